From an optimization exercise on the open Yosys and OpenROAD flow, aimed at small area; shortcuts taken in it are not production practice.
Where RTL was checked, it was by simulation tests only, not by an equivalence proof against the original.
Order is by start time. A run may have started before the one above it ended, and the first run may already hold edits.
Some runs may be left out. An edit can pass the tests and still lose a function that they never use.
Only the layout flow was run in run 17; the RTL was not checked for function there.
In runs 8 to 18 the design's own scripts or RTL, not TritonCTS, make the clock network.
The flow treats the clock pin as an ideal source. Dropping or thinning the clock tree relies on that and would not hold on a real chip.
Power is estimated from default activity; no workload was simulated.

**flow/design.v**
```verilog
module ROM (
    input  [4:0] address,
    output [3:0] data
);
    localparam [127:0] TABLE = 128'h65321100011235679acdeefffeedca98;
    assign data = TABLE >> {address, 2'b00};
endmodule
module LEDROM (
    input  [4:0] address,
    output [3:0] code
);
    localparam [127:0] TABLE = 128'h22100088800012234456667776665443;
    assign code = TABLE >> {address, 2'b00};
endmodule
module CLK_DIV #(
    parameter N     = 11,
    parameter TAPS  = 11'h401,
    parameter START = 11'h0,
    parameter DMASK = 11'h7ff,
    parameter DVAL  = 11'h0
) (
    input  clk,
    input  rst,
    output term
);
    reg [N-1:0] q;
    assign term = (q & DMASK) == DVAL;
    wire fb = ~^(q & TAPS);
    always @(posedge clk)
        if (rst | term) q <= START;
        else            q <= {q[N-2:0], fb};
endmodule
module CLK_DIV2 (
    input  clk,
    input  rst,
    output reg [4:0] q
);
    always @(posedge clk)
        if (rst) q <= 5'h0;
        else     q <= q + 5'h1;
endmodule
module MAIN(
    input c,
    input d,
    input e,
    input clk,
    input rst,
    output [3:0] data,
    output [7:0] ledsx,
    output [7:0] ledsy
);
    wire [4:0] t32;
    wire       end37, end665, end15625, end1493;
    CLK_DIV2 m32(.clk(clk), .rst(rst), .q(t32));
    CLK_DIV #(.N(6),  .TAPS(6'h21),     .START(6'h3E),     .DMASK(6'h07),     .DVAL(6'h07))
        m37   (.clk(clk), .rst(rst), .term(end37));
    CLK_DIV #(.N(10), .TAPS(10'h204),   .START(10'h338),   .DMASK(10'h137),   .DVAL(10'h136))
        m665  (.clk(clk), .rst(rst), .term(end665));
    CLK_DIV #(.N(14), .TAPS(14'h2205),  .START(14'h07CD),  .DMASK(14'h0FFF),  .DVAL(14'h03E7))
        m15625(.clk(clk), .rst(rst), .term(end15625));
    CLK_DIV #(.N(11), .TAPS(11'h401),   .START(11'h0AA),   .DMASK(11'h0FF),   .DVAL(11'h0FF))
        m1493 (.clk(clk), .rst(rst), .term(end1493));
    wire t31 = &t32;
    reg fc, fd, fe, s;
    always @(posedge clk)
        if (rst) begin
            fc <= 1'b0; fd <= 1'b0; fe <= 1'b0; s <= 1'b0;
        end else begin
            fc <= fc ^ end1493;
            fd <= fd ^ (t32[0] & end665);
            fe <= fe ^ (t31 & end37);
            s  <= s  ^ (t31 & end15625);
        end
    wire t  = c ? fc : d ? fd : e ? fe : 1'b0;
    wire t2 = (c | d | e) & s;
    reg tq, t2q;
    always @(posedge clk)
        if (rst) begin
            tq <= 1'b0; t2q <= 1'b0;
        end else begin
            tq <= t; t2q <= t2;
        end
    wire rise  = t & ~tq;
    wire rise2 = t2 & ~t2q;
    reg [4:0] address, address2;
    always @(posedge clk)
        if (rst) begin
            address <= 5'h0; address2 <= 5'h0;
        end else begin
            if (rise)  address  <= address + 5'h1;
            if (rise2) address2 <= address2 + 5'h1;
        end
    ROM vrom(.address(address), .data(data));
    wire [3:0] code;
    LEDROM vrom2(.address(address2), .code(code));
    reg z, posi;
    reg [2:0] k;
    always @(posedge clk)
        if (rst) begin
            z <= 1'b1; posi <= 1'b0;
        end else if (rise) begin
            if (code[3]) begin
                if (posi) z <= 1'b1;
            end else begin
                z <= 1'b0;
                k <= code[2:0];
                if (&code[2:0]) posi <= ~posi;
            end
        end
    wire       m = posi ^ (&k);
    wire [2:0] j = k ^ {3{m}};
    genvar i;
    generate
        for (i = 0; i < 8; i = i + 1) begin : g
            assign ledsx[7-i] = ~z & (k >= i);
            assign ledsy[i]   = ~z & (j != i);
        end
    endgenerate
endmodule
```
**flow/run.sh**
```bash
#!/bin/bash
# synth_recipe.tcl (not shown) runs the flow's synth.tcl, then flattens the netlist and writes it again
# the make line also repeats each setting of config.mk as NAME=value (left out here)
make -C /OpenROAD-flow-scripts/flow DESIGN_CONFIG=/design/flow/config.mk WORK_HOME=/design/flow/orfs CLKGATE_MAP_FILE= SYNTH_SCRIPT=/design/flow/synth_recipe.tcl finish
```
**flow/config.mk**
```make
export PLATFORM = sky130hd
export DESIGN_NAME = MAIN
export DESIGN_NICKNAME = MAIN
export VERILOG_FILES = /design/flow/design.v
export SDC_FILE = /design/flow/constraint.sdc
export NUM_CORES = 4
export LEC_CHECK = 0
export CAP_MARGIN = 20
export CORE_MARGIN = 2
export CORE_UTILIZATION = 40
export SLEW_MARGIN = 20
```
**flow/constraint.sdc**
```tcl
create_clock -name core_clock -period 5.0 [get_ports {clk}]
set_input_delay 1.0000 -clock core_clock [delete_from_list [all_inputs] [get_ports {clk}]]
set_output_delay 1.0000 -clock core_clock [all_outputs]
set_load 0.01 [all_outputs]
```
==> results of run 1 <==
power breakdown:
group	leakage, µW	total [µW]	switching (µW)	internal (µW)
combinational	0.000640	86.4	37.6	48.8
clock	0.0000953	394	178	216
sequential	0.000549	580	16.7	563
layout by cell type (no fill, tap or decap), types with 8 or more instances in the layout:
cell and instances:
clkbuf_8 12, nor2b_1 8, inv_1 12, or2_2 18, xor2_1 9, and2_1 12, nor2_1 43, nand2_1 19
ha_1 14, a21oi_1 10, xnor2_1 12, dfxtp_1 64, nor3_1 9, clkdlybuf4s50_1 24
metal layers:
layer  up-vias  global-route usage (%)
met4         0                   6.294
met2        34                   18.80
met3         4                   3.676
met5         -                       0
met1       868                   17.45
li1       1046                       -
sequential cells by signal, summed over array words and instances (netlist names), 3 cells and up:
name and flops:
address 5, address2 5, k 3, m1493.q 11, m15625.q 14, m32.q 5
m37.q 6, m665.q 10
per-stage QoR:
step | cell area, µm² | utilization [%]
floorplan | 2813 | -
global placement | 3137 | 46.17
detailed placement | 3137 | 46.17
CTS | 3316 | 48.80
global route | 3316 | 48.80
finish | 3316 | 48.80
cells by family after synthesis:
family | count (synthesis) | share of synthesized area, %
and+or+nand+nor | 136 | 25.76
AOI/OAI and AO/OA | 36 | 8.541
DFF | 67 | 48.75
muxes | 2 | 0.7562
buffers and inverters | 25 | 3.425
adders and majority gates | 14 | 6.228
xor gates and xnor gates | 21 | 6.539
Yosys cell counts (all sizes together):
cell and number:
mux2i 1, a21o 1, buf 5, nand4b 2, clkbuf 8, nand2b 5, o22ai 3, or3 2
a311oi 2, o31ai 1, o21a 3, nor2 43, nor2b 8, nand3b 2, xor2 9, and3 2
a21oi 10, inv 12, and2 12, edfxtp 3, o311ai 1, o211ai 2, nor3b 4, nand4 6
or2 18, nand4bb 1, nand2 19, xnor2 12, o21ai 8, ha 14, a31oi 1, a211oi 4
nand3 2, nor3 9, dfxtp 64, mux2 1, and4 1
critical path, stage by stage, from the launching register on:
cell and delay [ps]:
dfxtp_1 470, ha_1 220, inv_1 60, ha_1 170, nor2_1 80, a211oi_1 50, a21oi_1 130, clkdlybuf4s50_1 540
final cells by class:
class | count | area [µm²]
fill | 631 | 3478
sequential | 67 | 1371
multi-input combinational | 209 | 1345
timing repair buffer | 26 | 255.2
clock buffer | 13 | 168.9
tap | 96 | 120.1
inverter | 12 | 45.04
clock inverter | 2 | 10.01
worst max path at each step:
stage / cells past startpoint / to / slack (ps) / start
floorplan: 5 / posi / 2750 / d
global placement: 6 / posi / 2130 / d
detailed placement: 6 / posi / 2070 / d
CTS: 7 / data[2] / 1910 / address[1]
global route: 6 / data[0] / 1810 / address[0]
finish: 7 / data[2] / 1930 / address[0]
==> results.toml, run 1 <==
[detailed_routing]
finalWirelength_mm = 4.505
wl_met2_mm = 1.939
drt_first_pass_iters = 4
detail-route-antenna-nets = 0
route.layer.met1.wl_mm = 2.349
route.detailed.drc = 0
detailedRoute.firstIterationViolations = 94
topRoutingLayerUsed = "met4"
via_count = 1952
routedWlPerCell_um = 10.60
met3RoutedLength_um = 162
avgViaCountPerCell = 4.593

[synthesis]
yosysWarningCount = 6
syn_inst = 301
yosys.cell_types.count = 42
synthesis.area_um2 = 2813
synth_seq_cells = 67
synth.avg_cell_area_um2 = 9.345
syn_nets = 320
synthDominantCellAreaShare_pct = 45.55
synth.area.top_cells = "dfxtp_1 (46%), ha_1 (6.2%), nor2_1 (5.7%)"
seq_area_frac_synth_pct = 48.75
synth.largest_area_cell = "dfxtp_1"

[layout]
final_cell_count_no_fill = 425
areaGrowthSynthToFinish_pct = 17.88
finalNetCount = 344
antenna_cells = 0
final_layout_size_suffix_gt1_share_pct = 11.85

[worst_setup_path]
rr_startpoint = "address2[1]"
worst_ep_arrival_time_ps = 2070
crit_fanout = 7
critical_path_startpoint_category = "flop"
timing.critical_path.to_type = "output pin"
worst-r2r-setup-slack_ps = 3050
worst_r2r_path_depth = 6
critical_path_required_ps = 4000
rr_endpoint = "posi"
criticalPathCategory = "flop to output pin"

[global_route]
overflow = 0
grt_max_degree = 22
global_route.usage.total_pct = 12.87
vias_in_the_first_global_route = 1728
grt_pass1_wl_mm = 7.783
grt_antenna_before_repair = 0

[floorplan]
fp.dieArea_um2 = 7719
floorplan.core_area_um2 = 6794
floorplan.die.height_um = 87.86
die_width_um = 87.86
rows = 30
io_pins = 25
floorplan.initialDensity_pct = 41.40

[worst_hold_path]
hold_depth = 1
hold-path-endpoint = "m37.q[4]"
holdCritStartpoint = "m37.q[3]"
worst_min_delay_path_category = "flop to flop"

[timing]
period_share_pct = 61.33
fin_setup_tns_ps = 0
final-hold-violation-count = 0
worst-slew-pin-transition_ps = 606.2
final-setup-viol-count = 0
clock.fmax_ghz = 0.3261
finalHoldWorstSlack_ps = 407.4
finalMaxSlewViolations = 0
min_period_ps = 3067
finClkSkew_ps = 7.115
max-slew-margin-rel_pct = 59.46
setup_ws_post_layout_ps = 1933
grt_setup_unrepaired = "false"

[flow_run]
maxCapViolCount = 0

[placed_design]
place.detailed.instances = 410
hpwlAfterDp_mm = 3.209
place_congestion = 0.8135
detailedPlace.worstSlack_ps = 2074
buffer_ports.inserted = 24

[power]
report.power.total_uw = 1060
ir_drop_uv = 219.9
power.static_leakage_uw = 0.001284
power.density_cell_area_nw_per_um2 = 319.7

[clocking]
worstSkewPairLatency_ps = 320
cts.reportedPaths.clkPinSlew_ps = 70
postCtsHoldBufs = 0
clockRootBuffer = "clkbuf_8"
ctsResizeCount = 0
numCtsBuffers = 9
cts_tree = "yes"
clock_sink_count = 67
cts_htree_levels = 3
cts.repair_timing.setup_buffer_count = 0
max-clock-path-buffers = 2

[outcome]
run_status = "finished clean"
==> run 2, diff against run 1 <==
--- a/flow/design.v
+++ b/flow/design.v
@@ -23,12 +23,13 @@
     input  rst,
     output term
 );
-    reg [N-1:0] q;
-    assign term = (q & DMASK) == DVAL;
-    wire fb = ~^(q & TAPS);
+    localparam [N-1:0] P = {N{2'b10}};
+    reg [N-1:0] s;
+    assign term = (s & DMASK) == ((DVAL ^ P) & DMASK);
+    wire fb = ~^(s & TAPS) ^ (^(P & TAPS));
     always @(posedge clk)
-        if (rst | term) q <= START;
-        else            q <= {q[N-2:0], fb};
+        if (rst | term) s <= START ^ P;
+        else            s <= {~s[N-2:0], fb};
 endmodule
 module CLK_DIV2 (
     input  clk,
==> run 2 against run 1 <==
Compared with the run above:
- still clean on timing, DRC and antenna
- clock skew is 0.73 ps higher
- clock-buffer cell count shrank 3
- total power is 1.0% higher
- fmax fell by 0.31%
- non-clock buffer count shrank 2
- global-route usage increased by 0.83 points
- register-to-register slack barely moved
- via count hardly changed
- sequential share of layout area increased by 1.1 points
- flip-flop and latch count unchanged
- clock power increased by 3%
- critical path type unchanged
- highest routed layer unchanged
==> results.toml, run 2 <==
[placed_design]
buffer_ports.inserted = 24
hpwlAfterDp_mm = 3.077
detailedPlace.worstSlack_ps = 2049
place_congestion = 0.8178

[detailed_routing]
detail-route-antenna-nets = 0
detailedRoute.firstIterationViolations = 86
route.detailed.drc = 0
via_count = 1951
avgViaCountPerCell = 4.770
finalWirelength_mm = 4.500
drt_first_pass_iters = 4
routedWlPerCell_um = 11.00

[floorplan]
fp.dieArea_um2 = 7574
die_width_um = 87.03
floorplan.die.height_um = 87.03
rows = 30
io_pins = 25
floorplan.core_area_um2 = 6719
floorplan.initialDensity_pct = 41.04

[synthesis]
yosys.cell_types.count = 42
synth_ff_type = "dfxtp_1"
post-synth-top-count-cell = "nor2_1"
synth.largest_area_cell = "dfxtp_1"
post_synth_most_frequent_cells = "nor2_1 (67), dfxtp_1 (64), nand2_1 (24)"
yosysWarningCount = 6
seq_area_frac_synth_pct = 49.73
synth.avg_cell_area_um2 = 9.131
syn_nets = 321
syn_inst = 302
synth_seq_cells = 67
synthDominantCellAreaShare_pct = 46.46
synthesis.area_um2 = 2758
async_set_reset_flop_share_out_of_synthesis_pct = 0
synth_edf_count = 3
synth.area.top_cells = "dfxtp_1 (46%), nor2_1 (9.1%), ha_1 (6.4%)"

[worst_setup_path]
criticalPathCategory = "flop to output pin"
critical_path_required_ps = 4000
critical_path_startpoint_category = "flop"
crit_fanout = 7
worst_ep_arrival_time_ps = 2080
timing.critical_path.to_type = "output pin"

[timing]
finalMaxSlewViolations = 0
max-slew-margin-rel_pct = 39.60
grt_setup_unrepaired = "false"
final-setup-viol-count = 0
setup_ws_post_layout_ps = 1924
min_period_ps = 3076
worst-slew-pin-transition_ps = 905.9
finClkSkew_ps = 7.849
clock.fmax_ghz = 0.3251
final-hold-violation-count = 0
period_share_pct = 61.53
fin_setup_tns_ps = 0

[layout]
final_layout_size_suffix_gt1_share_pct = 6.991
largest_reg_flops = 14
layout.cells.most_common = "nor2_1"
largest_registers = "m15625.s (14), m1493.s (11), m665.s (10)"
mostFrequentLayoutCells = "nor2_1 (67), dfxtp_1 (64), nand2_1 (24)"
antenna_cells = 0
final.fill_count = 642
largest_register = "m15625.s"
areaGrowthSynthToFinish_pct = 17.11
finalNetCount = 343

[global_route]
met2_usage_pct = 20.61
grt_max_degree = 55
vias_in_the_first_global_route = 1822
global_route.usage.total_pct = 13.70
grt_most_used_layer = "met2"
overflow = 0
grt_pass1_wl_mm = 8.024
grt_util_met3_pct = 5.687
grt_antenna_before_repair = 0
grt_util_met1_pct = 16.83

[clocking]
ctsResizeCount = 0
cts_tree = "yes"
max-clock-path-buffers = 2
worstSkewPairLatency_ps = 340
clockRootBuffer = "clkbuf_8"
clock_sink_count = 67
cts_htree_levels = 3
cts.repair_timing.setup_buffer_count = 0
postCtsHoldBufs = 0
cts.reportedPaths.clkPinSlew_ps = 70
numCtsBuffers = 9

[power]
power.static_leakage_uw = 0.001264
ir_drop_uv = 266.6
power.density_cell_area_nw_per_um2 = 331.6

[flow_run]
maxCapViolCount = 0

[worst_hold_path]
worst_min_delay_path_category = "flop to flop"

[outcome]
run_status = "finished clean"
-- run 2: changes by cell type after synthesis, moves of 3 or more --
cell and change:
nor2_1 +24, or2_2 -17, and2_1 -11, nand2b_1 +7, nand2_1 +5, nand4_1 -3, nor2b_1 -3
-- run 2: layout make-up --
| type | count | area, µm² | share of cell area [%] |
|---|---|---|---|
| clock buffers | 10 | 137.6 | 4.262 |
| clock inverters | 6 | 50.05 | 1.550 |
| inverters | 12 | 45.04 | 1.395 |
| multi-input cells | 210 | 1290 | 39.95 |
| flip-flops and latches | 67 | 1371 | 42.46 |
| well taps | 80 | 100.1 | 3.100 |
| repair buffers | 24 | 235.2 | 7.284 |
-- run 2: cells by family (layout without fill, tap and decap cells) --
family	count (synthesis)	in the layout	share of synthesized area (%)
xor+xnor	21	21	6.670
mux	3	3	1.134
flops	67	67	49.73
simple gates	137	137	24.05
compound gates	35	35	8.576
fa+ha+maj	14	14	6.352
buf+inv	25	52	3.494
-- run 2: through the flow --
step | total power (µW) | hold WS, ps | utilization [%] | cells | instance area [µm²]
finish | 1071 | 363.3 | 48.06 | 409 | 3229
floorplan | 643.3 | 343.4 | - | 302 | 2758
CTS | 1092 | 368.2 | 48.06 | 409 | 3229
global route | 1125 | 380.3 | 48.06 | 409 | 3229
detailed placement | 676.9 | 351.5 | 45.27 | 393 | 3042
global placement | 675.5 | 346.6 | 45.27 | 393 | 3042
-- run 2: path summary, 6_finish.rpt --
check	to	slack, ps	cells past startpoint	startpoint
max	data[0]	1920	5	address[0]
min reg2reg	m37.s[4]	360	1	m37.s[3]
max reg2reg	posi	3050	6	address2[1]
min	m37.s[4]	360	1	m37.s[3]
-- run 2: worst max-delay path: stages (launching register included) --
cell and delay, ps:
dfxtp_1 450, inv_1 100, ha_1 340, xnor2_1 130, a21oi_1 150, clkdlybuf4s50_1 550
-- run 2: per-layer routing --
layer  part of all wire [%]  up-vias
met5                      0        -
met4                    1.7        0
li1                       -     1035
met2                     40       38
met1                     53      870
met3                    5.2        8
-- run 2: power by group --
group          total (µW)  internal [µW]  leakage (µW)  switching [µW]
Sequential            581            563      0.000548            18.1
Combinational        83.0           44.4      0.000626            38.6
Clock                 407            197     0.0000891             210
Total                1070            804       0.00126             267
==> run 3, diff against run 2 <==
--- a/flow/config.mk
+++ b/flow/config.mk
@@ -8,4 +8,7 @@
 export CAP_MARGIN = 20
 export CORE_MARGIN = 2
 export CORE_UTILIZATION = 40
+export CTS_BUF_LIST = sky130_fd_sc_hd__clkbuf_4
+export CTS_CLUSTER_DIAMETER = 100
+export CTS_CLUSTER_SIZE = 30
 export SLEW_MARGIN = 20
==> run 3 against run 2 <==
Compared with the run above:
- combinational power is essentially flat
- sequential share of layout area is 0.89 points higher
- register-to-register slack is essentially flat
- clock skew is 8.4 ps higher
- routed wire length shrank 1.9%
- critical path depth unchanged
- final cell count stayed put
- flip-flop and latch count unchanged
- clock power decreased by 26%
- core utilization fell by 0.99 points
- global-route usage down 0.63 points
==> results.toml, run 3 <==
[detailed_routing]
detail-route-antenna-nets = 0
via_count = 1956
avgViaCountPerCell = 4.782
drt_first_pass_iters = 4
route.detailed.drc = 0
finalWirelength_mm = 4.413
routedWlPerCell_um = 10.79
detailedRoute.firstIterationViolations = 98

[power]
swShare_pct = 26.24
report.power.total_uw = 964.6
ir_drop_uv = 190.6
power.share.combinational_pct = 8.6
power.static_leakage_uw = 0.001235
power_frac_clock_pct = 31.2
p_sw_uw = 253.1
p_int_uw = 711.4
power.density_cell_area_nw_per_um2 = 304.9
p_seq_share_pct = 60.2

[layout]
largest_register = "m15625.s"
largest_registers = "m15625.s (14), m1493.s (11), m665.s (10)"
antenna_cells = 0
final_layout_size_suffix_gt1_share_pct = 6.687
largest_reg_flops = 14
mostFrequentLayoutCells = "nor2_1 (67), dfxtp_1 (64), nand2_1 (24)"
finalNetCount = 343
finish.utilization_pct = 47.08
layout.cells.most_common = "nor2_1"
areaGrowthSynthToFinish_pct = 14.70

[synthesis]
seq_area_frac_synth_pct = 49.73
synth.area.top_cells = "dfxtp_1 (46%), nor2_1 (9.1%), ha_1 (6.4%)"
synth.largest_area_cell = "dfxtp_1"
yosysWarningCount = 6
post-synth-top-count-cell = "nor2_1"
synth_seq_cells = 67
syn_inst = 302
synthDominantCellAreaShare_pct = 46.46
post_synth_most_frequent_cells = "nor2_1 (67), dfxtp_1 (64), nand2_1 (24)"
synthesis.area_um2 = 2758
synth_edf_count = 3
syn_nets = 321
synth.avg_cell_area_um2 = 9.131
synth_ff_type = "dfxtp_1"
yosys.cell_types.count = 42
async_set_reset_flop_share_out_of_synthesis_pct = 0

[worst_setup_path]
crit_fanout = 7
critical_path.top_delay_family = "buffers and inverters"
worst_r2r_path_depth = 6
worst-r2r-setup-slack_ps = 3050
criticalPathCategory = "flop to output pin"
critical_path_depth = 5
cp_slowest_cell = "clkdlybuf4s50_1"
critical_path_startpoint_category = "flop"
crit_path_cell_trace = "inv_1 -> ha_1 -> xnor2_1 -> a21oi_1 -> clkdlybuf4s50_1"
critical_path_required_ps = 4000
timing.critical_path.to_type = "output pin"
worst_setup_path_endpoint = "data[0]"
rr_startpoint = "address2[1]"
critical_path_max_stage_delay_ps = 550
rr_endpoint = "posi"
worst_ep_arrival_time_ps = 2140
critical_path_buf_inv_count = 2
timing.critical_path.from = "address[0]"

[worst_hold_path]
worst_min_delay_path_category = "flop to flop"
hold_depth = 1

[floorplan]
fp.dieArea_um2 = 7574
floorplan.initialDensity_pct = 41.04
io_pins = 25
floorplan.core_area_um2 = 6719
rows = 30
floorplan.die.height_um = 87.03
die_width_um = 87.03

[clocking]
ctsResizeCount = 0
cts.repair_timing.setup_buffer_count = 0
max-clock-path-buffers = 2
postCtsHoldBufs = 0
numCtsBuffers = 9
worstSkewPairLatency_ps = 400
clock_sink_count = 67
cts_htree_levels = 3
cts_tree = "yes"
clockRootBuffer = "clkbuf_4"
cts.reportedPaths.clkPinSlew_ps = 110

[timing]
period_share_pct = 62.87
worst-slew-pin-transition_ps = 908.4
final-setup-viol-count = 0
finClkSkew_ps = 16.24
max-slew-margin-rel_pct = 39.44
min_period_ps = 3143
final-hold-violation-count = 0
fin_setup_tns_ps = 0
clock.fmax_ghz = 0.3181
grt_setup_unrepaired = "false"
finalHoldWorstSlack_ps = 373.4
setup_ws_post_layout_ps = 1857
finalMaxSlewViolations = 0

[placed_design]
place_congestion = 0.8178
hpwlAfterDp_mm = 3.077
buffer_ports.inserted = 24
detailedPlace.worstSlack_ps = 2049

[global_route]
global_route.usage.total_pct = 13.06
overflow = 0
vias_in_the_first_global_route = 1835
grt_max_degree = 55
grt_antenna_before_repair = 0
grt_pass1_wl_mm = 7.907

[outcome]
run_status = "finished clean"

[flow_run]
maxCapViolCount = 0
-- run 3: cell counts after synthesis --
No cell type changed its count.
-- run 3: metal layers --
layer / vias up / track usage [%] / share of wire, %
li1: 1040 / - / -
met3: 6 / 3.128 / 4.6
met5: - / 0 / 0
met1: 876 / 16.73 / 53
met2: 34 / 20.40 / 40
met4: 0 / 6.818 / 1.5
-- run 3: cells by family (layout without fill, tap and decap cells) --
kind of cell / count (synthesis) / in the layout / synth area share [%]
flops: 67 / 67 / 49.73
buf+inv: 25 / 52 / 3.494
mux: 3 / 3 / 1.134
fa+ha+maj: 14 / 14 / 6.352
compound gates: 35 / 35 / 8.576
simple gates: 137 / 137 / 24.05
xor+xnor: 21 / 21 / 6.670
-- run 3: how the worst min path moves through the flow --
| stage | end | slack (ps) | start |
|---|---|---|---|
| 2_1_floorplan | m15625.s[13] | 340 | m15625.s[12] |
| 3_3_place_gp | m37.s[4] | 350 | m37.s[3] |
| 3_5_place_dp | m37.s[4] | 350 | m37.s[3] |
| 4_1_cts | m37.s[4] | 380 | m37.s[3] |
| 5_1_grt | m37.s[4] | 390 | m37.s[3] |
| 6_report | m37.s[4] | 370 | m37.s[3] |
-- run 3: layout make-up --
cell class                      count  area (µm²)
Fill cell                         645        3556
Multi-Input combinational cell    210        1290
Sequential cell                    67        1371
Timing Repair Buffer               24       235.2
Clock buffer                        9       67.56
Inverter                           12       45.04
Clock inverter                      7       53.80
Tap cell                           80       100.1
-- run 3: metrics by stage --
step                cells  cell area, µm²
floorplan             302            2758
global placement      393            3042
detailed placement    393            3042
CTS                   409            3163
global route          409            3163
finish                409            3163
-- run 3: power groups by stage --
| stage | combinational (µW) | clock (µW) | sequential [µW] |
|---|---|---|---|
| 5_1_grt | 93.9 | 336 | 584 |
| 2_1_floorplan | 56.4 | 0 | 587 |
| 3_5_place_dp | 84.1 | 0 | 593 |
| 3_3_place_gp | 82.9 | 0 | 593 |
| 6_report | 83.1 | 301 | 581 |
| 4_1_cts | 84.6 | 318 | 581 |
==> run 4, diff against run 3 <==
==> flow/flow/run.sh (new file) <==
#!/bin/bash
# Standard synthesis, then an area-oriented remap of the combinational
# logic (registers untouched), then the standard layout with small port
# buffers and a lighter clock tree.
set -euo pipefail
HERE=$(pwd)
LIB=$FLOW_HOME/platforms/$FLOW_PLATFORM/lib/sky130_fd_sc_hd__tt_025C_1v80.lib
RES=$HERE/orfs/results/$FLOW_PLATFORM/MAIN/base

bash standard.sh synth > make_synth.log 2>&1

cp $RES/1_2_yosys.v $HERE/std_synth.v
DU=$(sed 's/^/-dont_use /' flow/dont_use.txt | tr '\n' ' ')
cat > reopt.ys <<EOS
read_liberty -ignore_miss_func $LIB
setattr -mod -set keep_hierarchy 1 sky130_fd_sc_hd__dfxtp_1 sky130_fd_sc_hd__edfxtp_1
read_verilog $HERE/std_synth.v
hierarchy -top $FLOW_TOP
flatten
opt -purge
abc -liberty $LIB $DU -script $HERE/flow/reopt.abc
opt_clean -purge
setundef -zero
hilomap -singleton -hicell sky130_fd_sc_hd__conb_1 HI -locell sky130_fd_sc_hd__conb_1 LO
insbuf -buf sky130_fd_sc_hd__buf_1 A X
splitnets
opt_clean -purge
stat -liberty $LIB
select $FLOW_TOP
write_verilog -noattr -nohex -nodec -selected $HERE/reopt.v
EOS
yosys -l reopt_yosys.log -s reopt.ys > /dev/null 2>&1
cp $HERE/reopt.v $RES/1_2_yosys.v
rm -f $RES/1_synth.odb $RES/1_synth.sdc

export BUFFER_PORTS_ARGS="-buffer_cell sky130_fd_sc_hd__buf_1"
export CTS_ARGS="${CTS_ARGS_OVERRIDE:--sink_clustering_enable -repair_clock_nets -dont_use_dummy_load -buf_list sky130_fd_sc_hd__clkbuf_4}"
bash standard.sh > make_layout.log 2>&1
==> flow/flow/dont_use.txt (new file) <==
sky130_fd_sc_hd__lpflow_bleeder_1
sky130_fd_sc_hd__lpflow_clkbufkapwr_1
sky130_fd_sc_hd__lpflow_clkbufkapwr_16
sky130_fd_sc_hd__lpflow_clkbufkapwr_2
sky130_fd_sc_hd__lpflow_clkbufkapwr_4
sky130_fd_sc_hd__lpflow_clkbufkapwr_8
sky130_fd_sc_hd__lpflow_clkinvkapwr_1
sky130_fd_sc_hd__lpflow_clkinvkapwr_16
sky130_fd_sc_hd__lpflow_clkinvkapwr_2
sky130_fd_sc_hd__lpflow_clkinvkapwr_4
sky130_fd_sc_hd__lpflow_clkinvkapwr_8
sky130_fd_sc_hd__lpflow_decapkapwr_12
sky130_fd_sc_hd__lpflow_decapkapwr_3
sky130_fd_sc_hd__lpflow_decapkapwr_4
sky130_fd_sc_hd__lpflow_decapkapwr_6
sky130_fd_sc_hd__lpflow_decapkapwr_8
sky130_fd_sc_hd__lpflow_inputiso0n_1
sky130_fd_sc_hd__lpflow_inputiso0p_1
sky130_fd_sc_hd__lpflow_inputiso1n_1
sky130_fd_sc_hd__lpflow_inputiso1p_1
sky130_fd_sc_hd__lpflow_inputisolatch_1
sky130_fd_sc_hd__lpflow_isobufsrc_1
sky130_fd_sc_hd__lpflow_isobufsrc_16
sky130_fd_sc_hd__lpflow_isobufsrc_2
sky130_fd_sc_hd__lpflow_isobufsrc_4
sky130_fd_sc_hd__lpflow_isobufsrc_8
sky130_fd_sc_hd__lpflow_isobufsrckapwr_16
sky130_fd_sc_hd__lpflow_lsbuf_lh_hl_isowell_tap_1
sky130_fd_sc_hd__lpflow_lsbuf_lh_hl_isowell_tap_2
sky130_fd_sc_hd__lpflow_lsbuf_lh_hl_isowell_tap_4
sky130_fd_sc_hd__lpflow_lsbuf_lh_isowell_4
sky130_fd_sc_hd__lpflow_lsbuf_lh_isowell_tap_1
sky130_fd_sc_hd__lpflow_lsbuf_lh_isowell_tap_2
sky130_fd_sc_hd__lpflow_lsbuf_lh_isowell_tap_4
sky130_fd_sc_hd__probe_p_8
sky130_fd_sc_hd__probec_p_8
==> flow/flow/reopt.abc (new file) <==
strash
dc2
dch -f
map -a
strash
dch -f
map -a
topo
==> flow/standard.sh (new file) <==
#!/bin/bash
# synth_recipe.tcl (not shown) runs the flow's synth.tcl, then flattens the netlist and writes it again
# the make line also repeats each setting of config.mk as NAME=value (left out here)
make -C /OpenROAD-flow-scripts/flow DESIGN_CONFIG=/design/flow/config.mk WORK_HOME=/design/flow/orfs CLKGATE_MAP_FILE= SYNTH_SCRIPT=/design/flow/synth_recipe.tcl "${@:-finish}"
--- a/flow/config.mk
+++ b/flow/config.mk
@@ -8,7 +8,4 @@
 export CAP_MARGIN = 20
 export CORE_MARGIN = 2
 export CORE_UTILIZATION = 40
-export CTS_BUF_LIST = sky130_fd_sc_hd__clkbuf_4
-export CTS_CLUSTER_DIAMETER = 100
-export CTS_CLUSTER_SIZE = 30
 export SLEW_MARGIN = 20
removed: flow/run.sh
==> run 4 against run 3 <==
Compared with the run above:
- clock skew rose by 5.5 ps
- sequential share of layout area rose by 7.6 points
- total power fell by 9.3%
- die area fell by 11%
- largest cell class unchanged
- clock-buffer cell count did not move
- cell area fell by 15%
- core utilization fell by 1.3 points
- via count fell by 1.5%
- still clean on timing, DRC and antenna
- combinational power fell by 24%
- non-clock buffer count rose by 1
- fmax rose by 15%
- routed wire length fell by 3.3%
==> results.toml, run 4 <==
[floorplan]
die_width_um = 82.02
fp.dieArea_um2 = 6727
rows = 28
floorplan.die.height_um = 82.02
floorplan.initialDensity_pct = 41.37
io_pins = 25
floorplan.core_area_um2 = 5886

[worst_setup_path]
rr_endpoint = "address[4]"
critical_path_required_ps = 4000
critical_path_startpoint_category = "flop"
rr_startpoint = "fe"
criticalPathCategory = "flop to output pin"
crit_fanout = 9
worst_r2r_path_depth = 10
worst_ep_arrival_time_ps = 1740
worst-r2r-setup-slack_ps = 3170
timing.critical_path.to_type = "output pin"

[layout]
finalNetCount = 342
final_layout_size_suffix_gt1_share_pct = 3.881
layout.cells.most_common = "nor2_1"
largest_registers = "m15625.s (14), m1493.s (11), m665.s (10)"
antenna_cells = 0
largest_reg_flops = 14
mostFrequentLayoutCells = "nor2_1 (68), dfxtp_1 (64), nand2_1 (41)"
largest_register = "m15625.s"
final.fill_count = 579
final-seq-area_um2 = 1371
final_cell_count_no_fill = 410
multiInputGateArea_um2 = 932.1
areaGrowthSynthToFinish_pct = 10.64

[placed_design]
place.detailed.instances = 401
place_congestion = 0.7797
hpwlAfterDp_mm = 3.025
buffer_ports.inserted = 24

[synthesis]
synthesis.area_um2 = 2435
syn_inst = 301
yosysWarningCount = 6
syn_nets = 306
synth.avg_cell_area_um2 = 8.089

[detailed_routing]
route.detailed.drc = 0
finalWirelength_mm = 4.268
drt_first_pass_iters = 4
via_count = 1926
avgViaCountPerCell = 4.698
detail-route-antenna-nets = 0
detailedRoute.firstIterationViolations = 74
routedWlPerCell_um = 10.41

[power]
p_seq_share_pct = 66.1
power.static_leakage_uw = 0.001009
power_frac_clock_pct = 26.7
power.density_cell_area_nw_per_um2 = 324.7
ir_drop_uv = 173.4
swShare_pct = 23.40
p_sw_uw = 204.7
p_int_uw = 669.9
power.share.combinational_pct = 7.2
report.power.total_uw = 874.6

[timing]
period_share_pct = 54.89
final-hold-violation-count = 0
min_period_ps = 2745
fin_setup_tns_ps = 0
clock.fmax_ghz = 0.3643
final-setup-viol-count = 0
grt_setup_unrepaired = "false"
finalMaxSlewViolations = 0
finClkSkew_ps = 21.74
worst-slew-pin-transition_ps = 578.2
max-slew-margin-rel_pct = 61.22

[clocking]
clock_sink_count = 67
max-clock-path-buffers = 2
worstSkewPairLatency_ps = 400
ctsResizeCount = 0
cts_tree = "yes"
cts.repair_timing.setup_buffer_count = 0
postCtsHoldBufs = 0
cts_htree_levels = 3
clockRootBuffer = "clkbuf_4"
cts.reportedPaths.clkPinSlew_ps = 80
numCtsBuffers = 9

[worst_hold_path]
hold_depth = 1
holdCritStartpoint = "m37.s[3]"
worst_min_delay_path_category = "flop to flop"
hold-path-endpoint = "m37.s[4]"

[global_route]
grt_antenna_before_repair = 0
grt_max_degree = 29
overflow = 0
vias_in_the_first_global_route = 1791
global_route.usage.total_pct = 14.56
grt_pass1_wl_mm = 7.300

[outcome]
run_status = "finished clean"

[flow_run]
maxCapViolCount = 0
## run 4: worst max-delay path: stages (launching register included)
cell and delay, ps:
edfxtp_1 510, clkinv_1 270, nor2_1 190, clkinv_1 130
o21ai_0 90, buf_1 170
## run 4: final cells by class
type / instances / area share (%)
Timing Repair Buffer: 25 / 3.623
Clock buffer: 9 / 2.508
Tap cell: 75 / 3.484
Inverter: 35 / 4.877
Multi-Input combinational cell: 199 / 34.60
Sequential cell: 67 / 50.91
## run 4: routing by layer
layer | wire length (µm) | vias up | global-route usage, % | part of all wire (%)
li1 | - | 1047 | - | -
met1 | 2135 | 835 | 16.45 | 50
met2 | 1819 | 37 | 23.25 | 43
met3 | 235 | 7 | 5.934 | 5.5
met4 | 77 | 0 | 8.167 | 1.8
met5 | 0 | - | 0 | 0
## run 4: worst max path at each step
stage | from | end
after floorplan | k[2] | ledsx[0]
after global placement | e | address[4]
after detailed placement | e | address[4]
after CTS | k[2] | ledsx[4]
after global routing | k[2] | ledsx[4]
final | k[2] | ledsx[4]
## run 4: per-stage QoR
| step | setup slack [ps] | hold slack (ps) | utilization [%] | cell area [µm²] |
|---|---|---|---|---|
| 2_1_floorplan | 2737 | 350.5 | - | 2435 |
| 3_3_place_gp | 2415 | 352.0 | 44.62 | 2626 |
| 3_5_place_dp | 2336 | 357.9 | 44.62 | 2626 |
| 4_1_cts | 2227 | 367.8 | 45.77 | 2694 |
| 5_1_grt | 2019 | 381.2 | 45.77 | 2694 |
| 6_report | 2255 | 363.6 | 45.77 | 2694 |
## run 4: power groups by stage
stage	Clock (µW)	Sequential [µW]	Combinational, µW
2_1_floorplan	0	587	43.9
3_3_place_gp	0	591	62.4
3_5_place_dp	0	590	63.7
4_1_cts	247	578	64.0
5_1_grt	269	581	73.4
6_report	234	578	62.9
==> run 5, diff against run 4 <==
--- a/flow/flow/run.sh
+++ b/flow/flow/run.sh
@@ -34,5 +34,5 @@
 rm -f $RES/1_synth.odb $RES/1_synth.sdc
 
 export BUFFER_PORTS_ARGS="-buffer_cell sky130_fd_sc_hd__buf_1"
-export CTS_ARGS="${CTS_ARGS_OVERRIDE:--sink_clustering_enable -repair_clock_nets -dont_use_dummy_load -buf_list sky130_fd_sc_hd__clkbuf_4}"
+export CTS_ARGS="$(cat flow/cts_args.txt)"
 bash standard.sh > make_layout.log 2>&1
==> flow/flow/cts_args.txt (new file) <==
-sink_clustering_enable -repair_clock_nets -dont_use_dummy_load -buf_list sky130_fd_sc_hd__clkbuf_8 -sink_clustering_size 35
==> run 5 against run 4 <==
Compared with the run above:
- synthesized area is the same
- critical path depth did not move
- fmax is 2.6% higher
- sequential power barely moved
- highest routed layer unchanged
- setup slack improved by 71 ps
- die area stayed put
- sequential share of layout area fell by 1.0 points
- flip-flop and latch count unchanged
- non-clock buffer count unchanged
- critical path type unchanged
- core utilization increased by 0.96 points
- total power grew 10%
- worst hold slack about the same
- largest cell class unchanged
==> results.toml, run 5 <==
[worst_setup_path]
critical_path_startpoint_category = "flop"
critical_path.most_common_cell = "clkinv_1"
critical_path_required_ps = 4000
cp_slowest_cell = "edfxtp_1"
crit_path_cell_trace = "clkinv_1 -> nor2_1 -> clkinv_1 -> o21ai_0 -> buf_1"
critical_path_buf_inv_count = 3
timing.critical_path.to_type = "output pin"
criticalPathCategory = "flop to output pin"
crit_fanout = 9
worst_ep_arrival_time_ps = 1670
critical_path.top_delay_family = "buffers and inverters"
critical_path_max_stage_delay_ps = 500

[layout]
layout.cells.most_common = "nor2_1"
areaGrowthSynthToFinish_pct = 12.95
antenna_cells = 0
final_layout_size_suffix_gt1_share_pct = 3.881
mostFrequentLayoutCells = "nor2_1 (68), dfxtp_1 (64), nand2_1 (41)"
largest_reg_flops = 14
finalNetCount = 342
largest_registers = "m15625.s (14), m1493.s (11), m665.s (10)"
final_cell_count_no_fill = 410
final.fill_count = 576
largest_register = "m15625.s"

[timing]
clock.fmax_ghz = 0.3740
final-hold-violation-count = 0
fin_setup_tns_ps = 0
max-slew-margin-rel_pct = 61.43
worst-slew-pin-transition_ps = 574.9
final-setup-viol-count = 0
grt_setup_unrepaired = "false"
finalHoldWorstSlack_ps = 363.3
period_share_pct = 53.48
finClkSkew_ps = 13.24
finalMaxSlewViolations = 0
setup_ws_post_layout_ps = 2326
min_period_ps = 2674

[global_route]
overflow = 0
vias_in_the_first_global_route = 1818
grt_util_met1_pct = 16.52
global_route.usage.total_pct = 14.54
grt_antenna_before_repair = 0
met2_usage_pct = 23.82
grt_pass1_wl_mm = 7.362
grt_max_degree = 29
grt_most_used_layer = "met2"
grt_util_met3_pct = 4.615

[clocking]
postCtsHoldBufs = 0
worstSkewPairLatency_ps = 330
ctsResizeCount = 0
cts_htree_levels = 3
cts.repair_timing.setup_buffer_count = 0
clockRootBuffer = "clkbuf_8"
max-clock-path-buffers = 2
cts.reportedPaths.clkPinSlew_ps = 60
clock_sink_count = 67
cts_tree = "yes"
numCtsBuffers = 9

[placed_design]
place_congestion = 0.7797
detailedPlace.worstSlack_ps = 2336
hpwlAfterDp_mm = 3.025
buffer_ports.inserted = 24
place.detailed.instances = 401

[outcome]
run_status = "finished clean"

[detailed_routing]
avgViaCountPerCell = 4.720
route.detailed.drc = 0
detail-route-antenna-nets = 0
finalWirelength_mm = 4.298
routedWlPerCell_um = 10.48
detailedRoute.firstIterationViolations = 79
drt_first_pass_iters = 4
via_count = 1935

[floorplan]
floorplan.die.height_um = 82.02
floorplan.core_area_um2 = 5886
io_pins = 25
fp.dieArea_um2 = 6727
rows = 28
die_width_um = 82.02
floorplan.initialDensity_pct = 41.37

[synthesis]
synthesis.area_um2 = 2435
yosysWarningCount = 6
syn_inst = 301
synth.avg_cell_area_um2 = 8.089
syn_nets = 306

[flow_run]
maxCapViolCount = 0

[power]
report.power.total_uw = 962.1
power.static_leakage_uw = 0.001032
power.density_cell_area_nw_per_um2 = 349.8
ir_drop_uv = 212.5

[worst_hold_path]
worst_min_delay_path_category = "flop to flop"
==> run 5: through the flow <==
stage	cell area [µm²]	util (%)
after global routing	2750	46.73
final	2750	46.73
after CTS	2750	46.73
after floorplan	2435	-
after global placement	2626	44.62
after detailed placement	2626	44.62
==> run 5: per-layer routing <==
layer,vias to the layer above,share of wire [%]
met4,0,2.5
met5,-,0
met1,836,49
li1,1048,-
met2,40,43
met3,11,5.1
==> run 5: final timing paths <==
check	startpoint	end	slack, ps	depth (start not counted)
setup / recovery	k[2]	ledsx[4]	2330	5
hold / removal	m37.s[3]	m37.s[4]	360	1
setup reg to reg	fe	address[4]	3170	10
hold reg to reg	m37.s[3]	m37.s[4]	360	1
==> run 5: power by group <==
group / total, µW / switching (µW) / internal [µW]
clock network: 320 / 160 / 160
registers: 579 / 15.8 / 563
logic: 62.9 / 38.7 / 24.3
==> run 5: area by class of cell <==
type	count	area (µm²)	area share (%)
inverter	35	131.4	4.777
timing repair buffer	25	97.59	3.549
clock buffer	9	123.9	4.504
tap	75	93.84	3.412
multi-input combinational	199	932.1	33.89
sequential	67	1371	49.86
==> run 6, diff against run 5 <==
==> flow/flow/cts_args.txt (replaced) <==
-sink_clustering_enable -repair_clock_nets -dont_use_dummy_load -buf_list sky130_fd_sc_hd__clkbuf_16 -root_buf sky130_fd_sc_hd__clkbuf_16 -sink_clustering_size 70 -sink_clustering_max_diameter 500
==> run 6 against run 5 <==
Compared with the run above:
- largest cell class unchanged
- register-to-register slack hardly changed
- routed wire length shrank 0.42%
- combinational power about the same
- total power up 18%
==> results.toml, run 6 <==
[outcome]
run_status = "finished clean"

[synthesis]
syn_inst = 301
synth.avg_cell_area_um2 = 8.089
synthesis.area_um2 = 2435
syn_nets = 306
yosysWarningCount = 6

[clocking]
max-clock-path-buffers = 2
postCtsHoldBufs = 0
clock_sink_count = 67
numCtsBuffers = 9
ctsResizeCount = 0
worstSkewPairLatency_ps = 320
cts_tree = "yes"
cts_htree_levels = 3
cts.reportedPaths.clkPinSlew_ps = 50
cts.repair_timing.setup_buffer_count = 0
clockRootBuffer = "clkbuf_16"

[timing]
finalHoldWorstSlack_ps = 362.4
fin_setup_tns_ps = 0
finalMaxSlewViolations = 0
final-hold-violation-count = 0
grt_setup_unrepaired = "false"
min_period_ps = 2656
period_share_pct = 53.13
max-slew-margin-rel_pct = 60.77
finClkSkew_ps = 9.331
worst-slew-pin-transition_ps = 584.8
clock.fmax_ghz = 0.3765
final-setup-viol-count = 0

[power]
p_sw_uw = 235.2
p_seq_share_pct = 51.0
swShare_pct = 20.68
p_int_uw = 901.9
power_frac_clock_pct = 43.4
power.share.combinational_pct = 5.5
power.density_cell_area_nw_per_um2 = 398.8
power.static_leakage_uw = 0.001078
ir_drop_uv = 242.5

[layout]
areaGrowthSynthToFinish_pct = 17.11
largest_register = "m15625.s"
largest_reg_flops = 14
layout.cells.most_common = "nor2_1"
finalNetCount = 342
final_layout_size_suffix_gt1_share_pct = 3.881
final.fill_count = 559
mostFrequentLayoutCells = "nor2_1 (68), dfxtp_1 (64), nand2_1 (41)"
antenna_cells = 0
largest_registers = "m15625.s (14), m1493.s (11), m665.s (10)"

[global_route]
grt_max_degree = 29
grt_antenna_before_repair = 0
overflow = 0
vias_in_the_first_global_route = 1800
global_route.usage.total_pct = 14.65
grt_pass1_wl_mm = 7.355

[worst_setup_path]
worst-r2r-setup-slack_ps = 3160
rr_endpoint = "address[4]"
rr_startpoint = "fe"
worst_ep_arrival_time_ps = 1660
crit_fanout = 9
timing.critical_path.to_type = "output pin"
critical_path_startpoint_category = "flop"
criticalPathCategory = "flop to output pin"
worst_r2r_path_depth = 10
critical_path_required_ps = 4000

[detailed_routing]
route.layer.met1.wl_mm = 2.080
met3RoutedLength_um = 213
finalWirelength_mm = 4.280
wl_met2_mm = 1.878
drt_first_pass_iters = 4
detail-route-antenna-nets = 0
routedWlPerCell_um = 10.44
topRoutingLayerUsed = "met4"
detailedRoute.firstIterationViolations = 84
route.detailed.drc = 0
via_count = 1928
avgViaCountPerCell = 4.702

[floorplan]
floorplan.core_area_um2 = 5886
fp.dieArea_um2 = 6727
floorplan.initialDensity_pct = 41.37
die_width_um = 82.02
rows = 28
floorplan.die.height_um = 82.02
io_pins = 25

[placed_design]
hpwlAfterDp_mm = 3.025
buffer_ports.inserted = 24
place_congestion = 0.7797

[worst_hold_path]
hold-path-endpoint = "m37.s[4]"
worst_min_delay_path_category = "flop to flop"
hold_depth = 1
holdCritStartpoint = "m37.s[3]"

[flow_run]
maxCapViolCount = 0
-- run 6: worst max path at each step --
stage               start         end  cells after the start
floorplan            k[2]    ledsx[0]                      4
global route         k[2]    ledsx[4]                      5
CTS                  k[2]    ledsx[4]                      5
detailed placement      e  address[4]                     11
finish               k[2]    ledsx[4]                      5
global placement        e  address[4]                     11
-- run 6: power groups by stage --
| stage | sequential (µW) | clock (µW) | combinational, µW |
|---|---|---|---|
| after CTS | 580 | 510 | 64.0 |
| after global placement | 591 | 0 | 62.4 |
| after global routing | 583 | 531 | 73.5 |
| after detailed placement | 590 | 0 | 63.7 |
| after floorplan | 587 | 0 | 43.9 |
| final | 580 | 494 | 62.9 |
-- run 6: metrics by stage --
| step | util [%] | setup slack, ps | cell area [µm²] | power, µW | std cells |
|---|---|---|---|---|---|
| 6_report | 48.45 | 2344 | 2851 | 1137 | 410 |
| 3_3_place_gp | 44.62 | 2415 | 2626 | 653.1 | 401 |
| 5_1_grt | 48.45 | 2136 | 2851 | 1187 | 410 |
| 3_5_place_dp | 44.62 | 2336 | 2626 | 654.1 | 401 |
| 4_1_cts | 48.45 | 2323 | 2851 | 1154 | 410 |
| 2_1_floorplan | - | 2737 | 2435 | 630.6 | 301 |
-- run 6: layer usage --
metal | global-route usage (%) | vias to the layer above
met4 | 8.667 | 0
met2 | 23.58 | 33
met5 | 0 | -
met3 | 5.604 | 10
li1 | - | 1045
met1 | 16.45 | 840
-- run 6: area by class of cell --
cell class | instances | area, µm² | share of cell area (%)
Clock buffer | 9 | 225.2 | 7.898
Inverter | 35 | 131.4 | 4.607
Multi-Input combinational cell | 199 | 932.1 | 32.69
Sequential cell | 67 | 1371 | 48.09
Tap cell | 75 | 93.84 | 3.291
Timing Repair Buffer | 25 | 97.59 | 3.423
-- run 6: worst max-delay path: stages, from the launching register on --
cell and delay, ps:
edfxtp_1 490, clkinv_1 270, nor2_1 190, clkinv_1 130
o21ai_0 90, buf_1 170
==> run 7, diff against run 6 <==
==> flow/flow/cts_args.txt (replaced) <==
-sink_clustering_enable -repair_clock_nets -dont_use_dummy_load -buf_list sky130_fd_sc_hd__clkbuf_4
==> run 7 against run 6 <==
Compared with the run above:
- routed wire length shrank 0.28%
- global-route usage shrank 0.093 points
- setup slack lost 88 ps
- critical path type unchanged
- critical endpoint unchanged
- largest cell class unchanged
- highest routed layer unchanged
==> results.toml, run 7 <==
[floorplan]
rows = 28
floorplan.core_area_um2 = 5886
floorplan.die.height_um = 82.02
io_pins = 25
fp.dieArea_um2 = 6727
floorplan.initialDensity_pct = 41.37
die_width_um = 82.02

[placed_design]
hpwlAfterDp_mm = 3.025
place_congestion = 0.7797
buffer_ports.inserted = 24

[layout]
layout.cells.most_common = "nor2_1"
areaGrowthSynthToFinish_pct = 10.64
antenna_cells = 0
largest_register = "m15625.s"
largest_registers = "m15625.s (14), m1493.s (11), m665.s (10)"
final_layout_size_suffix_gt1_share_pct = 3.881
final.fill_count = 579
finalNetCount = 342
largest_reg_flops = 14
mostFrequentLayoutCells = "nor2_1 (68), dfxtp_1 (64), nand2_1 (41)"

[clocking]
max-clock-path-buffers = 2
worstSkewPairLatency_ps = 400
numCtsBuffers = 9
clock_sink_count = 67
ctsResizeCount = 0
cts.repair_timing.setup_buffer_count = 0
cts.reportedPaths.clkPinSlew_ps = 80
cts_tree = "yes"
postCtsHoldBufs = 0
cts_htree_levels = 3
clockRootBuffer = "clkbuf_4"

[worst_hold_path]
worst_min_delay_path_category = "flop to flop"

[synthesis]
syn_inst = 301
synth.avg_cell_area_um2 = 8.089
yosysWarningCount = 6
syn_nets = 306
synthesis.area_um2 = 2435

[global_route]
global_route.usage.total_pct = 14.56
vias_in_the_first_global_route = 1791
grt_pass1_wl_mm = 7.300
overflow = 0
grt_antenna_before_repair = 0
grt_max_degree = 29

[worst_setup_path]
timing.critical_path.to_type = "output pin"
cp_slowest_cell = "edfxtp_1"
criticalPathCategory = "flop to output pin"
critical_path.most_common_cell = "clkinv_1"
crit_fanout = 9
crit_path_cell_trace = "clkinv_1 -> nor2_1 -> clkinv_1 -> o21ai_0 -> buf_1"
critical_path_required_ps = 4000
critical_path_max_stage_delay_ps = 510
worst_ep_arrival_time_ps = 1740
critical_path_startpoint_category = "flop"

[timing]
worst-slew-pin-transition_ps = 578.2
fin_setup_tns_ps = 0
finalHoldWorstSlack_ps = 363.6
max-slew-margin-rel_pct = 61.22
final-setup-viol-count = 0
period_share_pct = 54.89
final-hold-violation-count = 0
finalMaxSlewViolations = 0
finClkSkew_ps = 21.74
grt_setup_unrepaired = "false"
clock.fmax_ghz = 0.3643
min_period_ps = 2745

[power]
ir_drop_uv = 173.4
power.static_leakage_uw = 0.001009
power.density_cell_area_nw_per_um2 = 324.7
report.power.total_uw = 874.6

[detailed_routing]
detail-route-antenna-nets = 0
route.detailed.drc = 0
avgViaCountPerCell = 4.698
via_count = 1926
detailedRoute.firstIterationViolations = 74
finalWirelength_mm = 4.268
routedWlPerCell_um = 10.41
drt_first_pass_iters = 4

[outcome]
run_status = "finished clean"

[flow_run]
maxCapViolCount = 0
==> run 7: worst max-delay path, delay by kind of cell, from the launching register on <==
| family | cells | cell delay, ps |
|---|---|---|
| buffers and inverters | 3 | 570 |
| flip-flops | 1 | 510 |
| AND/OR/NAND/NOR | 1 | 190 |
| AO/OA/AOI/OAI | 1 | 90 |
==> run 7: path summary, 6_finish.rpt <==
| path | startpoint | end | slack [ps] | cells after the start |
|---|---|---|---|---|
| worst max-delay path | k[2] | ledsx[4] | 2260 | 5 |
| worst min-delay path | m37.s[3] | m37.s[4] | 360 | 1 |
| worst max register to register | fe | address[4] | 3170 | 10 |
| worst min register to register | m37.s[3] | m37.s[4] | 360 | 1 |
==> run 7: metrics by stage <==
step	util (%)	setup WS [ps]	cells	cell area (µm²)
after floorplan	-	2737	301	2435
after global placement	44.62	2415	401	2626
after detailed placement	44.62	2336	401	2626
after CTS	45.77	2227	410	2694
after global routing	45.77	2019	410	2694
final	45.77	2255	410	2694
==> run 7: power breakdown <==
part | leakage, µW | internal [µW] | switching [µW] | total, µW
Clock | 0.0000414 | 83.5 | 150 | 234
Combinational | 0.000418 | 24.3 | 38.6 | 62.9
Sequential | 0.000549 | 562 | 15.8 | 578
==> run 7: layout make-up <==
type | count | area, µm² | share of cell area (%)
clock buffer | 9 | 67.56 | 2.508
sequential | 67 | 1371 | 50.91
inverter | 35 | 131.4 | 4.877
multi-input combinational | 199 | 932.1 | 34.60
tap | 75 | 93.84 | 3.484
timing repair buffer | 25 | 97.59 | 3.623
==> run 7: routing by layer <==
| layer | GRT usage [%] | part of all wire, % | vias up |
|---|---|---|---|
| li1 | - | - | 1047 |
| met1 | 16.45 | 50 | 835 |
| met2 | 23.25 | 43 | 37 |
| met3 | 5.934 | 5.5 | 7 |
| met4 | 8.167 | 1.8 | 0 |
| met5 | 0 | 0 | - |
==> run 8, diff against run 7 <==
--- a/flow/flow/run.sh
+++ b/flow/flow/run.sh
@@ -34,5 +34,7 @@
 rm -f $RES/1_synth.odb $RES/1_synth.sdc
 
 export BUFFER_PORTS_ARGS="-buffer_cell sky130_fd_sc_hd__buf_1"
-export CTS_ARGS="$(cat flow/cts_args.txt)"
+export PRE_CTS_TCL=$HERE/flow/manual_cts.tcl
+export MANUAL_CTS_BUF=$(cat flow/cts_buf.txt)
+export MANUAL_CTS_N=$(cat flow/cts_n.txt)
 bash standard.sh > make_layout.log 2>&1
==> flow/flow/cts_buf.txt (new file) <==
sky130_fd_sc_hd__clkbuf_8
==> flow/flow/cts_n.txt (new file) <==
3
==> flow/flow/manual_cts.tcl (new file) <==
# Clock buffering in place of TritonCTS: the register clock pins are split
# into MANUAL_CTS_N groups by position (k-means); one clock buffer, placed at
# the centre of its group, drives each group straight from the clock port.
set block [ord::get_db_block]
set db [ord::get_db]
set master [$db findMaster $::env(MANUAL_CTS_BUF)]
set k $::env(MANUAL_CTS_N)
set clk_net [$block findNet clk]
set sinks [$clk_net getITerms]
set pts {}
foreach it $sinks {
  set b [[$it getInst] getBBox]
  lappend pts [list [expr {([$b xMin] + [$b xMax]) / 2}] [expr {([$b yMin] + [$b yMax]) / 2}]]
}
set n [llength $pts]
# initial centres: spread along the sinks sorted by x
set order [lsort -integer -index 0 [lmap p $pts {set p}]]
set cs {}
for {set i 0} {$i < $k} {incr i} {
  lappend cs [lindex $order [expr {int(($i + 0.5) * $n / $k)}]]
}
for {set iter 0} {$iter < 50} {incr iter} {
  set asg {}
  foreach p $pts {
    set best 0; set bd -1
    for {set i 0} {$i < $k} {incr i} {
      set c [lindex $cs $i]
      set d [expr {abs([lindex $p 0] - [lindex $c 0]) + abs([lindex $p 1] - [lindex $c 1])}]
      if {$bd < 0 || $d < $bd} { set bd $d; set best $i }
    }
    lappend asg $best
  }
  set ncs {}
  for {set i 0} {$i < $k} {incr i} {
    set sx 0; set sy 0; set m 0
    foreach p $pts a $asg {
      if {$a == $i} { set sx [expr {$sx + [lindex $p 0]}]; set sy [expr {$sy + [lindex $p 1]}]; incr m }
    }
    if {$m > 0} { lappend ncs [list [expr {$sx / $m}] [expr {$sy / $m}]] } else { lappend ncs [lindex $cs $i] }
  }
  set cs $ncs
}
for {set i 0} {$i < $k} {incr i} {
  set buf [odb::dbInst_create $block $master clkbuf_leaf_$i]
  set bnet [odb::dbNet_create $block clknet_leaf_$i]
  $bnet setSigType CLOCK
  set m 0
  foreach it $sinks a $asg {
    if {$a == $i} { $it disconnect; $it connect $bnet; incr m }
  }
  [$buf findITerm A] connect $clk_net
  [$buf findITerm X] connect $bnet
  set c [lindex $cs $i]
  $buf setLocation [lindex $c 0] [lindex $c 1]
  $buf setPlacementStatus PLACED
  puts "manual clock buffer $i: $m sinks at $c"
}
global_connect
rename ::clock_tree_synthesis ::clock_tree_synthesis_unused
proc ::clock_tree_synthesis {args} { puts "clock_tree_synthesis skipped: clock buffered by hand" }
removed: flow/flow/cts_args.txt
==> run 8 against run 7 <==
Compared with the run above:
- combinational power about the same
- die area unchanged
- largest cell class unchanged
- core utilization is 0.45 points lower
- via count down 1.8%
- sequential power about the same
- clock power fell by 23%
- setup slack improved by 200 ps
- routed wire length fell by 2.7%
- final cell count shrank 1.5%
- critical endpoint unchanged
==> results.toml, run 8 <==
[outcome]
run_status = "finished clean"

[layout]
finalNetCount = 336
layout.cells.most_common = "nor2_1"
mostFrequentLayoutCells = "nor2_1 (68), dfxtp_1 (64), nand2_1 (41)"
final_layout_size_suffix_gt1_share_pct = 2.128
antenna_cells = 0
largest_registers = "m15625.s (14), m1493.s (11), m665.s (10)"
finish.utilization_pct = 45.32
largest_register = "m15625.s"
areaGrowthSynthToFinish_pct = 9.558
final.fill_count = 575
largest_reg_flops = 14

[global_route]
grt_pass1_wl_mm = 7.141
vias_in_the_first_global_route = 1753
global_route.usage.total_pct = 12.73
grt_max_degree = 29
overflow = 0
grt_antenna_before_repair = 0

[floorplan]
floorplan.die.height_um = 82.02
rows = 28
floorplan.core_area_um2 = 5886
floorplan.initialDensity_pct = 41.37
fp.dieArea_um2 = 6727
io_pins = 25
die_width_um = 82.02

[detailed_routing]
drt_first_pass_iters = 4
avgViaCountPerCell = 4.683
via_count = 1892
detailedRoute.firstIterationViolations = 71
routedWlPerCell_um = 10.27
detail-route-antenna-nets = 0
route.detailed.drc = 0
finalWirelength_mm = 4.151

[power]
power_frac_clock_pct = 21.9
p_sw_uw = 177.8
ir_drop_uv = 210.3
p_int_uw = 643.2
p_seq_share_pct = 70.4
power.share.combinational_pct = 7.6
power.density_cell_area_nw_per_um2 = 307.8
power.static_leakage_uw = 0.0009887
swShare_pct = 21.65

[worst_setup_path]
criticalPathCategory = "flop to output pin"
timing.critical_path.to_type = "output pin"
critical_path_max_stage_delay_ps = 520
critical_path.most_common_cell = "clkinv_1"
critical_path_startpoint_category = "flop"
cp_slowest_cell = "edfxtp_1"
worst_ep_arrival_time_ps = 1550
crit_fanout = 9
crit_path_cell_trace = "clkinv_1 -> nor2_1 -> clkinv_1 -> o21ai_0 -> buf_1"
critical_path_required_ps = 4000

[clocking]
cts.repair_timing.setup_buffer_count = 0
ctsResizeCount = 0
worstSkewPairLatency_ps = 180
cts.reportedPaths.clkPinSlew_ps = 120
postCtsHoldBufs = 0

[synthesis]
synth.avg_cell_area_um2 = 8.089
yosysWarningCount = 6
syn_inst = 301
synthesis.area_um2 = 2435
syn_nets = 306

[flow_run]
maxCapViolCount = 0

[placed_design]
hpwlAfterDp_mm = 3.025
buffer_ports.inserted = 24
place_congestion = 0.7797

[timing]
period_share_pct = 50.93
finClkSkew_ps = 8.045
worst-slew-pin-transition_ps = 572.4
clock.fmax_ghz = 0.3927
finalMaxSlewViolations = 0
final-setup-viol-count = 0
min_period_ps = 2547
grt_setup_unrepaired = "false"
final-hold-violation-count = 0
fin_setup_tns_ps = 0
max-slew-margin-rel_pct = 61.60

[worst_hold_path]
worst_min_delay_path_category = "flop to flop"
-- run 8: critical path, delay by kind of cell, from the launching register on --
family                 cells  cell delay, ps
DFF                        1             520
and+or+nand+nor            1             190
buffers and inverters      3             570
AOI/OAI and AO/OA          1              90
-- run 8: metrics by stage --
| step | total power, µW | cells | hold WS, ps | instance area, µm² | setup slack (ps) |
|---|---|---|---|---|---|
| 3_3_place_gp | 653.1 | 401 | 352.0 | 2626 | 2415 |
| 5_1_grt | 862.4 | 404 | 398.7 | 2668 | 2245 |
| 2_1_floorplan | 630.6 | 301 | 350.5 | 2435 | 2737 |
| 3_5_place_dp | 654.1 | 401 | 357.9 | 2626 | 2336 |
| 6_report | 821.0 | 404 | 383.9 | 2668 | 2453 |
| 4_1_cts | 791.4 | 404 | 357.9 | 2668 | 2323 |
-- run 8: per-layer routing --
| layer | vias to the layer above | track usage [%] | wire [µm] |
|---|---|---|---|
| met4 | 0 | 1.833 | 60 |
| met5 | - | 0 | 0 |
| met3 | 5 | 1.319 | 163 |
| met2 | 28 | 23.33 | 1824 |
| li1 | 1034 | - | - |
| met1 | 825 | 16.45 | 2102 |
-- run 8: final cells by class --
type | instances | area, µm² | share of cell area, %
Timing Repair Buffer | 25 | 97.59 | 3.659
Multi-Input combinational cell | 199 | 932.1 | 34.94
Sequential cell | 67 | 1371 | 51.41
Inverter | 35 | 131.4 | 4.925
Tap cell | 75 | 93.84 | 3.518
Buffer | 3 | 41.29 | 1.548
-- run 8: final timing paths --
check,slack [ps],startpoint,to,depth (start not counted)
setup / recovery,2450,k[2],ledsx[4],5
hold reg to reg,380,m37.s[3],m37.s[4],1
setup reg to reg,3140,fe,address[4],10
hold / removal,380,m37.s[3],m37.s[4],1
-- run 8: power groups by stage --
stage / clock, µW / combinational [µW] / sequential [µW]
3_5_place_dp: 0 / 63.7 / 590
5_1_grt: 207 / 73.5 / 582
3_3_place_gp: 0 / 62.4 / 591
2_1_floorplan: 0 / 43.9 / 587
6_report: 180 / 62.7 / 578
4_1_cts: 137 / 64.0 / 591
==> run 9, diff against run 8 <==
==> flow/flow/cts_n.txt (replaced) <==
4
==> run 9 against run 8 <==
Compared with the run above:
- synthesized area is the same
- first-iteration DRC count grew 4.2%
- setup slack better by 44 ps
- routed wire length is 1.3% higher
- register-to-register slack is essentially flat
- clock skew rose by 12 ps
- total power rose by 1.9%
- combinational power barely moved
- fmax is 1.7% higher
==> results.toml, run 9 <==
[layout]
finish.utilization_pct = 45.56
antenna_cells = 0
largest_registers = "m15625.s (14), m1493.s (11), m665.s (10)"
areaGrowthSynthToFinish_pct = 10.12
final_layout_size_suffix_gt1_share_pct = 2.424
largest_reg_flops = 14
mostFrequentLayoutCells = "nor2_1 (68), dfxtp_1 (64), nand2_1 (41)"
largest_register = "m15625.s"
finalNetCount = 337
layout.cells.most_common = "nor2_1"

[worst_setup_path]
timing.critical_path.to_type = "output pin"
crit_fanout = 9
critical_path_required_ps = 4000
criticalPathCategory = "flop to output pin"
critical_path_startpoint_category = "flop"
worst-r2r-setup-slack_ps = 3150
worst_ep_arrival_time_ps = 1500
cp_slowest_cell = "edfxtp_1"
critical_path.most_common_cell = "clkinv_1"
crit_path_cell_trace = "clkinv_1 -> nor2_1 -> clkinv_1 -> o21ai_0 -> buf_1"
critical_path_max_stage_delay_ps = 510

[placed_design]
hpwlAfterDp_mm = 3.025
buffer_ports.inserted = 24
place_congestion = 0.7797

[global_route]
grt_antenna_before_repair = 0
overflow = 0
vias_in_the_first_global_route = 1763
grt_max_degree = 29
grt_pass1_wl_mm = 7.203
global_route.usage.total_pct = 12.89

[outcome]
run_status = "finished clean"

[timing]
clock.fmax_ghz = 0.3996
final-setup-viol-count = 0
finalMaxSlewViolations = 0
final-hold-violation-count = 0
max-slew-margin-rel_pct = 61.44
period_share_pct = 50.06
worst-slew-pin-transition_ps = 574.9
fin_setup_tns_ps = 0
min_period_ps = 2503
finClkSkew_ps = 20.34
grt_setup_unrepaired = "false"

[clocking]
postCtsHoldBufs = 0
cts.repair_timing.setup_buffer_count = 0
worstSkewPairLatency_ps = 160
ctsResizeCount = 0
cts.reportedPaths.clkPinSlew_ps = 80

[detailed_routing]
route.layer.met1.wl_mm = 2.073
routedWlPerCell_um = 10.39
finalWirelength_mm = 4.206
met3RoutedLength_um = 225
route.detailed.drc = 0
drt_first_pass_iters = 4
avgViaCountPerCell = 4.701
detailedRoute.firstIterationViolations = 74
topRoutingLayerUsed = "met4"
detail-route-antenna-nets = 0
via_count = 1904
wl_met2_mm = 1.836

[worst_hold_path]
worst_min_delay_path_category = "flop to flop"

[power]
ir_drop_uv = 266.6
power.density_cell_area_nw_per_um2 = 312.0
power.static_leakage_uw = 0.0009959

[synthesis]
syn_inst = 301
syn_nets = 306
synthesis.area_um2 = 2435
yosysWarningCount = 6
synth.avg_cell_area_um2 = 8.089

[floorplan]
floorplan.initialDensity_pct = 41.37
floorplan.die.height_um = 82.02
fp.dieArea_um2 = 6727
io_pins = 25
die_width_um = 82.02
rows = 28
floorplan.core_area_um2 = 5886

[flow_run]
maxCapViolCount = 0
run 9: area by class of cell:
cell class | instances | area [µm²]
fillers | 575 | 3204
flip-flops and latches | 67 | 1371
inverters | 35 | 131.4
well taps | 75 | 93.84
multi-input cells | 199 | 932.1
plain buffers | 4 | 55.05
repair buffers | 25 | 97.59
run 9: through the flow:
step	area (µm²)	cells	power (µW)	setup WS, ps	hold WS, ps
CTS	2681	405	809.1	2323	357.9
detailed placement	2626	401	654.1	2336	357.9
floorplan	2435	301	630.6	2737	350.5
finish	2681	405	836.5	2497	376.4
global route	2681	405	877.8	2250	392.6
global placement	2626	401	653.1	2415	352.0
run 9: final timing paths:
check / startpoint / end / cells past startpoint
max: k[2] / ledsx[4] / 5
min: m37.s[3] / m37.s[4] / 1
max reg2reg: fe / address[4] / 10
min reg2reg: m37.s[3] / m37.s[4] / 1
run 9: report_power, final:
part | total, µW | switching, µW | internal, µW
Combinational | 62.8 | 38.5 | 24.3
Clock | 196 | 122 | 74.0
Sequential | 578 | 15.8 | 562
Total | 837 | 176 | 661
run 9: routing by layer:
layer / vias up / global-route usage, %
met1: 823 / 16.31
met3: 8 / 1.868
li1: 1036 / -
met2: 37 / 23.58
met4: 0 / 2.000
met5: - / 0
run 9: worst max-delay path: cells and delay by family (launching register included):
family,cells,cell delay [ps]
DFF,1,510
AOI/OAI and AO/OA,1,90
buffers and inverters,3,570
and+or+nand+nor,1,190
==> run 10, diff against run 9 <==
==> flow/flow/run.sh (replaced) <==
#!/bin/bash
# Standard synthesis, then an area-oriented remap of the combinational
# logic (registers untouched, proven equivalent), then the standard layout
# with small port buffers and a hand-built clock buffer level.
set -euo pipefail
HERE=$(pwd)
LIB=$FLOW_HOME/platforms/$FLOW_PLATFORM/lib/sky130_fd_sc_hd__tt_025C_1v80.lib
RES=$HERE/orfs/results/$FLOW_PLATFORM/MAIN/base

bash standard.sh synth > make_synth.log 2>&1
cp $RES/1_2_yosys.v $HERE/std_synth.v

DU=$(sed 's/^/-dont_use /' flow/dont_use.txt | tr '\n' ' ')
best=$HERE/std_synth.v
best_area=1e9
for s in a b; do
  cat > reopt_$s.ys <<EOS
read_liberty -ignore_miss_func $LIB
setattr -mod -set keep_hierarchy 1 sky130_fd_sc_hd__dfxtp_1 sky130_fd_sc_hd__edfxtp_1
read_verilog $HERE/std_synth.v
hierarchy -top $FLOW_TOP
flatten
opt -purge
abc -liberty $LIB $DU -script $HERE/flow/reopt_$s.abc
opt_clean -purge
setundef -zero
hilomap -singleton -hicell sky130_fd_sc_hd__conb_1 HI -locell sky130_fd_sc_hd__conb_1 LO
insbuf -buf sky130_fd_sc_hd__buf_1 A X
splitnets
opt_clean -purge
tee -o $HERE/reopt_${s}_stat.txt stat -liberty $LIB
select $FLOW_TOP
write_verilog -noattr -nohex -nodec -selected $HERE/reopt_$s.v
EOS
  yosys -l reopt_${s}_yosys.log -s reopt_$s.ys > /dev/null 2>&1 || continue
  cat > equiv_$s.ys <<EOS
read_liberty -ignore_miss_func $LIB
read_verilog $HERE/std_synth.v
rename $FLOW_TOP gold
read_verilog $HERE/reopt_$s.v
rename $FLOW_TOP gate
flatten
opt_clean -purge
rename -hide w:_*
rename -hide w:\\\\_*
async2sync
equiv_make gold gate eq
hierarchy -top eq
equiv_simple -seq 2
equiv_induct -seq 2
equiv_status -assert
EOS
  if yosys -l equiv_${s}_yosys.log -s equiv_$s.ys > /dev/null 2>&1; then
    a=$(grep "Chip area for module '.$FLOW_TOP'" reopt_${s}_stat.txt | awk '{print $NF}')
    echo "remap $s: area $a, proven equivalent" >> reopt_choice.log
    if awk "BEGIN{exit !($a < $best_area)}"; then best=$HERE/reopt_$s.v; best_area=$a; fi
  else
    echo "remap $s: equivalence not proven, not used" >> reopt_choice.log
  fi
done
echo "using $best" >> reopt_choice.log
cp $best $RES/1_2_yosys.v
rm -f $RES/1_synth.odb $RES/1_synth.sdc

export BUFFER_PORTS_ARGS="-buffer_cell sky130_fd_sc_hd__buf_1"
export PRE_CTS_TCL=$HERE/flow/manual_cts.tcl
export MANUAL_CTS_BUF=sky130_fd_sc_hd__clkbuf_8
export MANUAL_CTS_N=4
bash standard.sh > make_layout.log 2>&1
==> flow/flow/reopt_a.abc (new file) <==
strash
&get -n
&deepsyn -T 60
&put
dch -f
amap
topo
==> flow/flow/reopt_b.abc (new file) <==
strash
dc2
dch -f
map -a
strash
dch -f
map -a
topo
removed: flow/flow/cts_buf.txt
removed: flow/flow/cts_n.txt
removed: flow/flow/reopt.abc
==> run 10 against run 9 <==
Compared with the run above:
- core utilization is 0.73 points higher
- clock power about the same
- critical path depth increased by 1
- die area down 3.8%
==> results.toml, run 10 <==
[clocking]
cts.repair_timing.setup_buffer_count = 0
ctsResizeCount = 0
cts.reportedPaths.clkPinSlew_ps = 120
postCtsHoldBufs = 0
worstSkewPairLatency_ps = 170

[worst_setup_path]
critical_path_startpoint_category = "flop"
criticalPathCategory = "flop to output pin"
worst_ep_arrival_time_ps = 1630
worst-r2r-setup-slack_ps = 3230
timing.critical_path.to_type = "output pin"
crit_fanout = 6
critical_path_required_ps = 4000

[detailed_routing]
finalWirelength_mm = 4.042
detail-route-antenna-nets = 0
route.detailed.drc = 0
detailedRoute.firstIterationViolations = 63
avgViaCountPerCell = 4.934
routedWlPerCell_um = 10.75
via_count = 1855
drt_first_pass_iters = 4

[floorplan]
io_pins = 25
die_width_um = 80.44
floorplan.core_area_um2 = 5574
floorplan.initialDensity_pct = 41.93
rows = 27
floorplan.die.height_um = 80.44
fp.dieArea_um2 = 6471

[timing]
fin_setup_tns_ps = 0
period_share_pct = 52.60
min_period_ps = 2630
worst-slew-pin-transition_ps = 507.4
finClkSkew_ps = 34.19
final-hold-violation-count = 0
finalMaxSlewViolations = 0
final-setup-viol-count = 0
max-slew-margin-rel_pct = 65.86
grt_setup_unrepaired = "false"
clock.fmax_ghz = 0.3803

[power]
power.static_leakage_uw = 0.0009094
ir_drop_uv = 200.0
power.density_cell_area_nw_per_um2 = 308.0

[global_route]
overflow = 0
grt_pass1_wl_mm = 7.231
grt_max_degree = 41
grt_antenna_before_repair = 0
vias_in_the_first_global_route = 1688
global_route.usage.total_pct = 13.19

[flow_run]
maxCapViolCount = 0

[synthesis]
yosysWarningCount = 6
syn_inst = 275
syn_nets = 280
synthesis.area_um2 = 2337
synth.avg_cell_area_um2 = 8.499

[layout]
largest_register = "m15625.s"
largest_registers = "m15625.s (14), m1493.s (11), m665.s (10)"
final_layout_size_suffix_gt1_share_pct = 1.645
antenna_cells = 0
mostFrequentLayoutCells = "nor2_1 (74), dfxtp_1 (64), nand2_1 (29)"
areaGrowthSynthToFinish_pct = 10.39
layout.cells.most_common = "nor2_1"
final_cell_count_no_fill = 376
largest_reg_flops = 14
finalNetCount = 311

[placed_design]
place_congestion = 0.7549
buffer_ports.inserted = 24
hpwlAfterDp_mm = 2.958
place.detailed.instances = 372

[outcome]
run_status = "finished clean"

[worst_hold_path]
worst_min_delay_path_category = "flop to flop"
[run 10: worst max-delay path, cell delays in order, from the launching register on]
cell,delay (ps)
edfxtp_1,420
clkinv_1,180
a31oi_1,300
nand2_1,110
o21ai_0,220
o22ai_1,130
buf_1,130
[run 10: per-stage QoR]
stage          hold slack (ps)  power [µW]  cell area (µm²)  util [%]  worst slack [ps]
4_1_cts                  350.9       764.2             2580     46.29              2449
3_3_place_gp             345.5       608.5             2525     45.30              2501
5_1_grt                  344.1       829.1             2580     46.29              2172
6_report                 332.2       794.7             2580     46.29              2370
3_5_place_dp             349.7       609.5             2525     45.30              2446
2_1_floorplan            343.4       595.6             2337         -              2735
[run 10: final cells by class]
class	count	area, µm²
well taps	72	90.09
multi-input cells	182	868.3
inverters	26	97.59
plain buffers	4	55.05
fillers	571	2994
repair buffers	25	97.59
flip-flops and latches	67	1371
[run 10: layer usage]
| layer | vias to the layer above | part of all wire, % | global-route usage [%] |
|---|---|---|---|
| li1 | 1001 | - | - |
| met1 | 805 | 50 | 17.78 |
| met2 | 42 | 43 | 23.58 |
| met3 | 7 | 5.0 | 1.124 |
| met4 | 0 | 1.5 | 1.695 |
| met5 | - | 0 | 0 |
[run 10: worst paths after layout]
path,startpoint,endpoint,cells after the start
setup / recovery,k[0],ledsy[5],6
hold / removal,m37.s[3],m37.s[4],1
setup reg to reg,fd,address[4],10
hold reg to reg,m37.s[3],m37.s[4],1
[run 10: power by group]
group          leakage, µW  switching, µW  internal, µW
logic             0.000328           17.3          10.0
registers         0.000553           11.4           558
clock network    0.0000288            124          74.1
total             0.000909            153           642
==> run 11, diff against run 10 <==
--- a/flow/flow/manual_cts.tcl
+++ b/flow/flow/manual_cts.tcl
@@ -1,5 +1,5 @@
 # Clock buffering in place of TritonCTS: the register clock pins are split
-# into MANUAL_CTS_N groups by position (k-means); one clock buffer, placed at
+# into MANUAL_CTS_N groups of equal size by position (balanced k-means); one clock buffer, placed at
 # the centre of its group, drives each group straight from the clock port.
 set block [ord::get_db_block]
 set db [ord::get_db]
@@ -19,16 +19,26 @@
 for {set i 0} {$i < $k} {incr i} {
   lappend cs [lindex $order [expr {int(($i + 0.5) * $n / $k)}]]
 }
+set cap [expr {($n + $k - 1) / $k}]
 for {set iter 0} {$iter < 50} {incr iter} {
-  set asg {}
+  # balanced assignment: sink-centre pairs in order of distance, each
+  # centre taking at most cap sinks
+  set pairs {}
+  set pi 0
   foreach p $pts {
-    set best 0; set bd -1
     for {set i 0} {$i < $k} {incr i} {
       set c [lindex $cs $i]
-      set d [expr {abs([lindex $p 0] - [lindex $c 0]) + abs([lindex $p 1] - [lindex $c 1])}]
-      if {$bd < 0 || $d < $bd} { set bd $d; set best $i }
+      lappend pairs [list [expr {abs([lindex $p 0] - [lindex $c 0]) + abs([lindex $p 1] - [lindex $c 1])}] $pi $i]
     }
-    lappend asg $best
+    incr pi
+  }
+  set asg [lrepeat $n -1]
+  set cnt [lrepeat $k 0]
+  foreach pr [lsort -integer -index 0 $pairs] {
+    lassign $pr d pi i
+    if {[lindex $asg $pi] >= 0 || [lindex $cnt $i] >= $cap} continue
+    lset asg $pi $i
+    lset cnt $i [expr {[lindex $cnt $i] + 1}]
   }
   set ncs {}
   for {set i 0} {$i < $k} {incr i} {
==> run 11 against run 10 <==
Compared with the run above:
- still clean on timing, DRC and antenna
- sequential share of layout area stayed put
- routed wire length is 1.1% higher
- via count barely moved
- clock power about the same
- die area unchanged
- final cell count did not move
- critical path depth unchanged
- synthesized area unchanged
- register-to-register slack hardly changed
- worst hold slack improved by 37 ps
- total power increased by 0.32%
- critical path type unchanged
- largest power group unchanged
==> results.toml, run 11 <==
[clocking]
ctsResizeCount = 0
postCtsHoldBufs = 0
worstSkewPairLatency_ps = 160
cts.reportedPaths.clkPinSlew_ps = 100
cts.repair_timing.setup_buffer_count = 0

[global_route]
met2_usage_pct = 23.33
overflow = 0
vias_in_the_first_global_route = 1680
grt_most_used_layer = "met2"
grt_pass1_wl_mm = 7.265
grt_max_degree = 41
global_route.usage.total_pct = 13.29
grt_util_met1_pct = 18.35
grt_antenna_before_repair = 0
grt_util_met3_pct = 1.236

[detailed_routing]
finalWirelength_mm = 4.088
routedWlPerCell_um = 10.87
detailedRoute.firstIterationViolations = 78
drt_first_pass_iters = 4
route.detailed.drc = 0
avgViaCountPerCell = 4.936
detail-route-antenna-nets = 0
via_count = 1856

[power]
p_int_uw = 641.9
power.share.combinational_pct = 3.4
p_seq_share_pct = 71.4
power.static_leakage_uw = 0.0009094
report.power.total_uw = 797.2
power.density_cell_area_nw_per_um2 = 309.0
swShare_pct = 19.49
p_sw_uw = 155.4
power_frac_clock_pct = 25.2
ir_drop_uv = 214.7

[layout]
final.fill_count = 567
finish.utilization_pct = 46.29
final_layout_size_suffix_gt1_share_pct = 1.645
multiInputGateArea_um2 = 868.3
antenna_cells = 0
final-seq-area_um2 = 1371
largest_register = "m15625.s"
largest_registers = "m15625.s (14), m1493.s (11), m665.s (10)"
mostFrequentLayoutCells = "nor2_1 (74), dfxtp_1 (64), nand2_1 (29)"
areaGrowthSynthToFinish_pct = 10.39
largest_reg_flops = 14
layout.cells.most_common = "nor2_1"
finalNetCount = 311

[worst_setup_path]
critical_path_max_stage_delay_ps = 420
critical_path.top_delay_family = "compound AO/OA/AOI/OAI gates"
timing.critical_path.to_type = "output pin"
criticalPathCategory = "flop to output pin"
crit_fanout = 6
worst-r2r-setup-slack_ps = 3230
timing.critical_path.from = "k[0]"
worst_setup_path_endpoint = "ledsy[5]"
rr_startpoint = "address2[0]"
critical_path_required_ps = 4000
crit_path_cell_trace = "clkinv_1 -> a31oi_1 -> nand2_1 -> o21ai_0 -> o22ai_1 -> buf_1"
critical_path_depth = 6
cp_slowest_cell = "edfxtp_1"
worst_ep_arrival_time_ps = 1640
critical_path_startpoint_category = "flop"
worst_r2r_path_depth = 9
critical_path_buf_inv_count = 2
rr_endpoint = "k[1]"

[synthesis]
syn_nets = 280
synth.avg_cell_area_um2 = 8.499
yosysWarningCount = 6
synthesis.area_um2 = 2337
syn_inst = 275

[timing]
clock.fmax_ghz = 0.3788
max-slew-margin-rel_pct = 66.51
finClkSkew_ps = 8.016
finalMaxSlewViolations = 0
setup_ws_post_layout_ps = 2360
period_share_pct = 52.80
worst-slew-pin-transition_ps = 497.8
final-hold-violation-count = 0
grt_setup_unrepaired = "false"
min_period_ps = 2640
final-setup-viol-count = 0
fin_setup_tns_ps = 0

[floorplan]
floorplan.die.height_um = 80.44
die_width_um = 80.44
floorplan.core_area_um2 = 5574
rows = 27
io_pins = 25
fp.dieArea_um2 = 6471
floorplan.initialDensity_pct = 41.93

[flow_run]
maxCapViolCount = 0

[worst_hold_path]
hold_depth = 1
worst_min_delay_path_category = "flop to flop"

[placed_design]
hpwlAfterDp_mm = 2.958
place_congestion = 0.7549
detailedPlace.worstSlack_ps = 2446
buffer_ports.inserted = 24

[outcome]
run_status = "finished clean"
[run 11: worst min path at each step]
stage | from | endpoint
after detailed placement | m665.s[7] | m665.s[8]
after global routing | m665.s[7] | m665.s[8]
final | m665.s[7] | m665.s[8]
after global placement | m665.s[7] | m665.s[8]
after CTS | m665.s[7] | m665.s[8]
after floorplan | m1493.s[8] | m1493.s[9]
[run 11: power by group through the flow]
stage	Clock, µW	Sequential [µW]	Combinational [µW]
3_5_place_dp	0	582	28.0
6_report	201	569	27.3
2_1_floorplan	0	578	17.2
4_1_cts	154	582	28.1
3_3_place_gp	0	581	27.0
5_1_grt	228	573	33.2
[run 11: area by class of cell]
class | instances | share of cell area [%]
Sequential cell | 67 | 53.15
Multi-Input combinational cell | 182 | 33.66
Timing Repair Buffer | 25 | 3.783
Inverter | 26 | 3.783
Tap cell | 72 | 3.492
Buffer | 4 | 2.134
[run 11: per-layer routing]
layer | wire (µm) | vias up
met3 | 178 | 5
met4 | 57 | 0
met2 | 1783 | 37
met5 | 0 | -
met1 | 2069 | 815
li1 | - | 999
[run 11: metrics by stage]
| step | hold slack (ps) | instances | area [µm²] |
|---|---|---|---|
| 4_1_cts | 350.9 | 376 | 2580 |
| 6_report | 369.4 | 376 | 2580 |
| 2_1_floorplan | 343.4 | 275 | 2337 |
| 3_3_place_gp | 345.5 | 372 | 2525 |
| 3_5_place_dp | 349.7 | 372 | 2525 |
| 5_1_grt | 380.0 | 376 | 2580 |
==> run 12, diff against run 11 <==
--- a/flow/flow/run.sh
+++ b/flow/flow/run.sh
@@ -65,5 +65,5 @@
 export BUFFER_PORTS_ARGS="-buffer_cell sky130_fd_sc_hd__buf_1"
 export PRE_CTS_TCL=$HERE/flow/manual_cts.tcl
 export MANUAL_CTS_BUF=sky130_fd_sc_hd__clkbuf_8
-export MANUAL_CTS_N=4
+export MANUAL_CTS_N=3
 bash standard.sh > make_layout.log 2>&1
==> run 12 against run 11 <==
Compared with the run above:
- critical path depth is the same
- global-route usage about the same
- synthesized area is the same
- flip-flop and latch count unchanged
- largest cell class unchanged
- core utilization down 0.25 points
==> results.toml, run 12 <==
[timing]
fin_setup_tns_ps = 0
worst-slew-pin-transition_ps = 494.8
min_period_ps = 2671
period_share_pct = 53.42
finalMaxSlewViolations = 0
max-slew-margin-rel_pct = 66.71
finClkSkew_ps = 4.289
setup_ws_post_layout_ps = 2329
final-hold-violation-count = 0
clock.fmax_ghz = 0.3744
final-setup-viol-count = 0
grt_setup_unrepaired = "false"

[worst_hold_path]
holdCritStartpoint = "m665.s[7]"
hold_depth = 1
hold-path-endpoint = "m665.s[8]"
worst_min_delay_path_category = "flop to flop"

[detailed_routing]
drt_first_pass_iters = 4
routedWlPerCell_um = 10.89
via_count = 1857
route.detailed.drc = 0
detail-route-antenna-nets = 0
finalWirelength_mm = 4.084
avgViaCountPerCell = 4.952
detailedRoute.firstIterationViolations = 71

[layout]
design_area_um2 = 2566
layout.cells.most_common = "nor2_1"
largest_register = "m15625.s"
final_layout_size_suffix_gt1_share_pct = 1.320
antenna_cells = 0
areaGrowthSynthToFinish_pct = 9.797
finish.utilization_pct = 46.04
mostFrequentLayoutCells = "nor2_1 (74), dfxtp_1 (64), nand2_1 (29)"
largest_registers = "m15625.s (14), m1493.s (11), m665.s (10)"
finalNetCount = 310
largest_reg_flops = 14

[floorplan]
floorplan.initialDensity_pct = 41.93
io_pins = 25
floorplan.core_area_um2 = 5574
rows = 27
floorplan.die.height_um = 80.44
die_width_um = 80.44
fp.dieArea_um2 = 6471

[clocking]
cts.reportedPaths.clkPinSlew_ps = 120
worstSkewPairLatency_ps = 180
postCtsHoldBufs = 0
ctsResizeCount = 0
cts.repair_timing.setup_buffer_count = 0

[power]
power.density_cell_area_nw_per_um2 = 305.0
power.static_leakage_uw = 0.0009022
ir_drop_uv = 187.7

[worst_setup_path]
crit_path_cell_trace = "clkinv_1 -> a31oi_1 -> nand2_1 -> o21ai_0 -> o22ai_1 -> buf_1"
worst_r2r_path_depth = 5
critical_path_startpoint_category = "flop"
critical_path_buf_inv_count = 2
critical_path_required_ps = 4000
critical_path_max_stage_delay_ps = 430
timing.critical_path.to_type = "output pin"
cp_slowest_cell = "edfxtp_1"
worst_ep_arrival_time_ps = 1670
rr_endpoint = "k[2]"
critical_path.top_delay_family = "compound AO/OA/AOI/OAI gates"
rr_startpoint = "address2[0]"
criticalPathCategory = "flop to output pin"
crit_fanout = 6
worst-r2r-setup-slack_ps = 3220

[synthesis]
yosysWarningCount = 6
synthesis.area_um2 = 2337
syn_nets = 280
synth.avg_cell_area_um2 = 8.499
syn_inst = 275

[global_route]
vias_in_the_first_global_route = 1678
grt_max_degree = 41
overflow = 0
global_route.usage.total_pct = 13.24
grt_antenna_before_repair = 0
grt_pass1_wl_mm = 7.238

[placed_design]
detailed_place.area_um2 = 2525
buffer_ports.inserted = 24
place_congestion = 0.7549
detailedPlace.worstSlack_ps = 2446
hpwlAfterDp_mm = 2.958

[flow_run]
maxCapViolCount = 0

[outcome]
run_status = "finished clean"
[run 12: cell count changes in the layout (fill, tap and decap cells not counted)]
cell | before | now
clkbuf_8 | 4 | 3
[run 12: power by group]
part / switching, µW / internal (µW) / leakage [µW] / total (µW)
Sequential: 11.4 / 558 / 0.000553 / 569
Combinational: 17.4 / 10.0 / 0.000328 / 27.4
Clock: 129 / 56.6 / 0.0000216 / 186
Total: 158 / 625 / 0.000902 / 783
[run 12: metrics by stage]
step	instances	hold WS [ps]	total power, µW
final	375	377.9	782.8
after global routing	375	386.8	815.0
after CTS	375	350.9	746.6
after detailed placement	372	349.7	609.5
after global placement	372	345.5	608.5
after floorplan	275	343.4	595.6
[run 12: worst max-delay path by stage]
stage                            end  start  cells after the start  slack (ps)
after global placement    address[4]      d                     12        2500
after floorplan             ledsy[0]   k[2]                      5        2730
final                       ledsy[5]   k[0]                      6        2330
after global routing        ledsy[2]   k[0]                      6        2130
after CTS                 address[4]      d                     12        2450
after detailed placement  address[4]      d                     12        2450
[run 12: final cells by class]
cell class | instances | area [µm²]
fillers | 571 | 3008
well taps | 72 | 90.09
flip-flops and latches | 67 | 1371
repair buffers | 25 | 97.59
plain buffers | 3 | 41.29
multi-input cells | 182 | 868.3
inverters | 26 | 97.59
[run 12: routing by layer]
metal	up-vias	track usage, %	share of wire (%)
li1	1000	-	-
met1	810	17.64	49
met2	44	24.17	44
met3	3	1.124	5.3
met4	0	1.186	1.1
met5	-	0	0
==> run 13, diff against run 12 <==
--- a/flow/flow/run.sh
+++ b/flow/flow/run.sh
@@ -64,6 +64,6 @@
 
 export BUFFER_PORTS_ARGS="-buffer_cell sky130_fd_sc_hd__buf_1"
 export PRE_CTS_TCL=$HERE/flow/manual_cts.tcl
-export MANUAL_CTS_BUF=sky130_fd_sc_hd__clkbuf_8
-export MANUAL_CTS_N=3
+export MANUAL_CTS_BUF=sky130_fd_sc_hd__clkbuf_16
+export MANUAL_CTS_N=2
 bash standard.sh > make_layout.log 2>&1
==> run 13 against run 12 <==
Compared with the run above:
- combinational power about the same
- synthesized cell count unchanged
- cell area increased by 0.34%
- setup slack improved by 1.9 ps
- via count decreased by 0.27%
- routed wire length shrank 2.1%
- total power increased by 1.5%
- clock power is 6% higher
- register-to-register slack about the same
- critical path type unchanged
- largest cell class unchanged
- largest power group unchanged
==> results.toml, run 13 <==
[floorplan]
io_pins = 25
fp.dieArea_um2 = 6471
rows = 27
die_width_um = 80.44
floorplan.initialDensity_pct = 41.93
floorplan.core_area_um2 = 5574
floorplan.die.height_um = 80.44

[worst_setup_path]
crit_fanout = 6
rr_startpoint = "address2[0]"
critical_path_startpoint_category = "flop"
critical_path_max_stage_delay_ps = 430
timing.critical_path.from = "k[0]"
criticalPathCategory = "flop to output pin"
critical_path_buf_inv_count = 2
crit_path_cell_trace = "clkinv_1 -> a31oi_1 -> nand2_1 -> o21ai_0 -> o22ai_1 -> buf_1"
critical_path_required_ps = 4000
rr_endpoint = "k[2]"
worst-r2r-setup-slack_ps = 3230
cp_slowest_cell = "edfxtp_1"
critical_path_depth = 6
timing.critical_path.to_type = "output pin"
critical_path.top_delay_family = "compound AO/OA/AOI/OAI gates"
worst_ep_arrival_time_ps = 1670
worst_r2r_path_depth = 5

[layout]
largest_registers = "m15625.s (14), m1493.s (11), m665.s (10)"
layout.cells.most_common = "nor2_1"
largest_register = "m15625.s"
antenna_cells = 0
mostFrequentLayoutCells = "nor2_1 (74), dfxtp_1 (64), nand2_1 (29)"
largest_reg_flops = 14
finalNetCount = 309
final_layout_size_suffix_gt1_share_pct = 0.9934
areaGrowthSynthToFinish_pct = 10.17

[global_route]
grt_antenna_before_repair = 0
global_route.usage.total_pct = 13.12
grt_max_degree = 41
vias_in_the_first_global_route = 1677
grt_pass1_wl_mm = 7.189
overflow = 0

[detailed_routing]
drt_first_pass_iters = 4
avgViaCountPerCell = 4.952
route.detailed.drc = 0
via_count = 1852
detailedRoute.firstIterationViolations = 65
finalWirelength_mm = 3.997
routedWlPerCell_um = 10.69
detail-route-antenna-nets = 0

[timing]
finalMaxSlewViolations = 0
fin_setup_tns_ps = 0
period_share_pct = 53.38
final-setup-viol-count = 0
final-hold-violation-count = 0
min_period_ps = 2669
worst-slew-pin-transition_ps = 492.1
grt_setup_unrepaired = "false"
finClkSkew_ps = 4.578
clock.fmax_ghz = 0.3746
max-slew-margin-rel_pct = 66.89
setup_ws_post_layout_ps = 2331

[clocking]
cts.reportedPaths.clkPinSlew_ps = 110
cts.repair_timing.setup_buffer_count = 0
worstSkewPairLatency_ps = 170
postCtsHoldBufs = 0
ctsResizeCount = 0

[synthesis]
synthesis.area_um2 = 2337
synth.avg_cell_area_um2 = 8.499
syn_inst = 275
yosysWarningCount = 6
syn_nets = 280

[power]
power.static_leakage_uw = 0.0009053
power.density_cell_area_nw_per_um2 = 308.6
ir_drop_uv = 264.9

[flow_run]
maxCapViolCount = 0

[worst_hold_path]
hold-path-endpoint = "m665.s[8]"
holdCritStartpoint = "m665.s[7]"
hold_depth = 1
worst_min_delay_path_category = "flop to flop"

[placed_design]
place_congestion = 0.7549
buffer_ports.inserted = 24
detailedPlace.worstSlack_ps = 2446
hpwlAfterDp_mm = 2.958

[outcome]
run_status = "finished clean"
==> run 13: worst max path at each step <==
stage,end,slack (ps)
after global placement,address[4],2500
after global routing,ledsy[2],2140
after CTS,address[4],2450
after floorplan,ledsy[0],2730
after detailed placement,address[4],2450
final,ledsy[5],2330
==> run 13: stage by stage <==
step                      hold WS, ps  utilization, %  power (µW)  instance area, µm²  std cells
final                           374.2           46.20       794.8                2575        374
after global routing            385.1           46.20       830.2                2575        374
after CTS                       350.9           46.20       764.2                2575        374
after detailed placement        349.7           45.30       609.5                2525        372
after global placement          345.5           45.30       608.5                2525        372
after floorplan                 343.4               -       595.6                2337        275
==> run 13: final cells by class <==
| type | instances | area [µm²] |
|---|---|---|
| plain buffers | 2 | 50.05 |
| repair buffers | 25 | 97.59 |
| fillers | 567 | 2999 |
| multi-input cells | 182 | 868.3 |
| flip-flops and latches | 67 | 1371 |
| well taps | 72 | 90.09 |
| inverters | 26 | 97.59 |
==> run 13: worst register-to-register path, stage by stage (launching register included) <==
cell and delay [ps]:
dfxtp_1 440, nand2_1 100, o22ai_1 180, or2_0 200
nor2_1 90, nor3_1 420
==> run 13: layer usage <==
layer / wire length, µm / vias to the layer above / track usage (%)
li1: - / 996 / -
met1: 2042 / 818 / 17.22
met2: 1762 / 36 / 24.42
met3: 161 / 2 / 1.011
met4: 31 / 0 / 1.017
met5: 0 / - / 0
==> run 13: power by group <==
| group | switching, µW | internal, µW |
|---|---|---|
| registers | 11.4 | 558 |
| logic | 17.3 | 10.0 |
| clock network | 123 | 74.7 |
| total | 152 | 643 |
==> run 14, diff against run 13 <==
--- a/flow/design.v
+++ b/flow/design.v
@@ -98,7 +98,7 @@
     reg [2:0] k;
     always @(posedge clk)
         if (rst) begin
-            z <= 1'b1; posi <= 1'b0;
+            z <= 1'b1; posi <= 1'b0; k <= 3'b000;
         end else if (rise) begin
             if (code[3]) begin
                 if (posi) z <= 1'b1;
==> run 14 against run 13 <==
Compared with the run above:
- sequential power is essentially flat
- sequential share of layout area down 0.91 points
- register-to-register slack got worse by 130 ps
- core utilization fell by 0.22 points
- final cell count fell by 0.27%
- critical path depth down 1
- first-iteration DRC count up 11%
- total power rose by 4.3%
- synthesized area decreased by 0.54%
- setup slack better by 120 ps
- worst hold slack got worse by 1.4 ps
- largest cell class unchanged
==> results.toml, run 14 <==
[timing]
fin_setup_tns_ps = 0
finalMaxSlewViolations = 0
max-slew-margin-rel_pct = 54.54
period_share_pct = 50.94
final-setup-viol-count = 0
final-hold-violation-count = 0
worst-slew-pin-transition_ps = 681.9
finClkSkew_ps = 11.93
grt_setup_unrepaired = "false"
clock.fmax_ghz = 0.3926
finalHoldWorstSlack_ps = 372.8
setup_ws_post_layout_ps = 2453
min_period_ps = 2547

[detailed_routing]
routedWlPerCell_um = 10.46
avgViaCountPerCell = 4.965
drt_first_pass_iters = 4
route.detailed.drc = 0
via_count = 1852
detailedRoute.firstIterationViolations = 72
detail-route-antenna-nets = 0
finalWirelength_mm = 3.902

[worst_setup_path]
rr_endpoint = "address[4]"
worst_ep_arrival_time_ps = 2650
critical_path.top_delay_family = "buffers and inverters"
critical_path_max_stage_delay_ps = 570
crit_path_cell_trace = "buf_1 -> clkinv_1 -> o21ai_0 -> clkinv_1 -> a31oi_1"
worst-r2r-setup-slack_ps = 3100
worst_r2r_path_depth = 10
timing.critical_path.from = "rst"
critical_path_buf_inv_count = 3
rr_startpoint = "fd"
cp_slowest_cell = "clkinv_1"
criticalPathCategory = "primary input to flop"
critical_path_startpoint_category = "primary input"
critical_path_required_ps = 5100
crit_fanout = 16
critical_path.most_common_cell = "clkinv_1"
timing.critical_path.to_type = "flop"

[layout]
antenna_cells = 0
finalNetCount = 308
largest_register = "m15625.s"
largest_registers = "m15625.s (14), m1493.s (11), m665.s (10)"
layout.cells.most_common = "nor2_1"
final_layout_size_suffix_gt1_share_pct = 0.9967
mostFrequentLayoutCells = "nor2_1 (68), dfxtp_1 (67), nand2_1 (33)"
finish.utilization_pct = 45.97
areaGrowthSynthToFinish_pct = 10.23
final_cell_count_no_fill = 373
final.fill_count = 574
largest_reg_flops = 14

[global_route]
grt_pass1_wl_mm = 6.927
overflow = 0
grt_max_degree = 35
grt_antenna_before_repair = 0
vias_in_the_first_global_route = 1635
global_route.usage.total_pct = 12.68

[floorplan]
io_pins = 25
die_width_um = 80.24
fp.dieArea_um2 = 6438
floorplan.core_area_um2 = 5574
rows = 27
floorplan.initialDensity_pct = 41.71
floorplan.die.height_um = 80.24

[clocking]
worstSkewPairLatency_ps = 180
cts.reportedPaths.clkPinSlew_ps = 110
cts.repair_timing.setup_buffer_count = 0
postCtsHoldBufs = 0
ctsResizeCount = 0

[worst_hold_path]
hold-path-endpoint = "m665.s[8]"
worst_min_delay_path_category = "flop to flop"
hold_depth = 1
holdCritStartpoint = "m665.s[7]"

[synthesis]
synthesis.area_um2 = 2325
syn_nets = 279
syn_inst = 274
synth.avg_cell_area_um2 = 8.484
yosysWarningCount = 6

[placed_design]
hpwlAfterDp_mm = 2.894
buffer_ports.inserted = 24
place.detailed.instances = 371
place_congestion = 0.7649
detailedPlace.worstSlack_ps = 2253

[outcome]
run_status = "finished clean"

[power]
power.density_cell_area_nw_per_um2 = 323.6
ir_drop_uv = 157.9
power.static_leakage_uw = 0.0009018

[flow_run]
maxCapViolCount = 0
## run 14: worst register-to-register path, cell delays in order (launching register included)
cell and delay [ps]:
dfxtp_1 370, clkinv_1 70, a211oi_1 230, a21oi_1 100
nor2_1 140, clkinv_1 170, nor2_1 190, clkinv_1 120
nor2_1 180, nor2_1 60, a211oi_1 200
## run 14: stage by stage
step	total power, µW	cell area, µm²
floorplan	619.6	2325
global placement	641.9	2512
detailed placement	642.9	2512
CTS	797.7	2562
global route	868.7	2562
finish	829.3	2562
## run 14: cell type report
| class | count | area [µm²] | share of cell area, % |
|---|---|---|---|
| buffer | 2 | 50.05 | 1.953 |
| multi-input combinational | 183 | 893.4 | 34.86 |
| sequential | 67 | 1341 | 52.34 |
| timing repair buffer | 25 | 97.59 | 3.809 |
| tap | 72 | 90.09 | 3.516 |
| inverter | 24 | 90.09 | 3.516 |
## run 14: how the worst max path moves through the flow
stage	end	slack, ps	depth (start not counted)
2_1_floorplan	ledsy[0]	2730	5
3_3_place_gp	z	2300	5
3_5_place_dp	z	2250	5
4_1_cts	z	2260	5
5_1_grt	z	2170	5
6_report	z	2450	5
## run 14: routing by layer
| metal | GRT usage, % | up-vias | wire length [µm] | part of all wire, % |
|---|---|---|---|---|
| li1 | - | 998 | - | - |
| met1 | 16.54 | 818 | 1975 | 51 |
| met2 | 23.42 | 32 | 1713 | 44 |
| met3 | 1.236 | 4 | 168 | 4.3 |
| met4 | 1.186 | 0 | 44 | 1.1 |
| met5 | 0 | - | 0 | 0 |
## run 14: power by group
part	internal, µW	total (µW)	switching (µW)
registers	558	572	14.6
logic	20.7	57.9	37.2
clock network	74.7	199	124
total	653	829	176
==> run 15, diff against run 14 <==
--- a/flow/flow/run.sh
+++ b/flow/flow/run.sh
@@ -11,9 +11,8 @@
 cp $RES/1_2_yosys.v $HERE/std_synth.v
 
 DU=$(sed 's/^/-dont_use /' flow/dont_use.txt | tr '\n' ' ')
-best=$HERE/std_synth.v
-best_area=1e9
-for s in a b; do
+remap() {
+  s=$1
   cat > reopt_$s.ys <<EOS
 read_liberty -ignore_miss_func $LIB
 setattr -mod -set keep_hierarchy 1 sky130_fd_sc_hd__dfxtp_1 sky130_fd_sc_hd__edfxtp_1
@@ -32,7 +31,7 @@
 select $FLOW_TOP
 write_verilog -noattr -nohex -nodec -selected $HERE/reopt_$s.v
 EOS
-  yosys -l reopt_${s}_yosys.log -s reopt_$s.ys > /dev/null 2>&1 || continue
+  yosys -l reopt_${s}_yosys.log -s reopt_$s.ys > /dev/null 2>&1 || return 0
   cat > equiv_$s.ys <<EOS
 read_liberty -ignore_miss_func $LIB
 read_verilog $HERE/std_synth.v
@@ -51,19 +50,22 @@
 equiv_status -assert
 EOS
   if yosys -l equiv_${s}_yosys.log -s equiv_$s.ys > /dev/null 2>&1; then
-    a=$(grep "Chip area for module '.$FLOW_TOP'" reopt_${s}_stat.txt | awk '{print $NF}')
-    echo "remap $s: area $a, proven equivalent" >> reopt_choice.log
-    if awk "BEGIN{exit !($a < $best_area)}"; then best=$HERE/reopt_$s.v; best_area=$a; fi
-  else
-    echo "remap $s: equivalence not proven, not used" >> reopt_choice.log
+    echo "$(grep "Chip area for module '.$FLOW_TOP'" reopt_${s}_stat.txt | awk '{print $NF}') $s" > proven_$s.txt
   fi
-done
+}
+# four seeds of the deep remap side by side, and one quick remap
+for s in s0 s2 s3 s5 b; do remap $s & done
+wait
+best=$HERE/std_synth.v
+pick=$(cat proven_*.txt 2>/dev/null | sort -g | head -1 | awk '{print $2}' || true)
+cat proven_*.txt > reopt_choice.log 2>/dev/null || true
+if [[ -n "$pick" ]]; then best=$HERE/reopt_$pick.v; fi
 echo "using $best" >> reopt_choice.log
 cp $best $RES/1_2_yosys.v
 rm -f $RES/1_synth.odb $RES/1_synth.sdc
 
 export BUFFER_PORTS_ARGS="-buffer_cell sky130_fd_sc_hd__buf_1"
 export PRE_CTS_TCL=$HERE/flow/manual_cts.tcl
-export MANUAL_CTS_BUF=sky130_fd_sc_hd__clkbuf_16
-export MANUAL_CTS_N=2
+export MANUAL_CTS_BUF=sky130_fd_sc_hd__clkbuf_8
+export MANUAL_CTS_N=3
 bash standard.sh > make_layout.log 2>&1
==> flow/flow/reopt_s0.abc (new file) <==
strash
&get -n
&deepsyn -T 60 -S 0
&put
dch -f
amap
topo
==> flow/flow/reopt_s2.abc (new file) <==
strash
&get -n
&deepsyn -T 60 -S 2
&put
dch -f
amap
topo
==> flow/flow/reopt_s3.abc (new file) <==
strash
&get -n
&deepsyn -T 60 -S 3
&put
dch -f
amap
topo
==> flow/flow/reopt_s5.abc (new file) <==
strash
&get -n
&deepsyn -T 60 -S 5
&put
dch -f
amap
topo
--- a/flow/config.mk
+++ b/flow/config.mk
@@ -7,5 +7,5 @@
 export LEC_CHECK = 0
 export CAP_MARGIN = 20
 export CORE_MARGIN = 2
-export CORE_UTILIZATION = 40
+export CORE_UTILIZATION = 70
 export SLEW_MARGIN = 20
removed: flow/flow/reopt_a.abc
==> run 15 against run 14 <==
Compared with the run above:
- still clean on timing, DRC and antenna
- sequential share of layout area is 0.94 points higher
- global-route usage grew 9.2 points
- clock power fell by about 10%
- total power shrank 3.9%
- via count grew 2.2%
- setup slack got worse by 91 ps
- final cell count is 7.2% lower
- routed wire length is 4.4% higher
- fmax shrank 3.4%
- die area decreased by 41%
- largest cell class unchanged
==> results.toml, run 15 <==
[synthesis]
yosysWarningCount = 6
syn_nets = 279
synth.avg_cell_area_um2 = 8.480
synthesis.area_um2 = 2323
syn_inst = 274

[timing]
min_period_ps = 2637
period_share_pct = 52.75
max-slew-margin-rel_pct = 55.57
finalMaxSlewViolations = 0
finClkSkew_ps = 9.793
clock.fmax_ghz = 0.3792
grt_setup_unrepaired = "false"
final-hold-violation-count = 0
fin_setup_tns_ps = 0
final-setup-viol-count = 0
worst-slew-pin-transition_ps = 666.4

[worst_setup_path]
rr_startpoint = "fd"
timing.critical_path.to_type = "output pin"
critical_path_max_stage_delay_ps = 420
cp_slowest_cell = "dfxtp_1"
critical_path.most_common_cell = "o21ai_0"
worst_ep_arrival_time_ps = 1640
crit_path_cell_trace = "clkinv_1 -> nor2_1 -> clkinv_1 -> o21ai_0 -> o21ai_0 -> o21ai_0 -> buf_1"
worst-r2r-setup-slack_ps = 3080
critical_path_required_ps = 4000
critical_path_startpoint_category = "flop"
rr_endpoint = "address[4]"
worst_setup_path_endpoint = "ledsy[7]"
timing.critical_path.from = "k[2]"
crit_fanout = 6
criticalPathCategory = "flop to output pin"
worst_r2r_path_depth = 10

[layout]
finalNetCount = 309
final_cell_count_no_fill = 346
final_layout_size_suffix_gt1_share_pct = 1.325
largest_reg_flops = 14
areaGrowthSynthToFinish_pct = 8.347
layout.cells.most_common = "nor2_1"
mostFrequentLayoutCells = "nor2_1 (68), dfxtp_1 (67), nand2_1 (36)"
antenna_cells = 0
largest_register = "m15625.s"
design_area_um2 = 2517
largest_registers = "m15625.s (14), m1493.s (11), m665.s (10)"
finish.utilization_pct = 81.13

[floorplan]
die_width_um = 61.61
floorplan.initialDensity_pct = 74.88
rows = 20
fp.dieArea_um2 = 3796
io_pins = 25
floorplan.die.height_um = 61.61
floorplan.core_area_um2 = 3103

[global_route]
global_route.usage.total_pct = 21.89
vias_in_the_first_global_route = 1623
overflow = 0
grt_pass1_wl_mm = 6.492
grt_antenna_before_repair = 0
grt_max_degree = 24

[detailed_routing]
via_count = 1893
avgViaCountPerCell = 5.471
detail-route-antenna-nets = 0
drt_first_pass_iters = 4
detailedRoute.firstIterationViolations = 97
routedWlPerCell_um = 11.77
route.detailed.drc = 0
finalWirelength_mm = 4.073

[clocking]
worstSkewPairLatency_ps = 170
cts.repair_timing.setup_buffer_count = 0
ctsResizeCount = 0
cts.reportedPaths.clkPinSlew_ps = 120
postCtsHoldBufs = 0

[worst_hold_path]
hold_depth = 1
worst_min_delay_path_category = "flop to flop"

[placed_design]
place.detailed.instances = 343
place_congestion = 0.7709
buffer_ports.inserted = 24
detailed_place.area_um2 = 2476
hpwlAfterDp_mm = 3.151

[power]
power.density_cell_area_nw_per_um2 = 316.4
power.static_leakage_uw = 0.0009021
ir_drop_uv = 411.8
report.power.total_uw = 796.6

[outcome]
run_status = "finished clean"

[flow_run]
maxCapViolCount = 0
[run 15: how the worst min path moves through the flow]
stage,from,endpoint,slack (ps)
6_report,m1493.s[8],m1493.s[9],380
4_1_cts,m1493.s[8],m1493.s[9],350
3_5_place_dp,m1493.s[8],m1493.s[9],360
5_1_grt,m15625.s[12],m15625.s[13],400
3_3_place_gp,m665.s[7],m665.s[8],350
2_1_floorplan,m1493.s[8],m1493.s[9],340
[run 15: cell type report]
type | count | area (µm²)
well taps | 44 | 55.05
repair buffers | 25 | 97.59
multi-input cells | 185 | 899.6
plain buffers | 3 | 41.29
inverters | 22 | 82.58
fillers | 220 | 585.6
flip-flops and latches | 67 | 1341
[run 15: per-stage QoR]
stage	hold slack (ps)	setup WS (ps)
after floorplan	343.4	2579
after global placement	346.3	2517
after detailed placement	358.2	2405
after CTS	352.0	2408
after global routing	400.2	2109
final	376.7	2363
[run 15: critical path, delay by kind of cell (launching register included)]
kind,cells,cell delay [ps]
buf+inv,3,510
compound gates,3,340
simple gates,1,180
flops,1,420
[run 15: power by group]
| group | switching, µW | total [µW] | internal (µW) |
|---|---|---|---|
| combinational | 29.1 | 45.7 | 16.5 |
| sequential | 15.1 | 572 | 557 |
| clock | 123 | 179 | 56.5 |
| total | 167 | 797 | 630 |
[run 15: routing by layer]
layer | global-route usage (%) | wire (µm)
met5 | 0 | 0
met4 | 2.128 | 42
met2 | 41.65 | 1989
met3 | 2.311 | 160
met1 | 27.55 | 1880
==> run 16, diff against run 15 <==
--- a/flow/flow/run.sh
+++ b/flow/flow/run.sh
@@ -66,6 +66,6 @@
 
 export BUFFER_PORTS_ARGS="-buffer_cell sky130_fd_sc_hd__buf_1"
 export PRE_CTS_TCL=$HERE/flow/manual_cts.tcl
-export MANUAL_CTS_BUF=sky130_fd_sc_hd__clkbuf_8
-export MANUAL_CTS_N=3
+export MANUAL_CTS_BUF=sky130_fd_sc_hd__clkbuf_16
+export MANUAL_CTS_N=2
 bash standard.sh > make_layout.log 2>&1
--- a/flow/config.mk
+++ b/flow/config.mk
@@ -7,5 +7,5 @@
 export LEC_CHECK = 0
 export CAP_MARGIN = 20
 export CORE_MARGIN = 2
-export CORE_UTILIZATION = 70
+export CORE_UTILIZATION = 40
 export SLEW_MARGIN = 20
==> run 16 against run 15 <==
Compared with the run above:
- synthesized cell count unchanged
- largest cell class unchanged
- still clean on timing, DRC and antenna
- flip-flop and latch count unchanged
- clock skew about the same
- via count fell by 2.9%
- sequential power about the same
- routed wire length decreased by 5.6%
- setup slack got worse by 2.4 ps
- fmax barely moved
- combinational power grew 0.9%
==> results.toml, run 16 <==
[global_route]
grt_pass1_wl_mm = 6.665
overflow = 0
grt_antenna_before_repair = 0
global_route.usage.total_pct = 12.07
grt_max_degree = 39
vias_in_the_first_global_route = 1613

[layout]
finalNetCount = 308
final_cell_count_no_fill = 373
final_layout_size_suffix_gt1_share_pct = 0.9967
largest_reg_flops = 14
antenna_cells = 0
layout.cells.most_common = "nor2_1"
largest_registers = "m15625.s (14), m1493.s (11), m665.s (10)"
mostFrequentLayoutCells = "nor2_1 (68), dfxtp_1 (67), nand2_1 (36)"
areaGrowthSynthToFinish_pct = 10.23
largest_register = "m15625.s"

[placed_design]
hpwlAfterDp_mm = 2.847
place.detailed.instances = 371
place_congestion = 0.7203
buffer_ports.inserted = 24

[detailed_routing]
detailedRoute.firstIterationViolations = 47
drt_first_pass_iters = 5
route.detailed.drc = 0
routedWlPerCell_um = 10.31
finalWirelength_mm = 3.844
via_count = 1839
avgViaCountPerCell = 4.930
detail-route-antenna-nets = 0

[worst_setup_path]
critical_path_required_ps = 4000
timing.critical_path.to_type = "output pin"
criticalPathCategory = "flop to output pin"
critical_path_max_stage_delay_ps = 430
critical_path.top_delay_family = "buffers and inverters"
critical_path_startpoint_category = "flop"
crit_path_cell_trace = "clkinv_1 -> nor2_1 -> clkinv_1 -> o21ai_0 -> o21ai_0 -> o21ai_0 -> buf_1"
critical_path_buf_inv_count = 3
critical_path.most_common_cell = "o21ai_0"
rr_startpoint = "fd"
cp_slowest_cell = "dfxtp_1"
timing.critical_path.from = "k[2]"
crit_fanout = 6
worst_ep_arrival_time_ps = 1640

[clocking]
worstSkewPairLatency_ps = 170
cts.repair_timing.setup_buffer_count = 0
ctsResizeCount = 0
cts.reportedPaths.clkPinSlew_ps = 110
postCtsHoldBufs = 0

[floorplan]
fp.dieArea_um2 = 6434
floorplan.die.height_um = 80.22
rows = 27
floorplan.core_area_um2 = 5574
floorplan.initialDensity_pct = 41.68
io_pins = 25
die_width_um = 80.22

[timing]
fin_setup_tns_ps = 0
finalMaxSlewViolations = 0
max-slew-margin-rel_pct = 65.46
final-hold-violation-count = 0
worst-slew-pin-transition_ps = 513.4
finClkSkew_ps = 10.10
final-setup-viol-count = 0
clock.fmax_ghz = 0.3788
period_share_pct = 52.80
min_period_ps = 2640
grt_setup_unrepaired = "false"

[synthesis]
syn_inst = 274
yosysWarningCount = 6
synthesis.area_um2 = 2323
synth.avg_cell_area_um2 = 8.480
syn_nets = 279

[power]
ir_drop_uv = 321.2
power.density_cell_area_nw_per_um2 = 318.2
power.static_leakage_uw = 0.0009052

[flow_run]
maxCapViolCount = 0

[worst_hold_path]
holdCritStartpoint = "m665.s[3]"
worst_min_delay_path_category = "flop to flop"

[outcome]
run_status = "finished clean"
[run 16: worst reg2reg max path, cell delays in order (launching register included)]
cell and delay (ps):
dfxtp_1 390, clkinv_1 90, a211oi_1 220, a21oi_1 90, nor2_1 230, nand2_1 110, nor2_1 140, clkinv_1 120
nor2_1 170, nor2_1 60, a211oi_1 200
[run 16: report_power, final]
| part | internal [µW] | total (µW) | switching (µW) | leakage (µW) |
|---|---|---|---|---|
| combinational | 16.6 | 46.1 | 29.5 | 0.000329 |
| sequential | 557 | 570 | 13.5 | 0.000551 |
| clock | 74.7 | 199 | 124 | 0.0000246 |
[run 16: final timing paths]
check | endpoint | cells past startpoint | slack (ps)
worst max register to register | address[4] | 10 | 3110
worst min register to register | m665.s[4] | 1 | 370
worst min-delay path | m665.s[4] | 1 | 370
worst max-delay path | ledsy[7] | 7 | 2360
[run 16: layout make-up]
cell class / count / area [µm²]
fillers: 567 / 3013
inverters: 22 / 82.58
plain buffers: 2 / 50.05
repair buffers: 25 / 97.59
well taps: 72 / 90.09
multi-input cells: 185 / 899.6
flip-flops and latches: 67 / 1341
[run 16: through the flow]
step / hold WS (ps) / worst slack [ps] / util (%) / power [µW] / cell area, µm²
2_1_floorplan: 343.4 / 2579 / - / 609.7 / 2323
3_3_place_gp: 345.8 / 2531 / 45.05 / 627.8 / 2511
3_5_place_dp: 349.5 / 2436 / 45.05 / 628.9 / 2511
4_1_cts: 350.8 / 2443 / 45.95 / 783.6 / 2561
5_1_grt: 382.8 / 2179 / 45.95 / 849.5 / 2561
6_report: 374.8 / 2360 / 45.95 / 815.0 / 2561
[run 16: layer usage]
layer  vias up  wire, µm  global-route usage, %
met5         -         0                      0
met4         0        27                  1.017
met3         2       143                 0.6742
met2        40      1742                  22.50
met1       808      1931                  15.93
li1        989         -                      -
==> run 17, diff against run 16 <==
--- a/flow/design.v
+++ b/flow/design.v
@@ -83,27 +83,32 @@
         end
     wire rise  = t & ~tq;
     wire rise2 = t2 & ~t2q;
-    reg [4:0] address, address2;
+    reg [3:0] address_lo;
+    reg       na4;
+    reg [4:0] address2;
+    wire [4:0] address = {~na4, address_lo};
+    wire [4:0] address_inc = address + 5'h1;
     always @(posedge clk)
         if (rst) begin
-            address <= 5'h0; address2 <= 5'h0;
+            address_lo <= 4'h0; na4 <= 1'b1; address2 <= 5'h0;
         end else begin
-            if (rise)  address  <= address + 5'h1;
+            if (rise)  {na4, address_lo} <= {~address_inc[4], address_inc[3:0]};
             if (rise2) address2 <= address2 + 5'h1;
         end
     ROM vrom(.address(address), .data(data));
     wire [3:0] code;
     LEDROM vrom2(.address(address2), .code(code));
-    reg z, posi;
+    reg nz, posi;
     reg [2:0] k;
+    wire z = ~nz;
     always @(posedge clk)
         if (rst) begin
-            z <= 1'b1; posi <= 1'b0; k <= 3'b000;
+            nz <= 1'b0; posi <= 1'b0; k <= 3'b000;
         end else if (rise) begin
             if (code[3]) begin
-                if (posi) z <= 1'b1;
+                if (posi) nz <= 1'b0;
             end else begin
-                z <= 1'b0;
+                nz <= 1'b1;
                 k <= code[2:0];
                 if (&code[2:0]) posi <= ~posi;
             end
==> run 17 against run 16 <==
Compared with the run above:
- still clean
- cell area grew 0.54%
- global-route usage increased by 0.45 points
- final cell count shrank 0.27%
- via count fell by 2.8%
- sequential power is 0.9% lower
==> results.toml, run 17 <==
[outcome]
run_status = "finished clean"

[floorplan]
rows = 27
floorplan.core_area_um2 = 5574
floorplan.initialDensity_pct = 42.07
die_width_um = 80.56
fp.dieArea_um2 = 6490
io_pins = 25
floorplan.die.height_um = 80.56

[layout]
finish.utilization_pct = 46.20
final_layout_size_suffix_gt1_share_pct = 1.000
largest_reg_flops = 14
largest_register = "m15625.s"
antenna_cells = 0
final_cell_count_no_fill = 372
design_area_um2 = 2575
largest_registers = "m15625.s (14), m1493.s (11), m665.s (10)"
multiInputGateArea_um2 = 905.9
final.fill_count = 565
finalNetCount = 307
areaGrowthSynthToFinish_pct = 9.819
mostFrequentLayoutCells = "nor2_1 (67), dfxtp_1 (67), nand2_1 (28)"
final-seq-area_um2 = 1341

[placed_design]
detailed_place.area_um2 = 2525
hpwlAfterDp_mm = 2.820
buffer_ports.inserted = 24
place_congestion = 0.7428
place.detailed.instances = 370

[timing]
grt_setup_unrepaired = "false"
min_period_ps = 2645
worst-slew-pin-transition_ps = 568.0
max-slew-margin-rel_pct = 61.73
clock.fmax_ghz = 0.3781
period_share_pct = 52.89
final-hold-violation-count = 0
finClkSkew_ps = 5.152
final-setup-viol-count = 0
finalMaxSlewViolations = 0
fin_setup_tns_ps = 0

[detailed_routing]
avgViaCountPerCell = 4.806
via_count = 1788
drt_first_pass_iters = 4
finalWirelength_mm = 3.893
detailedRoute.firstIterationViolations = 71
route.detailed.drc = 0
routedWlPerCell_um = 10.47
detail-route-antenna-nets = 0

[worst_hold_path]
worst_min_delay_path_category = "flop to flop"
hold-path-endpoint = "m665.s[4]"
holdCritStartpoint = "m665.s[3]"
hold_depth = 1

[power]
ir_drop_uv = 171.9
power.static_leakage_uw = 0.0008834
report.power.total_uw = 796.1
power.density_cell_area_nw_per_um2 = 309.2

[worst_setup_path]
critical_path_required_ps = 4000
worst-r2r-setup-slack_ps = 2820
timing.critical_path.to_type = "output pin"
criticalPathCategory = "flop to output pin"
worst_ep_arrival_time_ps = 1640
rr_endpoint = "posi"
rr_startpoint = "address2[0]"
crit_fanout = 9
worst_r2r_path_depth = 8
critical_path_startpoint_category = "flop"

[clocking]
worstSkewPairLatency_ps = 170
cts.repair_timing.setup_buffer_count = 0
postCtsHoldBufs = 0
cts.reportedPaths.clkPinSlew_ps = 120
ctsResizeCount = 0

[synthesis]
synthesis.area_um2 = 2345
syn_nets = 280
syn_inst = 275
synth.avg_cell_area_um2 = 8.526
yosysWarningCount = 6

[global_route]
grt_antenna_before_repair = 0
grt_pass1_wl_mm = 6.934
grt_max_degree = 42
overflow = 0
global_route.usage.total_pct = 12.52
vias_in_the_first_global_route = 1631

[flow_run]
maxCapViolCount = 0
run 17: routing by layer:
| metal | up-vias | share of wire (%) | GRT usage [%] |
|---|---|---|---|
| met4 | 0 | 0.74 | 0.8475 |
| met2 | 19 | 43 | 22.33 |
| met1 | 769 | 54 | 17.52 |
| li1 | 996 | - | - |
| met3 | 4 | 2.7 | 0.5618 |
| met5 | - | 0 | 0 |
run 17: critical path: stages (launching register included):
cell and delay [ps]:
dfxtp_1 510, clkinv_1 210, nor2_1 170, clkinv_1 130, o21ai_0 190, o21ai_0 130
buf_1 140
run 17: per-stage QoR:
stage,hold WS (ps),setup slack [ps]
floorplan,343.4,2704
global placement,345.9,2428
detailed placement,350.0,2363
CTS,351.3,2359
global route,386.3,2172
finish,375.1,2355
run 17: report_power, final:
| part | total [µW] | internal (µW) | switching (µW) |
|---|---|---|---|
| sequential | 565 | 555 | 10.3 |
| combinational | 28.9 | 10.7 | 18.2 |
| clock | 202 | 74.9 | 127 |
| total | 796 | 640 | 156 |
run 17: worst max path at each step:
stage / startpoint / to / slack (ps) / cells after the start
6_report: nz / ledsy[7] / 2360 / 6
5_1_grt: nz / ledsy[7] / 2170 / 6
4_1_cts: d / na4 / 2360 / 13
3_5_place_dp: d / na4 / 2360 / 13
3_3_place_gp: d / na4 / 2430 / 13
2_1_floorplan: nz / ledsy[0] / 2700 / 5
run 17: layout make-up:
class / instances / area share [%]
inverters: 24 / 3.499
repair buffers: 25 / 3.790
flip-flops and latches: 67 / 52.09
multi-input cells: 182 / 35.18
well taps: 72 / 3.499
plain buffers: 2 / 1.944
==> run 18, diff against run 17 <==
--- a/flow/design.v
+++ b/flow/design.v
@@ -83,32 +83,27 @@
         end
     wire rise  = t & ~tq;
     wire rise2 = t2 & ~t2q;
-    reg [3:0] address_lo;
-    reg       na4;
-    reg [4:0] address2;
-    wire [4:0] address = {~na4, address_lo};
-    wire [4:0] address_inc = address + 5'h1;
+    reg [4:0] address, address2;
     always @(posedge clk)
         if (rst) begin
-            address_lo <= 4'h0; na4 <= 1'b1; address2 <= 5'h0;
+            address <= 5'h0; address2 <= 5'h0;
         end else begin
-            if (rise)  {na4, address_lo} <= {~address_inc[4], address_inc[3:0]};
+            if (rise)  address  <= address + 5'h1;
             if (rise2) address2 <= address2 + 5'h1;
         end
     ROM vrom(.address(address), .data(data));
     wire [3:0] code;
     LEDROM vrom2(.address(address2), .code(code));
-    reg nz, posi;
+    reg z, posi;
     reg [2:0] k;
-    wire z = ~nz;
     always @(posedge clk)
         if (rst) begin
-            nz <= 1'b0; posi <= 1'b0; k <= 3'b000;
+            z <= 1'b1; posi <= 1'b0; k <= 3'b000;
         end else if (rise) begin
             if (code[3]) begin
-                if (posi) nz <= 1'b0;
+                if (posi) z <= 1'b1;
             end else begin
-                nz <= 1'b1;
+                z <= 1'b0;
                 k <= code[2:0];
                 if (&code[2:0]) posi <= ~posi;
             end
--- a/flow/flow/run.sh
+++ b/flow/flow/run.sh
@@ -53,8 +53,9 @@
     echo "$(grep "Chip area for module '.$FLOW_TOP'" reopt_${s}_stat.txt | awk '{print $NF}') $s" > proven_$s.txt
   fi
 }
-# four seeds of the deep remap side by side, and one quick remap
-for s in s0 s2 s3 s5 b; do remap $s & done
+# one quick remap, then four seeds of the deep remap side by side
+remap b
+for s in s0 s3 s4 s6; do remap $s & done
 wait
 best=$HERE/std_synth.v
 pick=$(cat proven_*.txt 2>/dev/null | sort -g | head -1 | awk '{print $2}' || true)
==> flow/flow/reopt_s0.abc (replaced) <==
strash
&get -n
&deepsyn -T 150 -S 0
&put
dch -f
amap
topo
==> flow/flow/reopt_s3.abc (replaced) <==
strash
&get -n
&deepsyn -T 150 -S 3
&put
dch -f
amap
topo
==> flow/flow/reopt_s4.abc (new file) <==
strash
&get -n
&deepsyn -T 150 -S 4
&put
dch -f
amap
topo
==> flow/flow/reopt_s6.abc (new file) <==
strash
&get -n
&deepsyn -T 150 -S 6
&put
dch -f
amap
topo
removed: flow/flow/reopt_s2.abc
removed: flow/flow/reopt_s5.abc
==> run 18 against run 17 <==
Compared with the run above:
- fmax shrank 3.8%
- clock power is essentially flat
- final cell count grew 0.27%
- highest routed layer unchanged
- sequential share of layout area grew 0.10 points
- critical path type unchanged
- critical path depth grew 1
- flip-flop and latch count is the same
- still clean on timing, DRC and antenna
- synthesized cell count shrank 0.36%
- combinational power shrank 3%
==> results.toml, run 18 <==
[timing]
final-hold-violation-count = 0
min_period_ps = 2748
max-slew-margin-rel_pct = 50.98
worst-slew-pin-transition_ps = 735.3
final-setup-viol-count = 0
grt_setup_unrepaired = "false"
setup_ws_post_layout_ps = 2252
fin_setup_tns_ps = 0
period_share_pct = 54.97
finalMaxSlewViolations = 0
clock.fmax_ghz = 0.3639
finClkSkew_ps = 3.423

[synthesis]
syn_nets = 279
synth.avg_cell_area_um2 = 8.512
synthesis.area_um2 = 2332
syn_inst = 274
yosysWarningCount = 6

[detailed_routing]
route.detailed.drc = 0
via_count = 1814
detailedRoute.firstIterationViolations = 98
detail-route-antenna-nets = 0
finalWirelength_mm = 3.975
avgViaCountPerCell = 4.863
drt_first_pass_iters = 4
routedWlPerCell_um = 10.66

[placed_design]
detailedPlace.worstSlack_ps = 2420
buffer_ports.inserted = 24
detailed_place.area_um2 = 2520
hpwlAfterDp_mm = 2.953
place_congestion = 0.7127

[worst_setup_path]
crit_path_cell_trace = "clkinv_1 -> nor2_1 -> clkinv_1 -> nor3_1 -> nor2b_1 -> or2_0 -> buf_1"
timing.critical_path.to_type = "output pin"
crit_fanout = 6
worst_setup_path_endpoint = "ledsy[7]"
rr_endpoint = "k[0]"
critical_path_max_stage_delay_ps = 440
cp_slowest_cell = "dfxtp_1"
critical_path_startpoint_category = "flop"
worst_ep_arrival_time_ps = 1750
critical_path_required_ps = 4000
rr_startpoint = "fe"
worst_r2r_path_depth = 8
timing.critical_path.from = "k[2]"
critical_path.most_common_cell = "clkinv_1"
criticalPathCategory = "flop to output pin"
worst-r2r-setup-slack_ps = 3170

[floorplan]
fp.dieArea_um2 = 6458
floorplan.initialDensity_pct = 41.84
die_width_um = 80.36
floorplan.die.height_um = 80.36
io_pins = 25
floorplan.core_area_um2 = 5574
rows = 27

[global_route]
grt_pass1_wl_mm = 6.879
vias_in_the_first_global_route = 1606
overflow = 0
global_route.usage.total_pct = 12.43
grt_antenna_before_repair = 0
grt_max_degree = 35

[layout]
design_area_um2 = 2570
largest_registers = "m15625.s (14), m1493.s (11), m665.s (10)"
finish.utilization_pct = 46.11
largest_reg_flops = 14
layout.cells.most_common = "nor2_1"
final_layout_size_suffix_gt1_share_pct = 0.9967
mostFrequentLayoutCells = "nor2_1 (70), dfxtp_1 (67), nand2_1 (29)"
largest_register = "m15625.s"
antenna_cells = 0
finalNetCount = 308
areaGrowthSynthToFinish_pct = 10.19

[power]
power.density_cell_area_nw_per_um2 = 308.7
power.static_leakage_uw = 0.0009234
ir_drop_uv = 258.8

[worst_hold_path]
worst_min_delay_path_category = "flop to flop"

[clocking]
postCtsHoldBufs = 0
ctsResizeCount = 0
cts.repair_timing.setup_buffer_count = 0
cts.reportedPaths.clkPinSlew_ps = 110
worstSkewPairLatency_ps = 170

[outcome]
run_status = "finished clean"

[flow_run]
maxCapViolCount = 0
-- run 18: how the worst min path moves through the flow --
stage	end	from	cells after the start
2_1_floorplan	m1493.s[9]	m1493.s[8]	1
5_1_grt	m665.s[4]	m665.s[3]	1
3_3_place_gp	m665.s[4]	m665.s[3]	1
4_1_cts	m665.s[4]	m665.s[3]	1
3_5_place_dp	m665.s[7]	m665.s[6]	1
6_report	m665.s[4]	m665.s[3]	1
-- run 18: metal layers --
layer,share of wire (%),global-route usage [%],routed length (µm),vias up
li1,-,-,-,997
met1,53,17.38,2094,786
met2,43,21.92,1696,27
met3,3.8,0.8989,152,4
met4,0.81,0.8475,32,0
met5,0,0,0,-
-- run 18: worst max-delay path: cells and delay by family (launching register included) --
| family | cells | cell delay (ps) |
|---|---|---|
| buffers and inverters | 3 | 420 |
| and+or+nand+nor | 4 | 720 |
| DFF | 1 | 440 |
-- run 18: power by group --
group	total [µW]	leakage [µW]	internal, µW	switching (µW)
clock	200	0.0000246	74.7	125
sequential	566	0.000551	555	11.0
combinational	28.0	0.000348	10.4	17.6
total	793	0.000923	640	154
-- run 18: cell type report --
class	instances	area, µm²
timing repair buffer	25	97.59
fill	573	3004
inverter	22	82.58
multi-input combinational	185	908.4
tap	72	90.09
buffer	2	50.05
sequential	67	1341
-- run 18: through the flow --
| step | total power, µW | cells | hold WS [ps] |
|---|---|---|---|
| global route | 830.1 | 373 | 390.1 |
| floorplan | 593.2 | 274 | 343.4 |
| detailed placement | 606.5 | 371 | 351.7 |
| CTS | 761.1 | 373 | 350.8 |
| finish | 793.3 | 373 | 374.0 |
| global placement | 606.0 | 371 | 344.8 |

==> re-timing with driven ports <==
In the flow no input, the clock included, has a driving cell. The finished layouts below were timed again as built, in two steps.
Step 1 assumes that a clkbuf_16 drives the clock port and a buf_2 every other input.
Step 2 times the ports against the registers' clock, not the clock port: input delays grow and output delays shrink by t, the midpoint of the rising clock arrivals with the driver on.
Three values: ideal ports, drivers, drivers and shift; two values: the first two.
run | shift t [ns] | setup slack, ns | worst setup path at the end | pins driven straight from the clock port
run 1 | 0.347 | 1.933 / 1.906 / 2.089 | input to register | 1
run 2 | 0.365 | 1.924 / 1.896 / 2.081 | input to register | 1
run 3 | 0.418 | 1.857 / 1.832 / 2.076 | input to register | 1
run 4 | 0.411 | 2.255 / 2.232 / 2.389 | input to register | 1
run 5 | 0.350 | 2.326 / 2.300 / 2.375 | input to register | 1
run 6 | 0.346 | 2.344 / 2.314 / 2.366 | input to register | 1
run 7 | 0.411 | 2.255 / 2.232 / 2.389 | input to register | 1
run 8 | 0.218 | 2.453 / 2.406 / 2.377 | input to register | 3
run 9 | 0.209 | 2.497 / 2.439 / 2.376 | input to register | 4
run 10 | 0.212 | 2.370 / 2.317 / 2.468 | input to register | 4
run 11 | 0.208 | 2.360 / 2.306 / 2.495 | input to register | 4
run 12 | 0.225 | 2.329 / 2.279 / 2.482 | input to register | 3
run 13 | 0.214 | 2.331 / 2.285 / 2.490 | input to register | 2
run 14 | 0.218 | 2.453 / 2.433 / 2.258 | input to register | 2
run 15 | 0.213 | 2.363 / 2.319 / 2.402 | input to register | 3
run 16 | 0.212 | 2.360 / 2.317 / 2.465 | input to register | 2
run 17 | 0.214 | 2.355 / 2.312 / 2.386 | input to register | 2
run 18 | 0.216 | 2.252 / 2.205 / 2.409 | input to register | 2
After both steps every run listed still meets setup and hold. The setup slack of run 14, which loses most, moves by -0.020 ns with the drivers and by -0.195 ns with both steps.
